This is an optimization exercise on Yosys and OpenROAD, whose aim is small area, a short achievable clock period and few clock cycles, not a production implementation. Only simulation tests tie the RTL to the original design; equivalence was not proved. The runs stand in the order in which they began. Some may have run side by side, so a run need not build on the results above it, and the first need not be the original design. Not every run is shown, and edits may drop behaviour that the tests do not exercise. Power is estimated from default activity; no workload was simulated.

[flow/run.sh]
#!/bin/bash
# synth_recipe.tcl (not shown) runs the flow's synth.tcl, then flattens the netlist and writes it again
# the make line also repeats each setting of config.mk as NAME=value (left out here)
make -C /OpenROAD-flow-scripts/flow DESIGN_CONFIG=/design/flow/config.mk WORK_HOME=/design/flow/orfs CLKGATE_MAP_FILE= SYNTH_SCRIPT=/design/flow/synth_recipe.tcl finish
[flow/config.mk]
export PLATFORM = sky130hd
export DESIGN_NAME = RV32ICore
export DESIGN_NICKNAME = RV32ICore
export VERILOG_FILES = /design/flow/design.v
export SDC_FILE = /design/flow/constraint.sdc
export NUM_CORES = 4
export LEC_CHECK = 0
export CAP_MARGIN = 20
export CELL_PAD_IN_SITES_DETAIL_PLACEMENT = 1
export CELL_PAD_IN_SITES_GLOBAL_PLACEMENT = 2
export CORE_MARGIN = 2
export CORE_UTILIZATION = 30
export SLEW_MARGIN = 20
[flow/constraint.sdc]
create_clock -name core_clock -period 12.0 [get_ports {CPU_CLK}]
set_input_delay 2.4000 -clock core_clock [delete_from_list [all_inputs] [get_ports {CPU_CLK}]]
set_output_delay 2.4000 -clock core_clock [all_outputs]
set_load 0.01 [all_outputs]
[flow/design.v]
`timescale 1ns / 1ps
module RV32ICore(
    input         CPU_CLK,
    input         CPU_RST,
    output [31:0] imem_addr,
    input  [31:0] imem_rdata,
    output        dmem_rd,
    output [3:0]  dmem_wstrb,
    output [31:0] dmem_addr,
    output [31:0] dmem_wdata,
    input  [31:0] dmem_rdata,
    input         dmem_wait
    );
    wire clk = CPU_CLK;
    wire rst = CPU_RST;
    reg  [31:0] pc_f;
    reg  [31:0] pc_d;
    reg         v_d, pt_d, use_hold;
    reg  [31:0] ir_hold;
    reg         bp_v;
    reg  [31:0] bp_tag, bp_tgt;
    reg         e_valid, e_pt;
    reg  [31:0] e_pc, e_rs1v, e_rs2v, e_imm;
    reg  [4:0]  e_rd;
    reg         e_we, e_load, e_store, e_br, e_jal, e_jalr, e_csr;
    reg         e_f1, e_f2, e_bimm;
    reg  [2:0]  e_f3;
    reg         e_sub, e_left, e_arith;
    reg         r_add, r_slt, r_sltu, r_xor, r_or, r_and, r_sh, r_link;
    reg  [3:0]  e_csr_a;
    reg         m_we, m_rdreq, m_load;
    reg  [3:0]  m_wstrb;
    reg  [31:0] m_res, m_wdata;
    reg  [4:0]  m_rd;
    reg  [2:0]  m_f3;
    reg         w_we, w_load;
    reg  [4:0]  w_rd;
    reg  [31:0] w_res;
    reg  [2:0]  w_f3;
    reg  [31:0] rf [1:31];
    reg  [31:1] rf_v;
    reg  [31:0] csr [0:15];
    reg  [15:0] csr_v;
    wire stall_m = (m_rdreq | (|m_wstrb)) & dmem_wait;
    wire redirect;
    wire [31:0] redirect_pc;
    wire luse;
    assign imem_addr = pc_f;
    wire bp_hit = bp_v & (pc_f == bp_tag);
    always @(posedge clk) begin
        if (rst) begin
            pc_f <= 32'b0;
            v_d <= 1'b0;
            pt_d <= 1'b0;
            use_hold <= 1'b0;
        end else if (redirect & ~stall_m) begin
            pc_f <= redirect_pc;
            v_d <= 1'b0;
            use_hold <= 1'b0;
        end else if (stall_m | luse) begin
            use_hold <= 1'b1;
        end else begin
            pc_f <= bp_hit ? bp_tgt : pc_f + 32'd4;
            pc_d <= pc_f;
            pt_d <= bp_hit;
            v_d <= 1'b1;
            use_hold <= 1'b0;
        end
    end
    wire [31:0] inst = use_hold ? ir_hold : imem_rdata;
    always @(posedge clk) ir_hold <= inst;
    wire [6:0] op  = inst[6:0];
    wire [4:0] rd  = inst[11:7];
    wire [2:0] f3  = inst[14:12];
    wire [4:0] rs1 = inst[19:15];
    wire [4:0] rs2 = inst[24:20];
    wire d_lui   = op == 7'b0110111;
    wire d_auipc = op == 7'b0010111;
    wire d_jal   = op == 7'b1101111;
    wire d_jalr  = op == 7'b1100111;
    wire d_br    = op == 7'b1100011;
    wire d_load  = op == 7'b0000011;
    wire d_store = op == 7'b0100011;
    wire d_opi   = op == 7'b0010011;
    wire d_op    = op == 7'b0110011;
    wire d_csr   = (op == 7'b1110011) & (f3[1:0] != 2'b00);
    wire d_csri  = d_csr & f3[2];
    wire d_wr    = d_lui | d_auipc | d_jal | d_jalr | d_load | d_opi | d_op | d_csr;
    wire d_we    = d_wr & (rd != 5'd0);
    wire use1    = d_jalr | d_br | d_load | d_store | d_opi | d_op | (d_csr & ~f3[2]);
    wire use2    = d_br | d_store | d_op;
    wire [31:0] imm_i = {{20{inst[31]}}, inst[31:20]};
    wire [31:0] imm_s = {{20{inst[31]}}, inst[31:25], inst[11:7]};
    wire [31:0] imm_b = {{19{inst[31]}}, inst[31], inst[7], inst[30:25], inst[11:8], 1'b0};
    wire [31:0] imm_u = {inst[31:12], 12'b0};
    wire [31:0] imm_j = {{11{inst[31]}}, inst[31], inst[19:12], inst[20], inst[30:21], 1'b0};
    wire [31:0] d_imm = d_store ? imm_s :
                        d_br    ? imm_b :
                        (d_lui | d_auipc) ? imm_u :
                        d_jal   ? imm_j : imm_i;
    wire [31:0] rf1 = (rs1 != 5'd0 && rf_v[rs1]) ? rf[rs1] : 32'b0;
    wire [31:0] rf2 = (rs2 != 5'd0 && rf_v[rs2]) ? rf[rs2] : 32'b0;
    wire [31:0] w_ext;
    wire [31:0] w_data = w_load ? w_ext : w_res;
    wire m_hit1 = m_we & ~m_load & (m_rd == rs1);
    wire m_hit2 = m_we & ~m_load & (m_rd == rs2);
    wire w_hit1 = w_we & (w_rd == rs1);
    wire w_hit2 = w_we & (w_rd == rs2);
    wire [31:0] byp1 = m_hit1 ? m_res : w_hit1 ? w_data : rf1;
    wire [31:0] byp2 = m_hit2 ? m_res : w_hit2 ? w_data : rf2;
    wire e_hit1 = e_valid & e_we & (e_rd == rs1);
    wire e_hit2 = e_valid & e_we & (e_rd == rs2);
    assign luse = v_d & (
        (use1 & ((e_hit1 & e_load) | (m_we & m_load & (m_rd == rs1)))) |
        (use2 & ((e_hit2 & e_load) | (m_we & m_load & (m_rd == rs2)))));
    wire alu_r = d_op;
    wire alu_i = d_opi;
    wire is_alu = alu_r | alu_i;
    wire d_sub   = (alu_r & f3 == 3'b000 & inst[30]) | d_br | (is_alu & (f3 == 3'b010 | f3 == 3'b011));
    wire d_sh    = is_alu & (f3 == 3'b001 | f3 == 3'b101);
    always @(posedge clk) begin
        if (rst) begin
            e_valid <= 1'b0;
            e_we <= 1'b0; e_load <= 1'b0; e_store <= 1'b0; e_br <= 1'b0;
            e_jal <= 1'b0; e_jalr <= 1'b0; e_csr <= 1'b0; e_pt <= 1'b0;
        end else if (~stall_m) begin
            e_valid <= v_d & ~redirect & ~luse;
            e_pt    <= pt_d;
            e_pc    <= pc_d;
            e_rs1v  <= d_lui ? 32'b0 : d_auipc ? pc_d : d_csri ? {27'b0, rs1} : byp1;
            e_rs2v  <= byp2;
            e_imm   <= d_imm;
            e_f1    <= e_hit1 & use1;
            e_f2    <= e_hit2;
            e_rd    <= rd;
            e_we    <= d_we;
            e_load  <= d_load;
            e_store <= d_store;
            e_br    <= d_br;
            e_jal   <= d_jal;
            e_jalr  <= d_jalr;
            e_csr   <= d_csr;
            e_bimm  <= ~(d_op | d_br);
            e_f3    <= f3;
            e_sub   <= d_sub;
            e_left  <= f3 == 3'b001;
            e_arith <= inst[30];
            r_add   <= ~(is_alu & f3 != 3'b000) & ~d_jal & ~d_jalr & ~d_csr;
            r_slt   <= is_alu & f3 == 3'b010;
            r_sltu  <= is_alu & f3 == 3'b011;
            r_xor   <= is_alu & f3 == 3'b100;
            r_or    <= is_alu & f3 == 3'b110;
            r_and   <= is_alu & f3 == 3'b111;
            r_sh    <= d_sh;
            r_link  <= d_jal | d_jalr;
            e_csr_a <= inst[23:20];
        end
    end
    wire [31:0] a   = e_f1 ? m_res : e_rs1v;
    wire [31:0] r2  = e_f2 ? m_res : e_rs2v;
    wire [31:0] b   = e_bimm ? e_imm : r2;
    wire [31:0] bx  = e_sub ? ~b : b;
    wire [32:0] sum = {1'b0, a} + {1'b0, bx} + {32'b0, e_sub};
    wire ltu = ~sum[32];
    wire lt  = (a[31] == b[31]) ? sum[31] : a[31];
    wire eq  = (a == b);
    function [31:0] rev32(input [31:0] x);
        integer k;
        for (k = 0; k < 32; k = k + 1) rev32[k] = x[31-k];
    endfunction
    wire [31:0] sh_in  = e_left ? rev32(a) : a;
    wire        sh_fill = e_arith & ~e_left & sh_in[31];
    wire [31:0] sh_r   = (sh_in >> b[4:0]) | ({32{sh_fill}} & ~(32'hffffffff >> b[4:0]));
    wire [31:0] sh_out = e_left ? rev32(sh_r) : sh_r;
    wire [31:0] pc4 = e_pc + 32'd4;
    wire [31:0] tgt = e_pc + e_imm;
    wire [31:0] csr_old = csr_v[e_csr_a] ? csr[e_csr_a] : 32'b0;
    wire [31:0] csr_new = (e_f3[1:0] == 2'b01) ? a :
                          (e_f3[1:0] == 2'b10) ? (csr_old | a) : (csr_old & ~a);
    wire [31:0] result =
        ({32{r_add}}  & sum[31:0]) |
        ({32{r_slt}}  & {31'b0, lt}) |
        ({32{r_sltu}} & {31'b0, ltu}) |
        ({32{r_xor}}  & (a ^ b)) |
        ({32{r_or}}   & (a | b)) |
        ({32{r_and}}  & (a & b)) |
        ({32{r_sh}}   & sh_out) |
        ({32{r_link}} & pc4) |
        ({32{e_csr}}  & csr_old);
    reg cond;
    always @(*) begin
        case (e_f3)
            3'b000: cond = eq;
            3'b001: cond = ~eq;
            3'b100: cond = lt;
            3'b101: cond = ~lt;
            3'b110: cond = ltu;
            3'b111: cond = ~ltu;
            default: cond = 1'b0;
        endcase
    end
    wire br_taken = e_br & cond;
    assign redirect = e_valid & (e_jal | e_jalr | (e_pt ^ br_taken));
    assign redirect_pc = e_jalr ? sum[31:0] : (br_taken | e_jal) ? tgt : pc4;
    wire [3:0] strb = (e_f3[1:0] == 2'b00) ? (4'b0001 << sum[1:0]) :
                      (e_f3[1:0] == 2'b01) ? (sum[1] ? 4'b1100 : 4'b0011) : 4'b1111;
    wire [31:0] wd  = (e_f3[1:0] == 2'b00) ? {4{r2[7:0]}} :
                      (e_f3[1:0] == 2'b01) ? {2{r2[15:0]}} : r2;
    always @(posedge clk) begin
        if (rst) begin
            csr_v <= 16'b0;
        end else if (e_valid & e_csr & ~stall_m) begin
            csr_v[e_csr_a] <= 1'b1;
        end
        if (e_valid & e_csr & ~stall_m)
            csr[e_csr_a] <= csr_new;
    end
    always @(posedge clk) begin
        if (rst)
            bp_v <= 1'b0;
        else if (e_valid & br_taken & ~e_pt & e_imm[31] & ~stall_m) begin
            bp_v <= 1'b1;
            bp_tag <= e_pc;
            bp_tgt <= tgt;
        end
    end
    always @(posedge clk) begin
        if (rst) begin
            m_we <= 1'b0; m_rdreq <= 1'b0; m_wstrb <= 4'b0; m_load <= 1'b0;
        end else if (~stall_m) begin
            m_we    <= e_valid & e_we;
            m_rdreq <= e_valid & e_load;
            m_wstrb <= (e_valid & e_store) ? strb : 4'b0;
            m_load  <= e_load;
            m_res   <= result;
            m_wdata <= wd;
            m_rd    <= e_rd;
            m_f3    <= e_f3;
        end
    end
    assign dmem_rd    = m_rdreq;
    assign dmem_wstrb = m_wstrb;
    assign dmem_addr  = m_res;
    assign dmem_wdata = m_wdata;
    always @(posedge clk) begin
        if (rst) begin
            w_we <= 1'b0;
        end else begin
            w_we <= m_we & ~stall_m;
        end
        w_load <= m_load;
        w_rd   <= m_rd;
        w_res  <= m_res;
        w_f3   <= m_f3;
    end
    wire [15:0] w_half = w_res[1] ? dmem_rdata[31:16] : dmem_rdata[15:0];
    wire [7:0]  w_byte = w_res[0] ? w_half[15:8] : w_half[7:0];
    assign w_ext = (w_f3[1:0] == 2'b00) ? {{24{w_byte[7] & ~w_f3[2]}}, w_byte} :
                   (w_f3[1:0] == 2'b01) ? {{16{w_half[15] & ~w_f3[2]}}, w_half} : dmem_rdata;
    always @(posedge clk) begin
        if (w_we) rf[w_rd] <= w_data;
    end
    always @(posedge clk) begin
        if (rst) rf_v <= 31'b0;
        else if (w_we) rf_v[w_rd] <= 1'b1;
    end
endmodule
==> results.cfg, run 1 <==
[grt]
grt_pass1_vias = 79800
grt_usage_pct = 26.1
grt_pass1_wl_um = 635000
antenna_found_initial = 37
grt_start_max_net_pins = 144
grt_overflow = 0

[timing]
slew_viol_final = 0
max_slew_margin_pct = 16.7
finClkSkew_ps = 79.6
rsz0062_at_grt = false
fin_crit_ps = 7370
setup_viol = 0
hold_viol = 0
fin_setup_tns_ps = 0
finalCritPeriodShare_pct = 61.4
clock.fmax_ghz = 0.136
worst_slack_ps = 4630
worst_pin_slew_ps = 1230

[cts]
ctsRootBufferMaster = clkbuf_16
htree_levels = 4
post_cts_buffers = 0
cts_tree = done
cts_resized = 0
postCtsHoldBufs = 0
clock-sinks = 2003
clockBufferDepth = 4
clk_latency_ps = 960
numCtsBuffers = 232
clk_pin_slew_ps = 70

[run_status]
outcome = finished clean

[setup_path]
critPathKind = in2reg
cp.required_ps = 12770
cp-end-kind = flop
path_max_fanout = 62
rrSetupSlack_ps = 4870
cp-start-kind = input port
cp.arrival_ps = 8140

[synthesis]
synth_warnings = 1
yosys.area_share.simple_pct = 17.0
netlist_area_um2 = 100000
ys_dominant_reg_cell = edfxtp_1
synth-seq-cells = 2003
synth_cells = 9198
synth-seq-area-share_pct = 58.1
yosysUniqueCellTypes = 91
synth_fp_nets = 9416
ys_async_sr_fraction_pct = 0
synth-edff-count = 1826
synth-xor-area-share_pct = 2.13
synth_top_family_by_area = simple AND/OR/NAND/NOR gates
synth_compound_area_share_pct = 10.5
synth-adder-area-share_pct = 1.90
synth.mux.area_fraction_pct = 7.08
avgSynthCellArea_um2 = 10.9

[power]
powerDensity_nw_per_um2 = 156
vdd_ir_drop_max_v = 0.000137
leakage_uw = 0.0398
total_power_uw = 18000

[cells_and_area]
fin_area_um2 = 116000
area_growth_pct = 15.1
layout.cells.most_common_list = 2,250 x nand2_1, 1,826 x edfxtp_1, 919 x nand3_1
nets = 9372
final_common_cell = nand2_1
utilization_pct = 34.7
drive_gt1_share_pct = 10.9

[detailed_routing]
vias = 79500
wl_per_cell_um = 33.0
drc = 0
dr.pass1.iters = 5
via_per_inst = 5.78
wl_um = 454000
dr.first_iter.drc_count = 7819
ant_nets = 0

[die]
pin_count = 168
floorplan.initialDensity_pct = 30.1
die_h_um = 583
dieArea_um2 = 340000
rows = 212
die_w_um = 583
core_region_area_um2 = 333000

[worst_hold_path]
hold_path.class = reg2reg

[place]
io_buffers = 167
place_area_um2 = 108000
hpwl_um = 281000
preCtsSetupSlack_ps = 4200
place.gp.congestion = 0.932

[run]
maxCapViolCount = 0
## per-layer routing
| metal | GRT usage [%] | vias up | wire length (µm) |
|---|---|---|---|
| met5 | 0 | - | 68 |
| met4 | 8.88 | 10 | 17000 |
| met3 | 3.98 | 627 | 30100 |
| met2 | 40.3 | 2835 | 202000 |
| met1 | 37.0 | 41900 | 204000 |
| li1 | - | 34100 | - |
## critical path, cell delays in order
cell	delay, ps
clkdlybuf4s50_1	570
mux2i_4	200
buf_4	540
inv_8	350
xnor2_1	250
nand4_1	120
or3_1	380
o21a_1	180
o21ai_0	890
a21oi_1	210
buf_4	240
inv_1	160
a311o_2	260
clkinv_2	720
a221o_1	610
## flip-flops by register name, summed over array words and instances (netlist names), 3 cells and up, named ones only
register and cells:
w_f3 3, pc_f 32, e_rs2v 32, rf_v 31, w_rd 5, e_f3 3
pc_d 32, ir_hold 32, m_rd 5, rf 992, e_rs1v 32, csr 512
bp_tgt 32, m_f3 3, e_rd 5, m_wdata 32, w_res 32, m_wstrb 4
e_pc 32, bp_tag 32, m_res 32, csr_v 16, e_csr_a 4, e_imm 32
## Yosys cell counts, types with 13 or more instances
cell type	number	share of area, %
nand2_1	2252	8.4
edfxtp_1	1826	55
nand3_1	921	4.6
clkbuf_1	599	2.2
a21oi_1	458	2.3
a311oi_1	354	3.1
nor2_1	352	1.3
mux4_2	210	4.7
o21ai_0	207	1.0
dfxtp_1	177	3.5
inv_1	176	0.66
xnor2_1	165	1.4
and3_1	161	1.0
mux2i_1	150	1.5
ha_1	149	1.9
a31oi_1	129	0.80
xor2_1	79	0.69
nor3_1	76	0.38
mux2_2	68	0.76
o211ai_1	68	0.51
buf_1	59	0.22
o22ai_1	46	0.29
a221o_1	44	0.44
o221ai_1	43	0.37
a211oi_1	37	0.28
nand4_1	34	0.21
and2_1	28	0.17
a21o_1	27	0.20
nor2b_1	27	0.17
buf_2	19	0.095
nor4_1	19	0.12
a221oi_1	16	0.14
or3_1	16	0.10
o21a_1	13	0.097
## power by group
part           switching (µW)  total (µW)  internal, µW
combinational            1900        2690           792
sequential                171        8080          7910
clock                    3040        7230          4190
## worst paths after layout
| path | startpoint | to | depth (start not counted) |
|---|---|---|---|
| setup / recovery | imem_rdata[16] | pc_f[26] | 15 |
| hold / removal | m_f3[0] | w_f3[0] | 0 |
| setup reg to reg | e_f2 | pc_f[26] | 18 |
| hold reg to reg | m_f3[0] | w_f3[0] | 0 |
## cell families after synthesis
logic type	after synthesis
and+or+nand+nor	3947
buffers and inverters	869
DFF	2003
AOI/OAI and AO/OA	1550
adders and majority gates	151
xor gates and xnor gates	244
muxes	434
## final cells by class
type                       instances  area [µm²]
inverter                         188         767
clock inverter                   113        1210
timing repair buffer             403        3780
clock buffer                     313        6350
multi-input combinational       6326       39600
antenna                           11        27.5
tap                             4387        5490
fill                           36100      218000
sequential                      2003       58400
## through the flow
stage	std cells	hold slack, ps
global placement	13300	328
finish	13700	328
detailed placement	13300	329
floorplan	9198	323
CTS	13700	312
global route	13700	322
Testbench counts, summed over its fixed seeds: cycles 31,561.
==> run 2: changes to the inputs <==
--- a/flow/design.v
+++ b/flow/design.v
@@ -15,7 +15,7 @@
     wire rst = CPU_RST;
     reg  [31:0] pc_f;
-    reg  [31:0] pc_d;
-    reg         v_d, pt_d, use_hold;
-    reg  [31:0] ir_hold;
+    reg  [31:0] pc_r, pc_d;
+    reg         v_r, pt_r, v_d, pt_d, rhold;
+    reg  [31:0] rbuf, ir;
     reg         bp_v;
     reg  [31:0] bp_tag, bp_tgt;
@@ -25,4 +25,5 @@
     reg         e_we, e_load, e_store, e_br, e_jal, e_jalr, e_csr;
     reg         e_f1, e_f2, e_bimm;
+    reg         e_off4, e_off8, e_off12;
     reg  [2:0]  e_f3;
     reg         e_sub, e_left, e_arith;
@@ -46,28 +47,37 @@
     wire [31:0] redirect_pc;
     wire luse;
+    wire skip1, skip2;
     assign imem_addr = pc_f;
     wire bp_hit = bp_v & (pc_f == bp_tag);
+    wire [31:0] inst_r = rhold ? rbuf : imem_rdata;
     always @(posedge clk) begin
         if (rst) begin
             pc_f <= 32'b0;
+            v_r <= 1'b0;
+            pt_r <= 1'b0;
             v_d <= 1'b0;
             pt_d <= 1'b0;
-            use_hold <= 1'b0;
+            rhold <= 1'b0;
         end else if (redirect & ~stall_m) begin
             pc_f <= redirect_pc;
+            v_r <= 1'b0;
             v_d <= 1'b0;
-            use_hold <= 1'b0;
-        end else if (stall_m | luse) begin
-            use_hold <= 1'b1;
+            rhold <= 1'b0;
+        end else if (stall_m | (luse & ~skip1 & ~skip2)) begin
+            rhold <= 1'b1;
+            if (~rhold) rbuf <= imem_rdata;
         end else begin
             pc_f <= bp_hit ? bp_tgt : pc_f + 32'd4;
-            pc_d <= pc_f;
-            pt_d <= bp_hit;
-            v_d <= 1'b1;
-            use_hold <= 1'b0;
-        end
-    end
-    wire [31:0] inst = use_hold ? ir_hold : imem_rdata;
-    always @(posedge clk) ir_hold <= inst;
+            pc_r <= pc_f;
+            pt_r <= bp_hit;
+            v_r <= 1'b1;
+            ir <= inst_r;
+            pc_d <= pc_r;
+            pt_d <= pt_r;
+            v_d <= v_r & ~skip2;
+            rhold <= 1'b0;
+        end
+    end
+    wire [31:0] inst = ir;
     wire [6:0] op  = inst[6:0];
     wire [4:0] rd  = inst[11:7];
@@ -125,5 +135,5 @@
             e_jal <= 1'b0; e_jalr <= 1'b0; e_csr <= 1'b0; e_pt <= 1'b0;
         end else if (~stall_m) begin
-            e_valid <= v_d & ~redirect & ~luse;
+            e_valid <= v_d & ~redirect & ~luse & ~skip1 & ~skip2;
             e_pt    <= pt_d;
             e_pc    <= pc_d;
@@ -131,4 +141,7 @@
             e_rs2v  <= byp2;
             e_imm   <= d_imm;
+            e_off4  <= (d_br | d_jal) & (d_imm == 32'd4);
+            e_off8  <= (d_br | d_jal) & (d_imm == 32'd8);
+            e_off12 <= (d_br | d_jal) & (d_imm == 32'd12);
             e_f1    <= e_hit1 & use1;
             e_f2    <= e_hit2;
@@ -201,5 +214,10 @@
     end
     wire br_taken = e_br & cond;
-    assign redirect = e_valid & (e_jal | e_jalr | (e_pt ^ br_taken));
+    wire jump    = e_jal | br_taken;
+    wire sk1     = jump & ~e_pt & e_off8 & ~pt_d;
+    wire sk2     = jump & ~e_pt & e_off12 & ~pt_d & ~pt_r;
+    assign skip1 = e_valid & sk1;
+    assign skip2 = e_valid & sk2;
+    assign redirect = e_valid & (e_jalr | (jump & ~e_pt & ~e_off4 & ~sk1 & ~sk2) | (e_pt & ~br_taken));
     assign redirect_pc = e_jalr ? sum[31:0] : (br_taken | e_jal) ? tgt : pc4;
     wire [3:0] strb = (e_f3[1:0] == 2'b00) ? (4'b0001 << sum[1:0]) :
==> results.cfg, run 2 <==
[run_status]
outcome = finished clean

[timing]
max_slew_margin_pct = 21.7
finClkSkew_ps = 88.0
clock.fmax_ghz = 0.110
finalCritPeriodShare_pct = 75.7
slew_viol_final = 0
fin_setup_tns_ps = 0
worst_pin_slew_ps = 1140
holdWs_ps = 347
fin_crit_ps = 9080
hold_viol = 0
rsz0062_at_grt = false
setup_viol = 0

[die]
die_h_um = 583
core_region_area_um2 = 334000
die_w_um = 583
dieArea_um2 = 340000
rows = 212
pin_count = 168
floorplan.initialDensity_pct = 30.2

[place]
dp_cells = 10700
place.gp.congestion = 0.924
hpwl_um = 265000
place_area_um2 = 108000
io_buffers = 167

[power]
total_power_uw = 18300
vdd_ir_drop_max_v = 0.000126
leakage_uw = 0.0379
powerDensity_nw_per_um2 = 157

[cells_and_area]
layout.cells.most_common_list = 1,925 x edfxtp_1, 787 x mux4_2, 415 x nand2_1
num-fill-cells = 33900
top_register = rf
final_cells = 11200
final_common_cell = edfxtp_1
multiInputGateArea_um2 = 37900
drive_gt1_share_pct = 23.0
area_growth_pct = 15.4
fin_area_um2 = 116000
seq_area_um2 = 61000
nets = 6774
largest_reg_flops = 992
reg_top3 = rf (992), csr (512)

[synthesis]
avgSynthCellArea_um2 = 15.7
synth-edff-count = 1925
synth-seq-cells = 2082
netlist_area_um2 = 101000
ys_dominant_reg_cell = edfxtp_1
synth_largest_area_cell = edfxtp_1
ys_async_sr_fraction_pct = 0
yosysUniqueCellTypes = 92
synth_cells = 6394
synth_fp_nets = 6610
synth_warnings = 1
synth_common_cells = 1,925 x edfxtp_1, 787 x mux4_2, 418 x nand2_1, 312 x clkbuf_1, 304 x nor2_1
synth_area_leaders = edfxtp_1 57%, mux4_2 18%, dfxtp_1 3.1%
synth_most_common_cell = edfxtp_1
synth_top_area_share_pct = 57.4
synth-seq-area-share_pct = 60.6

[setup_path]
reg2reg_depth = 23
cp.arrival_ps = 9850
cp.required_ps = 12770
cp-start-kind = flop
cp-end-kind = flop
path_max_fanout = 33
critPathKind = reg2reg

[detailed_routing]
wl_um = 402000
via_per_inst = 5.65
dr.first_iter.drc_count = 6759
vias = 63100
ant_nets = 0
dr.pass1.iters = 6
drc = 0
wl_per_cell_um = 36.0

[worst_hold_path]
holdPathStages = 0
hold_path.class = reg2reg

[cts]
post_cts_buffers = 0
clockBufferDepth = 4
htree_levels = 4
ctsRootBufferMaster = clkbuf_16
clock-sinks = 2082
clk_pin_slew_ps = 60
cts_tree = done
numCtsBuffers = 235
postCtsHoldBufs = 0
cts_resized = 0
clk_latency_ps = 940

[grt]
grt_start_max_net_pins = 145
antenna_found_initial = 27
grt_usage_pct = 23.2
grt_pass1_wl_um = 552000
grt_pass1_vias = 65200
grt_overflow = 0

[run]
maxCapViolCount = 0
==> run 2: cell types whose count changed after synthesis, sizes merged, moves of 124 or more <==
cell / delta
nand2: -1834
nand3: -817
mux4: +575
a311oi: -352
clkbuf: -287
a21oi: -167
and3: -125
mux2i: +124
==> run 2: power by group <==
group          switching (µW)  total [µW]  leakage, µW  internal, µW
sequential                199        8380       0.0188          8180
clock                    3110        7450      0.00378          4350
combinational            1570        2450       0.0152           878
total                    4870       18300       0.0379         13400
==> run 2: area by class of cell <==
cell class              instances  area share (%)
clock inverters               159            1.53
repair buffers                368            2.81
diodes                         12          0.0259
well taps                    4387            4.73
inverters                     154           0.502
flip-flops and latches       2082            52.5
multi-input cells            3717            32.7
clock buffers                 275            5.20
==> run 2: through the flow <==
stage                     utilization, %  worst slack, ps
final                               34.8             2920
after global routing                34.8             2640
after CTS                           34.8             2920
after detailed placement            32.4             2920
after global placement              32.4             2950
after floorplan                        -             1850
==> run 2: final timing paths <==
kind / slack, ps / from / end
worst max-delay path: 2920 / e_f2 / flop
worst min-delay path: 350 / m_f3[1] / w_f3[1]
worst max register to register: 2920 / e_f2 / flop
worst min register to register: 350 / m_f3[1] / w_f3[1]
==> run 2: worst max-delay path, stage by stage (launching register included) <==
cell,delay (ps)
edfxtp_1,320
buf_4,410
mux2_4,310
o21ai_2,60
buf_4,280
inv_2,600
o21ai_0,300
fa_1,530
nor2b_1,130
o21a_1,140
o21ai_0,130
a21oi_1,310
a31oi_1,190
buf_4,200
o31ai_1,920
nand3b_1,210
nand4_1,200
or3_4,470
o31a_1,350
o31ai_2,310
nand3_2,820
inv_6,770
buf_4,470
mux2_2,380
==> run 2: per-layer routing <==
layer  GRT usage (%)  up-vias  wire length, µm
li1                -    26100                -
met1            30.7    34400           167000
met2            38.3     2093           193000
met3            3.18      522            22300
met4            9.73        6            19200
met5               0        -               36
==> run 2: logic make-up after synthesis <==
group,synth area share [%]
xor gates and xnor gates,2.20
and+or+nand+nor,5.01
buffers and inverters,2.24
AOI/OAI and AO/OA,6.58
adders and majority gates,1.87
muxes,21.5
DFF,60.6
Testbench counts for the RTL of run 2, summed over its fixed seeds: cycles 31,203.
==> run 3: changes to the inputs <==
--- a/flow/config.mk
+++ b/flow/config.mk
@@ -6,4 +6,5 @@
 export NUM_CORES = 4
 export LEC_CHECK = 0
+export ABC_CLOCK_PERIOD_IN_PS = 4000
 export CAP_MARGIN = 20
 export CELL_PAD_IN_SITES_DETAIL_PLACEMENT = 1
@@ -11,3 +12,4 @@
 export CORE_MARGIN = 2
 export CORE_UTILIZATION = 30
+export SETUP_SLACK_MARGIN = 5
 export SLEW_MARGIN = 20
==> results.cfg, run 3 <==
[run_status]
outcome = finished clean

[grt]
grt_overflow = 0
antenna_found_initial = 41
grt_pass1_vias = 64200
grt_usage_pct = 23.1
grt_start_max_net_pins = 99
grt_pass1_wl_um = 547000

[synthesis]
synth-seq-area-share_pct = 60.6
synth_largest_area_cell = edfxtp_1
synth_fp_nets = 6610
ys_async_sr_fraction_pct = 0
synth-edff-count = 1925
synth_common_cells = 1,925 x edfxtp_1, 787 x mux4_2, 418 x nand2_1, 312 x clkbuf_1, 304 x nor2_1
synth_warnings = 1
synth_most_common_cell = edfxtp_1
ys_dominant_reg_cell = edfxtp_1
synth-seq-cells = 2082
synth_top_area_share_pct = 57.4
netlist_area_um2 = 101000
synth_area_leaders = edfxtp_1 57%, mux4_2 18%, dfxtp_1 3.1%
synth_cells = 6394
yosysUniqueCellTypes = 92
avgSynthCellArea_um2 = 15.7

[die]
rows = 212
floorplan.initialDensity_pct = 30.2
die_h_um = 583
core_region_area_um2 = 334000
pin_count = 168
die_w_um = 583
dieArea_um2 = 340000

[setup_path]
cp.arrival_ps = 7170
critPathMaxStageDelay_ps = 640
cp_cell_sequence = buf_4, mux2i_1, inv_1, ha_1, and3_1, nand4_1, o311ai_4, o221ai_2, o21ai_2, a31oi_4, o211a_1, o31a_1, buf_4, o31a_1, o31ai_4, nand3_4, inv_12, buf_12
crit_buf_inv = 5
crit_family = compound AO/OA/AOI/OAI gates
cp-end-kind = flop
cp-start-kind = flop
path_max_fanout = 56
cp_slowest_cell = mux2i_1
cp.required_ps = 12550
critPathKind = reg2reg

[place]
place_area_um2 = 108000
dp_cells = 10700
io_buffers = 167
place.gp.congestion = 0.930
hpwl_um = 263000

[power]
p_seq_share_pct = 45.7
swShare_pct = 26.7
combPwrFrac_pct = 13.4
total_power_uw = 18400
powerDensity_nw_per_um2 = 158
power.share.clock_pct = 40.9
intPower_uw = 13500
leakage_uw = 0.0380
switchingPower_uw = 4900
vdd_ir_drop_max_v = 0.000134

[cts]
htree_levels = 4
postCtsHoldBufs = 0
clockBufferDepth = 4
ctsRootBufferMaster = clkbuf_16
clk_pin_slew_ps = 60
cts_tree = done
numCtsBuffers = 232
clock-sinks = 2082
clk_latency_ps = 930

[timing]
rsz0062_at_grt = false
hold_viol = 0
slew_viol_final = 0
worst_pin_slew_ps = 1180
finClkSkew_ps = 61.4
fin_setup_tns_ps = 0
clock.fmax_ghz = 0.151
holdWs_ps = 360
max_slew_margin_pct = 18.8
finalCritPeriodShare_pct = 55.2
fin_crit_ps = 6620
setup_viol = 0

[cells_and_area]
area_growth_pct = 15.6
drive_gt1_share_pct = 23.2
layout.cells.most_common_list = 1,925 x edfxtp_1, 787 x mux4_2, 415 x nand2_1
final_cells = 11200
final_common_cell = edfxtp_1
num-fill-cells = 33900
nets = 6772
largest_reg_flops = 992
fin_area_um2 = 116000
top_register = rf
reg_top3 = rf (992), csr (512)

[detailed_routing]
wl_um = 399000
drc = 0
ant_nets = 0
dr.first_iter.drc_count = 6780
wl_per_cell_um = 35.8
vias = 62700
dr.pass1.iters = 6
via_per_inst = 5.62

[run]
maxCapViolCount = 0

[worst_hold_path]
hold_path.class = reg2reg
## run 3: cell counts after synthesis
No cell type changed its count.
## run 3: per-stage QoR
stage | util [%] | setup WS, ps
5_1_grt | 34.8 | 5030
2_1_floorplan | - | 5230
3_5_place_dp | 32.4 | 3640
3_3_place_gp | 32.4 | 3730
4_1_cts | 34.8 | 5000
6_report | 34.9 | 5380
## run 3: repair_timing
| action | CTS | global route |
|---|---|---|
| resized for setup | 12 | 10 |
| setup buffers | 2 | 2 |
| setup endpoints to repair | 167 | 130 |
| hold endpoints to repair | 0 | 0 |
| cloned | 1 | 0 |
| pin swaps | 2 | 1 |
## run 3: power by group through the flow
stage          Clock (µW)  Sequential [µW]  Combinational [µW]
6_report             7510             8400                2470
5_1_grt              7920             8400                2580
4_1_cts              7680             8390                2440
3_5_place_dp            0             8540                2430
3_3_place_gp            0             8540                2420
2_1_floorplan           0             8390                1450
## run 3: path summary, 6_finish.rpt
kind / to / slack, ps / cells past startpoint / from
worst max-delay path: pc_r[14] / 5380 / 18 / e_f1
worst min-delay path: w_f3[0] / 360 / 0 / m_f3[0]
worst max register to register: pc_r[14] / 5380 / 18 / e_f1
worst min register to register: w_f3[0] / 360 / 0 / m_f3[0]
## run 3: logic make-up after synthesis
| kind of cell | share of synthesized area (%) |
|---|---|
| mux | 21.5 |
| xor+xnor | 2.20 |
| simple gates | 5.01 |
| buf+inv | 2.24 |
| fa+ha+maj | 1.87 |
| flops | 60.6 |
| compound gates | 6.58 |
## run 3: worst register-to-register path: stages, from the launching register on
cell and delay (ps):
edfxtp_1 330, buf_4 570, mux2i_1 720, inv_1 250, ha_1 440, and3_1 290
nand4_1 180, o311ai_4 460, o221ai_2 220, o21ai_2 280, a31oi_4 180, o211a_1 320
o31a_1 330, buf_4 230, o31a_1 360, o31ai_4 260, nand3_4 170, inv_12 240
buf_12 300
## run 3: per-layer routing
| layer | vias up | wire (µm) | global-route usage, % |
|---|---|---|---|
| li1 | 26100 | - | - |
| met1 | 34000 | 166000 | 30.5 |
| met2 | 2092 | 194000 | 38.6 |
| met3 | 507 | 22500 | 3.13 |
| met4 | 14 | 17100 | 8.49 |
| met5 | - | 99 | 0 |
## run 3: final cells by class
type | instances | area [µm²] | area share [%]
flip-flops and latches | 2082 | 61000 | 52.4
multi-input cells | 3718 | 38000 | 32.7
clock buffers | 284 | 6100 | 5.25
well taps | 4387 | 5490 | 4.72
repair buffers | 368 | 3300 | 2.84
clock inverters | 148 | 1760 | 1.52
inverters | 154 | 593 | 0.510
diodes | 18 | 45.0 | 0.0387
==> run 4: changes to the inputs <==
--- a/flow/design.v
+++ b/flow/design.v
@@ -109,6 +109,14 @@
                         (d_lui | d_auipc) ? imm_u :
                         d_jal   ? imm_j : imm_i;
-    wire [31:0] rf1 = (rs1 != 5'd0 && rf_v[rs1]) ? rf[rs1] : 32'b0;
-    wire [31:0] rf2 = (rs2 != 5'd0 && rf_v[rs2]) ? rf[rs2] : 32'b0;
+    reg  [31:0] rf1, rf2;
+    integer ri;
+    always @(*) begin
+        rf1 = 32'b0;
+        rf2 = 32'b0;
+        for (ri = 1; ri < 32; ri = ri + 1) begin
+            rf1 = rf1 | ({32{rs1 == ri && rf_v[ri]}} & rf[ri]);
+            rf2 = rf2 | ({32{rs2 == ri && rf_v[ri]}} & rf[ri]);
+        end
+    end
     wire [31:0] w_ext;
     wire [31:0] w_data = w_load ? w_ext : w_res;
@@ -188,5 +196,11 @@
     wire [31:0] pc4 = e_pc + 32'd4;
     wire [31:0] tgt = e_pc + e_imm;
-    wire [31:0] csr_old = csr_v[e_csr_a] ? csr[e_csr_a] : 32'b0;
+    reg  [31:0] csr_old;
+    integer ci;
+    always @(*) begin
+        csr_old = 32'b0;
+        for (ci = 0; ci < 16; ci = ci + 1)
+            csr_old = csr_old | ({32{e_csr_a == ci && csr_v[ci]}} & csr[ci]);
+    end
     wire [31:0] csr_new = (e_f3[1:0] == 2'b01) ? a :
                           (e_f3[1:0] == 2'b10) ? (csr_old | a) : (csr_old & ~a);
==> results.cfg, run 4 <==
[place]
hpwl_um = 319000
io_buffers = 167
place.gp.congestion = 0.993
place_area_um2 = 102000

[synthesis]
synth_top_area_share_pct = 61.3
synth_largest_area_cell = edfxtp_1
synth_warnings = 1
synth_fp_nets = 7392
ys_async_sr_fraction_pct = 0
synth-seq-cells = 2068
yosysUniqueCellTypes = 84
netlist_area_um2 = 94300
synth_cells = 7178
avgSynthCellArea_um2 = 13.1
synth_common_cells = 1,925 x edfxtp_1, 675 x a22oi_1, 487 x clkbuf_1, 427 x nor2_1, 342 x nand2_1
ys_dominant_reg_cell = edfxtp_1
synth_area_leaders = edfxtp_1 61%, a22oi_1 5.4%, dfxtp_1 3.0%
synth_most_common_cell = edfxtp_1
synth-seq-area-share_pct = 64.4
synth-edff-count = 1925

[grt]
grt_usage_pct = 31.0
grt_pass1_vias = 73200
grt_overflow = 0
grt_pass1_wl_um = 674000
antenna_found_initial = 42
grt_start_max_net_pins = 138

[setup_path]
cp-end-kind = flop
rrSetupSlack_ps = 5370
cp-start-kind = flop
path_max_fanout = 68
reg2reg_depth = 16
timing.rr.end = ir[6]
cp.required_ps = 12500
worstReg2RegStart = e_f1
crit_start = e_f1
endpoint = ir[6]
cp.arrival_ps = 7130
critPathKind = reg2reg

[detailed_routing]
dr.pass1.iters = 10
wl_per_cell_um = 43.7
ant_nets = 0
wl_um = 509000
drc = 0
vias = 76400
via_per_inst = 6.56
dr.first_iter.drc_count = 13600

[cells_and_area]
multiInputGateArea_um2 = 31800
fin_area_um2 = 109000
layout.cells.most_common_list = 1,925 x edfxtp_1, 675 x a22oi_1, 376 x nor2_1
drive_gt1_share_pct = 13.1
final_common_cell = edfxtp_1
reg_top3 = rf (992), csr (512)
largest_reg_flops = 992
top_register = rf
num-fill-cells = 32500
nets = 7503
area_growth_pct = 16.0
seq_area_um2 = 60700

[timing]
finalCritPeriodShare_pct = 55.2
rsz0062_at_grt = false
holdWs_ps = 288
max_slew_margin_pct = 17.8
hold_viol = 0
finClkSkew_ps = 89.7
fin_crit_ps = 6630
clock.fmax_ghz = 0.151
worst_pin_slew_ps = 1230
fin_setup_tns_ps = 0
setup_viol = 0
slew_viol_final = 0

[die]
core_region_area_um2 = 312000
die_w_um = 565
pin_count = 168
rows = 205
floorplan.initialDensity_pct = 30.2
dieArea_um2 = 319000
die_h_um = 565

[power]
powerDensity_nw_per_um2 = 156
vdd_ir_drop_max_v = 0.000123
leakage_uw = 0.0363

[cts]
ctsRootBufferMaster = clkbuf_16
clk_latency_ps = 960
numCtsBuffers = 230
clockBufferDepth = 4
clock-sinks = 2068
htree_levels = 4
cts_tree = done
clk_pin_slew_ps = 60

[worst_hold_path]
hold_path.class = reg2reg

[run_status]
outcome = finished clean

[run]
maxCapViolCount = 0
-- run 4: cell types whose count changed in the layout (fill, tap and decap cells not counted), sizes merged, moves of 95 or more --
cell,previous run,this run
a221oi,18,247
a222oi,1,96
a22o,4,218
a22oi,17,675
mux2i,277,92
mux4,787,39
nand3,107,286
nand4,34,173
nor2,305,428
-- run 4: metrics by stage --
| step | setup slack (ps) | total power (µW) | cells | util [%] |
|---|---|---|---|---|
| 2_1_floorplan | 3920 | 9130 | 7178 | - |
| 6_report | 5370 | 17000 | 11600 | 35.0 |
| 4_1_cts | 5230 | 17000 | 11600 | 35.0 |
| 3_5_place_dp | 4960 | 9970 | 11200 | 32.6 |
| 5_1_grt | 5100 | 17400 | 11600 | 35.0 |
| 3_3_place_gp | 5200 | 9950 | 11200 | 32.6 |
-- run 4: how the worst min path moves through the flow --
| stage | slack (ps) | start | endpoint | cells after the start |
|---|---|---|---|---|
| after floorplan | 320 | m_f3[0] | w_f3[0] | 0 |
| after detailed placement | 330 | m_f3[2] | w_f3[2] | 0 |
| final | 290 | m_f3[1] | w_f3[1] | 0 |
| after global placement | 330 | m_f3[0] | w_f3[0] | 0 |
| after CTS | 290 | m_f3[1] | w_f3[1] | 0 |
| after global routing | 300 | m_f3[1] | w_f3[1] | 0 |
-- run 4: final cells by class --
| cell class | instances | area share, % |
|---|---|---|
| clock buffers | 290 | 5.56 |
| flip-flops and latches | 2068 | 55.5 |
| repair buffers | 435 | 3.38 |
| inverters | 130 | 0.448 |
| diodes | 25 | 0.0572 |
| clock inverters | 137 | 1.23 |
| well taps | 4140 | 4.74 |
| multi-input cells | 4424 | 29.1 |
-- run 4: power by group --
group | internal (µW) | switching, µW | leakage, µW
clock | 4010 | 3140 | 0.00359
combinational | 447 | 1150 | 0.0139
sequential | 8120 | 167 | 0.0187
total | 12600 | 4460 | 0.0363
-- run 4: cell families (layout without fill, tap and decap cells) --
family	Yosys count	after routing	share of synthesized area (%)
AO/OA/AOI/OAI	2156	2156	17.0
flip-flops	2068	2068	64.4
AND/OR/NAND/NOR	1641	1641	8.49
buffers and inverters	686	992	2.76
XOR/XNOR	247	247	2.29
multiplexers	233	233	3.15
adder cells (fa/ha/maj)	147	147	1.97
other	0	25	0
-- run 4: timing repair --
| action | 4_1_cts | 5_1_grt |
|---|---|---|
| endpoints found under the setup margin | 32 | 99 |
| gates cloned | 0 | 0 |
| setup buffers | 0 | 0 |
| gates resized for setup | 1 | 3 |
| hold buffers | 0 | 0 |
| pin swaps | 0 | 0 |
-- run 4: worst max-delay path: stages (launching register included) --
cell and delay, ps:
edfxtp_1 330, buf_4 490, mux2i_1 860, inv_1 510, ha_1 560, a21oi_1 190, o21bai_1 130, a311oi_1 380
xor2_1 180, o21ai_0 110, mux2_4 360, mux2_4 400, a21oi_1 270, nor2_2 70, buf_4 290, nor3_4 230
buf_4 730
-- run 4: metal layers --
layer  vias up  global-route usage [%]  share of wire [%]
li1      29200                       -                  -
met2      5896                    44.0                 41
met3      1343                    7.57                 11
met4        16                    18.2                6.8
met5         -                  0.0149              0.020
met1     39900                    42.8                 41
Testbench counts for the RTL of run 4, summed over its fixed seeds: cycles 31,203.
==> run 5: changes to the inputs <==
==> flow/flow/run.sh (new file) <==
#!/bin/bash
# The standard layout (standard.sh: standard synthesis, floorplan,
# place, CTS, route, finish) with a larger setup margin for ORFS's
# repair_timing, so that timing repair keeps working below the period.
# Clock, constraints and every other setting are the standard flow's.
set -euo pipefail
bash standard.sh SETUP_SLACK_MARGIN=8 finish > standard_flow.log 2>&1
==> flow/standard.sh (new file) <==
#!/bin/bash
# synth_recipe.tcl (not shown) runs the flow's synth.tcl, then flattens the netlist and writes it again
# the make line also repeats each setting of config.mk as NAME=value (left out here)
make -C /OpenROAD-flow-scripts/flow DESIGN_CONFIG=/design/flow/config.mk WORK_HOME=/design/flow/orfs CLKGATE_MAP_FILE= SYNTH_SCRIPT=/design/flow/synth_recipe.tcl "${@:-finish}"
--- a/flow/config.mk
+++ b/flow/config.mk
@@ -6,5 +6,4 @@
 export NUM_CORES = 4
 export LEC_CHECK = 0
-export ABC_CLOCK_PERIOD_IN_PS = 4000
 export CAP_MARGIN = 20
 export CELL_PAD_IN_SITES_DETAIL_PLACEMENT = 1
@@ -12,4 +11,3 @@
 export CORE_MARGIN = 2
 export CORE_UTILIZATION = 30
-export SETUP_SLACK_MARGIN = 5
 export SLEW_MARGIN = 20
removed: flow/run.sh
==> results.cfg, run 5 <==
[run]
maxCapViolCount = 0

[synthesis]
synth_fp_nets = 7392
synth_area_leaders = edfxtp_1 61%, a22oi_1 5.4%, dfxtp_1 3.0%
synth_cells = 7178
avgSynthCellArea_um2 = 13.1
synth_warnings = 1
synth-seq-cells = 2068
synth_top_area_share_pct = 61.3
yosysUniqueCellTypes = 84
ys_dominant_reg_cell = edfxtp_1
synth_largest_area_cell = edfxtp_1
synth-seq-area-share_pct = 64.4
synth_most_common_cell = edfxtp_1
ys_async_sr_fraction_pct = 0
synth_common_cells = 1,925 x edfxtp_1, 675 x a22oi_1, 487 x clkbuf_1, 427 x nor2_1, 342 x nand2_1
synth-edff-count = 1925
netlist_area_um2 = 94300

[cells_and_area]
layout.cells.most_common_list = 1,925 x edfxtp_1, 674 x a22oi_1, 510 x buf_4
top_register = rf
nets = 8015
area_growth_pct = 27.0
reg_top3 = rf (992), csr (512)
multiInputGateArea_um2 = 35600
largest_reg_flops = 992
num-fill-cells = 32000
seq_area_um2 = 60800
drive_gt1_share_pct = 25.8
final_common_cell = edfxtp_1

[power]
total_power_uw = 17600
leakage_uw = 0.0404
powerDensity_nw_per_um2 = 147
vdd_ir_drop_max_v = 0.000132

[worst_hold_path]
hold_path.class = reg2reg

[detailed_routing]
wl_um = 536000
dr.first_iter.drc_count = 14300
via_per_inst = 6.56
dr.pass1.iters = 9
wl_per_cell_um = 44.1
drc = 0
ant_nets = 0
vias = 79700

[grt]
grt_pass1_vias = 76200
grt_pass1_wl_um = 700000
grt_overflow = 0
grt_usage_pct = 32.3
grt_start_max_net_pins = 66
antenna_found_initial = 41

[cts]
clockBufferDepth = 4
clk_pin_slew_ps = 70
htree_levels = 4
ctsRootBufferMaster = clkbuf_16
cts_tree = done
postCtsHoldBufs = 0
clk_latency_ps = 960
numCtsBuffers = 231
clock-sinks = 2068

[timing]
slew_viol_final = 0
rsz0062_at_grt = true
max_slew_margin_pct = 16.7
finClkSkew_ps = 115
worst_pin_slew_ps = 1250
setup_viol = 0
hold_viol = 0
finalCritPeriodShare_pct = 41.9
fin_crit_ps = 5030
clock.fmax_ghz = 0.199
fin_setup_tns_ps = 0

[die]
rows = 205
pin_count = 168
dieArea_um2 = 319000
floorplan.initialDensity_pct = 30.2
die_h_um = 565
die_w_um = 565
core_region_area_um2 = 312000

[place]
io_buffers = 167
place.gp.congestion = 0.963
hpwl_um = 313000

[setup_path]
path_max_fanout = 9
critPathKind = reg2reg
critPathMaxStageDelay_ps = 680
cp-start-kind = flop
cp.arrival_ps = 5930
cp.required_ps = 12890
cp_cell_sequence = buf_6, buf_16, mux2_4, mux2i_4, xnor2_2, ha_1, nand4_1, buf_6, nor4_4, o2111ai_2, nand3_4, o21ai_4, mux2_4, mux2_4, buf_4, buf_12, nand2_8, o211ai_1, a211oi_1, a221o_1
cp_common_cell = mux2_4
cp_slowest_cell = a211oi_1
cp-end-kind = flop

[run_status]
outcome = finished clean
-- run 5: changes by cell type in the layout (fill, tap and decap cells not counted), moves of 32 or more --
cell | before | now
mux2i_1 | 87 | 34
buf_12 | 1 | 84
clkdlybuf4s50_1 | 166 | 39
a21oi_1 | 282 | 205
buf_4 | 267 | 510
dfxtp_1 | 139 | 106
buf_16 | 0 | 34
o21ai_0 | 170 | 124
mux2i_4 | 4 | 41
buf_6 | 0 | 116
a21oi_4 | 8 | 40
a21oi_2 | 12 | 69
-- run 5: repair_timing --
item	CTS	global route
pin swaps	144	169
resized for setup	1197	321
setup endpoints to repair	1895	611
gates cloned	68	15
buffers inserted	328	118
-- run 5: cell families (layout without fill, tap and decap cells) --
logic type	Yosys count	count (layout)	synth area share [%]
compound gates	2156	2170	17.0
flops	2068	2068	64.4
simple gates	1641	1647	8.49
buf+inv	686	1476	2.76
xor+xnor	247	247	2.29
mux	233	234	3.15
fa+ha+maj	147	147	1.97
other cells	0	24	0
-- run 5: critical path, delay by kind of cell, from the launching register on --
kind | cells | cell delay [ps]
buf+inv | 5 | 790
compound gates | 5 | 1290
simple gates | 4 | 750
flops | 1 | 410
mux | 4 | 1290
xor+xnor | 1 | 120
fa+ha+maj | 1 | 360
-- run 5: power breakdown --
| part | switching [µW] | internal (µW) | total (µW) |
|---|---|---|---|
| registers | 127 | 8110 | 8240 |
| logic | 1400 | 789 | 2190 |
| clock network | 3160 | 4020 | 7180 |
-- run 5: metrics by stage --
step | instance area, µm² | hold slack, ps | utilization, % | setup WS (ps) | std cells
final | 120000 | 342 | 38.4 | 6970 | 12200
after global routing | 120000 | 351 | 38.3 | 6940 | 12100
after CTS | 117000 | 345 | 37.5 | 7160 | 12000
after detailed placement | 102000 | 330 | 32.7 | 5270 | 11200
after global placement | 102000 | 331 | 32.7 | 5290 | 11200
after floorplan | 95300 | 323 | - | 3920 | 7178
-- run 5: cell type report --
class	instances	share of cell area, %
sequential	2068	50.8
multi-input combinational	4445	29.7
timing repair buffer	919	8.38
clock buffer	277	5.08
tap	4140	4.33
clock inverter	144	1.18
inverter	130	0.440
antenna	24	0.0502
timing repair inverter	6	0.0251
-- run 5: path summary, 6_finish.rpt --
| kind | from | end | slack [ps] | cells after the start |
|---|---|---|---|---|
| setup reg to reg | e_f2 | pc_f[4] | 6970 | 20 |
| setup / recovery | e_f2 | pc_f[4] | 6970 | 20 |
| hold / removal | m_f3[1] | w_f3[1] | 340 | 0 |
| hold reg to reg | m_f3[1] | w_f3[1] | 340 | 0 |
-- run 5: routing by layer --
metal	GRT usage, %	vias to the layer above	wire length [µm]
met3	8.79	1529	67600
li1	-	30300	-
met1	43.8	41400	209000
met5	0	-	100
met2	45.6	6417	218000
met4	20.0	14	40900
==> run 6: changes to the inputs <==
--- a/flow/design.v
+++ b/flow/design.v
@@ -20,17 +20,17 @@
     reg         bp_v;
     reg  [31:0] bp_tag, bp_tgt;
-    reg         e_valid, e_pt;
-    reg  [31:0] e_pc, e_rs1v, e_rs2v, e_imm;
+    reg         e_valid, e_pt, e_ptf;
+    reg  [31:0] e_pc, e_a, e_b, e_x;
     reg  [4:0]  e_rd;
     reg         e_we, e_load, e_store, e_br, e_jal, e_jalr, e_csr;
-    reg         e_f1, e_f2, e_bimm;
-    reg         e_off4, e_off8, e_off12;
+    reg         e_off4, e_off8, e_off12, e_bwd;
     reg  [2:0]  e_f3;
     reg         e_sub, e_left, e_arith;
     reg         r_add, r_slt, r_sltu, r_xor, r_or, r_and, r_sh, r_link;
     reg  [3:0]  e_csr_a;
+    reg         c_eq, c_ne, c_lt, c_ge, c_ltu, c_geu;
     reg         m_we, m_rdreq, m_load;
     reg  [3:0]  m_wstrb;
-    reg  [31:0] m_res, m_wdata;
+    reg  [31:0] m_res, m_wdata, m_pc4;
     reg  [4:0]  m_rd;
     reg  [2:0]  m_f3;
@@ -48,31 +48,47 @@
     wire luse;
     wire skip1, skip2;
+    wire id_redir;
+    wire [31:0] d_tgt;
     assign imem_addr = pc_f;
     wire bp_hit = bp_v & (pc_f == bp_tag);
     wire [31:0] inst_r = rhold ? rbuf : imem_rdata;
     always @(posedge clk) begin
+        if (~rhold) rbuf <= imem_rdata;
+        if (~luse) begin
+            pc_r <= pc_f;
+            pt_r <= bp_hit;
+            ir <= inst_r;
+            pc_d <= pc_r;
+            pt_d <= pt_r;
+        end
+    end
+    always @(posedge clk) begin
         if (rst) begin
             pc_f <= 32'b0;
             v_r <= 1'b0;
-            pt_r <= 1'b0;
             v_d <= 1'b0;
-            pt_d <= 1'b0;
             rhold <= 1'b0;
-        end else if (redirect & ~stall_m) begin
+        end else if (stall_m) begin
+            pc_f <= m_pc4;
+            v_r <= 1'b0;
+            v_d <= 1'b0;
+            rhold <= 1'b0;
+        end else if (redirect) begin
             pc_f <= redirect_pc;
             v_r <= 1'b0;
             v_d <= 1'b0;
             rhold <= 1'b0;
-        end else if (stall_m | (luse & ~skip1 & ~skip2)) begin
+        end else if (id_redir) begin
+            pc_f <= d_tgt;
+            v_r <= 1'b0;
+            v_d <= 1'b0;
+            rhold <= 1'b0;
+        end else if (luse) begin
             rhold <= 1'b1;
-            if (~rhold) rbuf <= imem_rdata;
+            if (skip1 | skip2) v_d <= 1'b0;
+            if (skip2) v_r <= 1'b0;
         end else begin
             pc_f <= bp_hit ? bp_tgt : pc_f + 32'd4;
-            pc_r <= pc_f;
-            pt_r <= bp_hit;
             v_r <= 1'b1;
-            ir <= inst_r;
-            pc_d <= pc_r;
-            pt_d <= pt_r;
             v_d <= v_r & ~skip2;
             rhold <= 1'b0;
@@ -129,4 +145,11 @@
     wire e_hit1 = e_valid & e_we & (e_rd == rs1);
     wire e_hit2 = e_valid & e_we & (e_rd == rs2);
+    wire [31:0] result;
+    wire [31:0] fwd1 = e_hit1 ? result : byp1;
+    wire [31:0] fwd2 = e_hit2 ? result : byp2;
+    assign d_tgt = pc_d + d_imm;
+    wire d_short = (d_imm == 32'd4) | (d_imm == 32'd8) | (d_imm == 32'd12);
+    wire d_pred  = (d_br & d_imm[31]) | (d_jal & ~d_short);
+    assign id_redir = v_d & ~pt_d & d_pred & ~luse & ~stall_m & ~redirect & ~skip1 & ~skip2;
     assign luse = v_d & (
         (use1 & ((e_hit1 & e_load) | (m_we & m_load & (m_rd == rs1)))) |
@@ -138,20 +161,16 @@
     wire d_sh    = is_alu & (f3 == 3'b001 | f3 == 3'b101);
     always @(posedge clk) begin
-        if (rst) begin
-            e_valid <= 1'b0;
-            e_we <= 1'b0; e_load <= 1'b0; e_store <= 1'b0; e_br <= 1'b0;
-            e_jal <= 1'b0; e_jalr <= 1'b0; e_csr <= 1'b0; e_pt <= 1'b0;
-        end else if (~stall_m) begin
-            e_valid <= v_d & ~redirect & ~luse & ~skip1 & ~skip2;
-            e_pt    <= pt_d;
+        e_valid <= ~rst & v_d & ~stall_m & ~redirect & ~luse & ~skip1 & ~skip2;
+        begin
+            e_pt    <= pt_d | (~pt_d & d_pred);
+            e_ptf   <= pt_d;
             e_pc    <= pc_d;
-            e_rs1v  <= d_lui ? 32'b0 : d_auipc ? pc_d : d_csri ? {27'b0, rs1} : byp1;
-            e_rs2v  <= byp2;
-            e_imm   <= d_imm;
+            e_a     <= d_lui ? 32'b0 : d_auipc ? pc_d : d_csri ? {27'b0, rs1} : fwd1;
+            e_b     <= (d_op | d_br) ? fwd2 : d_imm;
+            e_x     <= d_store ? fwd2 : d_tgt;
+            e_bwd   <= d_imm[31];
             e_off4  <= (d_br | d_jal) & (d_imm == 32'd4);
             e_off8  <= (d_br | d_jal) & (d_imm == 32'd8);
             e_off12 <= (d_br | d_jal) & (d_imm == 32'd12);
-            e_f1    <= e_hit1 & use1;
-            e_f2    <= e_hit2;
             e_rd    <= rd;
             e_we    <= d_we;
@@ -162,6 +181,11 @@
             e_jalr  <= d_jalr;
             e_csr   <= d_csr;
-            e_bimm  <= ~(d_op | d_br);
             e_f3    <= f3;
+            c_eq    <= d_br & (f3 == 3'b000);
+            c_ne    <= d_br & (f3 == 3'b001);
+            c_lt    <= d_br & (f3 == 3'b100);
+            c_ge    <= d_br & (f3 == 3'b101);
+            c_ltu   <= d_br & (f3 == 3'b110);
+            c_geu   <= d_br & (f3 == 3'b111);
             e_sub   <= d_sub;
             e_left  <= f3 == 3'b001;
@@ -178,7 +202,6 @@
         end
     end
-    wire [31:0] a   = e_f1 ? m_res : e_rs1v;
-    wire [31:0] r2  = e_f2 ? m_res : e_rs2v;
-    wire [31:0] b   = e_bimm ? e_imm : r2;
+    wire [31:0] a   = e_a;
+    wire [31:0] b   = e_b;
     wire [31:0] bx  = e_sub ? ~b : b;
     wire [32:0] sum = {1'b0, a} + {1'b0, bx} + {32'b0, e_sub};
@@ -195,5 +218,5 @@
     wire [31:0] sh_out = e_left ? rev32(sh_r) : sh_r;
     wire [31:0] pc4 = e_pc + 32'd4;
-    wire [31:0] tgt = e_pc + e_imm;
+    wire [31:0] tgt = e_x;
     reg  [31:0] csr_old;
     integer ci;
@@ -205,5 +228,5 @@
     wire [31:0] csr_new = (e_f3[1:0] == 2'b01) ? a :
                           (e_f3[1:0] == 2'b10) ? (csr_old | a) : (csr_old & ~a);
-    wire [31:0] result =
+    assign result =
         ({32{r_add}}  & sum[31:0]) |
         ({32{r_slt}}  & {31'b0, lt}) |
@@ -215,17 +238,6 @@
         ({32{r_link}} & pc4) |
         ({32{e_csr}}  & csr_old);
-    reg cond;
-    always @(*) begin
-        case (e_f3)
-            3'b000: cond = eq;
-            3'b001: cond = ~eq;
-            3'b100: cond = lt;
-            3'b101: cond = ~lt;
-            3'b110: cond = ltu;
-            3'b111: cond = ~ltu;
-            default: cond = 1'b0;
-        endcase
-    end
-    wire br_taken = e_br & cond;
+    wire br_taken = (c_eq & eq) | (c_ne & ~eq) | (c_lt & lt) | (c_ge & ~lt) |
+                    (c_ltu & ltu) | (c_geu & ~ltu);
     wire jump    = e_jal | br_taken;
     wire sk1     = jump & ~e_pt & e_off8 & ~pt_d;
@@ -233,10 +245,10 @@
     assign skip1 = e_valid & sk1;
     assign skip2 = e_valid & sk2;
-    assign redirect = e_valid & (e_jalr | (jump & ~e_pt & ~e_off4 & ~sk1 & ~sk2) | (e_pt & ~br_taken));
+    assign redirect = e_valid & (e_jalr | (jump & ~e_pt & ~e_off4 & ~sk1 & ~sk2) | (e_pt & ~jump));
     assign redirect_pc = e_jalr ? sum[31:0] : (br_taken | e_jal) ? tgt : pc4;
     wire [3:0] strb = (e_f3[1:0] == 2'b00) ? (4'b0001 << sum[1:0]) :
                       (e_f3[1:0] == 2'b01) ? (sum[1] ? 4'b1100 : 4'b0011) : 4'b1111;
-    wire [31:0] wd  = (e_f3[1:0] == 2'b00) ? {4{r2[7:0]}} :
-                      (e_f3[1:0] == 2'b01) ? {2{r2[15:0]}} : r2;
+    wire [31:0] wd  = (e_f3[1:0] == 2'b00) ? {4{e_x[7:0]}} :
+                      (e_f3[1:0] == 2'b01) ? {2{e_x[15:0]}} : e_x;
     always @(posedge clk) begin
         if (rst) begin
@@ -251,6 +263,6 @@
         if (rst)
             bp_v <= 1'b0;
-        else if (e_valid & br_taken & ~e_pt & e_imm[31] & ~stall_m) begin
-            bp_v <= 1'b1;
+        else if (e_valid & e_br & e_bwd & ~e_ptf) begin
+            bp_v <= br_taken;
             bp_tag <= e_pc;
             bp_tgt <= tgt;
@@ -267,4 +279,5 @@
             m_res   <= result;
             m_wdata <= wd;
+            m_pc4   <= pc4;
             m_rd    <= e_rd;
             m_f3    <= e_f3;
--- a/flow/config.mk
+++ b/flow/config.mk
@@ -7,7 +7,8 @@
 export LEC_CHECK = 0
 export CAP_MARGIN = 20
-export CELL_PAD_IN_SITES_DETAIL_PLACEMENT = 1
-export CELL_PAD_IN_SITES_GLOBAL_PLACEMENT = 2
+export CELL_PAD_IN_SITES_DETAIL_PLACEMENT = 0
+export CELL_PAD_IN_SITES_GLOBAL_PLACEMENT = 1
 export CORE_MARGIN = 2
-export CORE_UTILIZATION = 30
+export CORE_UTILIZATION = 50
+export CTS_BUF_LIST = sky130_fd_sc_hd__clkbuf_4 sky130_fd_sc_hd__clkbuf_8
 export SLEW_MARGIN = 20
==> results.cfg, run 6 <==
[worst_hold_path]
hold_path.class = reg2reg
min_from = m_f3[2]
holdPathStages = 0
hold_end = w_f3[2]

[setup_path]
cp-start-kind = flop
rrSetupSlack_ps = 7330
reg2reg_depth = 16
cp.required_ps = 13010
critPathKind = reg2reg
crit_start = e_a[7]
worstReg2RegStart = e_a[7]
path_max_fanout = 9
cp-end-kind = flop
cp.arrival_ps = 5680
timing.rr.end = pc_f[17]

[place]
io_buffers = 167
dp_cells = 9423
place.gp.congestion = 1.04
hpwl_um = 267000

[synthesis]
synth-seq-cells = 2105
ys_dominant_reg_cell = edfxtp_1
netlist_area_um2 = 93300
synth_fp_nets = 7340
synth_most_common_cell = edfxtp_1
synth-seq-area-share_pct = 64.2
synth_area_leaders = edfxtp_1 57%, dfxtp_1 7.2%, a221oi_1 4.5%
yosysUniqueCellTypes = 93
ys_async_sr_fraction_pct = 0
synth_cells = 7126
synth_warnings = 1
synth_largest_area_cell = edfxtp_1
synth_common_cells = 1,770 x edfxtp_1, 484 x clkbuf_1, 478 x a221oi_1, 459 x a22o_1, 401 x nand2_1
synth_top_area_share_pct = 57.0
synth-edff-count = 1770
avgSynthCellArea_um2 = 13.1

[power]
leakage_uw = 0.0390
vdd_ir_drop_max_v = 0.000123
total_power_uw = 15500
powerDensity_nw_per_um2 = 139

[timing]
hold_viol = 0
fin_setup_tns_ps = 0
fin_crit_ps = 4670
worst_pin_slew_ps = 1290
setup_viol = 0
clock.fmax_ghz = 0.214
finalCritPeriodShare_pct = 38.9
max_slew_margin_pct = 14.1
rsz0062_at_grt = true
finClkSkew_ps = 110
slew_viol_final = 0

[cells_and_area]
final_cells = 10400
num-fill-cells = 14800
top_register = rf
largest_reg_flops = 992
drive_gt1_share_pct = 25.0
reg_top3 = rf (992), csr (512)
layout.cells.most_common_list = 1,770 x edfxtp_1, 458 x a22o_1, 453 x a221oi_1
utilization_pct = 60.5
nets = 7897
area_growth_pct = 20.3
final_common_cell = edfxtp_1

[die]
floorplan.initialDensity_pct = 50.3
die_h_um = 436
core_region_area_um2 = 185000
rows = 158
dieArea_um2 = 190000
pin_count = 168
die_w_um = 436

[detailed_routing]
dr.pass1.iters = 10
via_per_inst = 7.51
vias = 78500
drc = 0
wl_um = 462000
ant_nets = 0
wl_per_cell_um = 44.3
dr.first_iter.drc_count = 14900

[grt]
grt_usage_pct = 46.8
grt_start_max_net_pins = 66
antenna_found_initial = 34
grt_pass1_vias = 72500
grt_overflow = 0
grt_pass1_wl_um = 611000

[cts]
numCtsBuffers = 361
clock-sinks = 2105
ctsRootBufferMaster = clkbuf_8
cts_tree = done
htree_levels = 5
postCtsHoldBufs = 0
clockBufferDepth = 4
clk_latency_ps = 1150
clk_pin_slew_ps = 70

[run_status]
outcome = finished clean

[run]
maxCapViolCount = 0
-- run 6: how the worst max path moves through the flow --
stage | endpoint | cells after the start
after floorplan | pc_f[27] | 5
after global placement | e_a[19] | 12
after detailed placement | e_a[21] | 11
after CTS | pc_f[27] | 18
after global routing | pc_f[29] | 20
final | pc_f[17] | 16
-- run 6: cell families (layout without fill, tap and decap cells) --
group                      Yosys count  in the layout  synth area share, %
AOI/OAI and AO/OA                 2203           2221                 18.0
DFF                               2105           2105                 64.2
and+or+nand+nor                   1522           1529                 7.89
buffers and inverters              704           1502                 2.89
muxes                              234            236                 3.08
xor gates and xnor gates           211            211                 1.98
adders and majority gates          147            147                 1.99
other                                0             12                    0
-- run 6: through the flow --
| step | hold WS [ps] | instance area [µm²] | setup slack, ps |
|---|---|---|---|
| 2_1_floorplan | 323 | 94000 | 7090 |
| 3_3_place_gp | 333 | 98500 | 6060 |
| 3_5_place_dp | 336 | 98500 | 5990 |
| 4_1_cts | 356 | 109000 | 7450 |
| 5_1_grt | 361 | 112000 | 7200 |
| 6_report | 354 | 112000 | 7330 |
-- run 6: report_power, final --
group	leakage (µW)	switching (µW)	total, µW	internal (µW)
clock	0.00376	3010	6570	3560
sequential	0.0187	125	8110	7980
combinational	0.0166	568	867	299
total	0.0390	3710	15500	11800
-- run 6: final cells by class --
class | count | area [µm²] | share of cell area (%)
timing repair inverter | 3 | 22.5 | 0.0201
inverter | 150 | 584 | 0.521
antenna | 12 | 30.0 | 0.0268
clock buffer | 506 | 6290 | 5.60
multi-input combinational | 4344 | 34500 | 30.8
clock inverter | 125 | 787 | 0.701
timing repair buffer | 718 | 6840 | 6.09
sequential | 2105 | 60000 | 53.5
tap | 2480 | 3100 | 2.77
-- run 6: critical path: stages (launching register included) --
cell and delay [ps]:
dfxtp_1 790, inv_1 100, ha_1 390, nor4_1 360
nand4_1 190, nor2_2 230, mux2i_2 310, or4b_4 530
buf_6 140, a21o_4 210, o21ai_4 170, nand4_1 250
buf_6 230, clkbuf_16 180, mux2i_1 130, o21ai_1 270
o22ai_1 140
-- run 6: layer usage --
metal,routed length [µm],global-route usage [%]
met5,644,0.655
met1,155000,56.4
met3,66900,17.4
met4,45300,35.6
met2,194000,68.1
-- run 6: repair_timing --
item                                    4_1_cts  5_1_grt
cloned                                       36       14
endpoints found under the setup margin     1141      466
pin swaps                                   110      151
setup buffers                               213      112
resized for setup                           889      337
Testbench counts for the RTL of run 6, summed over its fixed seeds: cycles 30,817.
==> run 7: changes to the inputs <==
==> flow/config.mk (replaced) <==
export PLATFORM = sky130hd
export DESIGN_NAME = RV32ICore
export DESIGN_NICKNAME = RV32ICore
export VERILOG_FILES = /design/flow/design.v
export SDC_FILE = /design/flow/constraint.sdc
export NUM_CORES = 4
export LEC_CHECK = 0
export CAP_MARGIN = 20
export CELL_PAD_IN_SITES_DETAIL_PLACEMENT = 1
export CELL_PAD_IN_SITES_GLOBAL_PLACEMENT = 2
export CORE_MARGIN = 2
export CORE_UTILIZATION = 30
export SLEW_MARGIN = 20
==> results.cfg, run 7 <==
[worst_hold_path]
hold_path.class = reg2reg

[cells_and_area]
layout.cells.most_common_list = 1,770 x edfxtp_1, 480 x buf_4, 457 x a22o_1
reg_top3 = rf (992), csr (512)
drive_gt1_share_pct = 24.5
final_cells = 12000
top_register = rf
final_common_cell = edfxtp_1
largest_reg_flops = 992
nets = 7879
area_growth_pct = 25.5

[cts]
ctsRootBufferMaster = clkbuf_16
clock-sinks = 2105
clk_pin_slew_ps = 70
clk_latency_ps = 970
clockBufferDepth = 4
numCtsBuffers = 235
cts_tree = done
htree_levels = 4

[setup_path]
cp.arrival_ps = 5460
path_max_fanout = 3
cp.required_ps = 12810
critPathKind = reg2reg
cp-start-kind = flop
cp-end-kind = flop

[synthesis]
ys_async_sr_fraction_pct = 0
synth_top_area_share_pct = 57.0
yosysUniqueCellTypes = 93
ys_dominant_reg_cell = edfxtp_1
synth_most_common_cell = edfxtp_1
synth-edff-count = 1770
synth_area_leaders = edfxtp_1 57%, dfxtp_1 7.2%, a221oi_1 4.5%
synth-seq-area-share_pct = 64.2
synth-seq-cells = 2105
synth_largest_area_cell = edfxtp_1
synth_common_cells = 1,770 x edfxtp_1, 484 x clkbuf_1, 478 x a221oi_1, 459 x a22o_1, 401 x nand2_1
synth_warnings = 1
avgSynthCellArea_um2 = 13.1
synth_fp_nets = 7340
netlist_area_um2 = 93300
synth_cells = 7126

[grt]
grt_overflow = 0
grt_start_max_net_pins = 66
grt_pass1_wl_um = 682000
grt_pass1_vias = 75100
antenna_found_initial = 33
grt_usage_pct = 31.4

[power]
swShare_pct = 23.4
vdd_ir_drop_max_v = 0.000116
leakage_uw = 0.0399
intPower_uw = 12800
p_seq_share_pct = 48.4
combPwrFrac_pct = 5.5
power.share.clock_pct = 46.1
powerDensity_nw_per_um2 = 143
switchingPower_uw = 3930

[timing]
rsz0062_at_grt = true
max_slew_margin_pct = 17.0
slew_viol_final = 0
fin_setup_tns_ps = 0
setup_viol = 0
clock.fmax_ghz = 0.215
fin_crit_ps = 4660
worst_slack_ps = 7340
finClkSkew_ps = 71.5
finalCritPeriodShare_pct = 38.8
worst_pin_slew_ps = 1250
hold_viol = 0

[detailed_routing]
wl_um = 516000
vias = 77500
drc = 0
ant_nets = 0
via_per_inst = 6.45
dr.pass1.iters = 7
dr.first_iter.drc_count = 11800
wl_per_cell_um = 43.0

[run_status]
outcome = finished clean

[place]
preCtsSetupSlack_ps = 5820
place.gp.congestion = 0.964
hpwl_um = 304000
io_buffers = 167
dp_cells = 11100

[die]
core_region_area_um2 = 309000
rows = 204
die_w_um = 562
floorplan.initialDensity_pct = 30.2
pin_count = 168
die_h_um = 562
dieArea_um2 = 315000

[run]
maxCapViolCount = 0
## run 7: cell counts after synthesis
No cell type changed its count.
## run 7: power groups by stage
| stage | combinational [µW] | clock, µW | sequential [µW] |
|---|---|---|---|
| 6_report | 923 | 7730 | 8110 |
| 5_1_grt | 947 | 8040 | 8100 |
| 4_1_cts | 842 | 7790 | 8100 |
| 3_5_place_dp | 651 | 0 | 8280 |
| 3_3_place_gp | 641 | 0 | 8280 |
| 2_1_floorplan | 340 | 0 | 8190 |
## run 7: worst paths after layout
| path | slack [ps] | to | cells past startpoint | start |
|---|---|---|---|---|
| min | 360 | w_f3[1] | 0 | m_f3[1] |
| max | 7340 | pc_f[30] | 24 | ir[4] |
| max reg2reg | 7340 | pc_f[30] | 24 | ir[4] |
| min reg2reg | 360 | w_f3[1] | 0 | m_f3[1] |
## run 7: per-stage QoR
stage | hold slack, ps | util, % | instance area (µm²) | total power, µW
6_report | 362 | 37.9 | 117000 | 16800
5_1_grt | 381 | 37.9 | 117000 | 17100
4_1_cts | 364 | 37.2 | 115000 | 16700
3_5_place_dp | 334 | 32.6 | 101000 | 8930
3_3_place_gp | 346 | 32.6 | 101000 | 8920
2_1_floorplan | 323 | - | 94000 | 8530
## run 7: cell families after synthesis
| logic type | after synthesis | synth area share (%) |
|---|---|---|
| xor gates and xnor gates | 211 | 1.98 |
| AOI/OAI and AO/OA | 2203 | 18.0 |
| adders and majority gates | 147 | 1.99 |
| DFF | 2105 | 64.2 |
| and+or+nand+nor | 1522 | 7.89 |
| buffers and inverters | 704 | 2.89 |
| muxes | 234 | 3.08 |
## run 7: metal layers
metal | part of all wire [%] | GRT usage, %
met3 | 11 | 9.17
met1 | 37 | 38.3
met2 | 45 | 49.6
met4 | 7.1 | 17.9
met5 | 0.082 | 0.331
## run 7: final cells by class
cell class                 count  area [µm²]
timing repair inverter         8        57.6
inverter                     150         604
clock buffer                 281        6230
clock inverter               159        1870
tap                         4120        5150
multi-input combinational   4353       35200
fill                       31800      192000
sequential                  2105       60000
timing repair buffer         812        7900
antenna                       16        40.0
## run 7: critical path, cell delays in order, from the launching register on
cell	delay (ps)
edfxtp_1	450
buf_6	160
nor2b_4	120
nand4_1	200
inv_2	140
nor2_4	50
a32oi_4	280
inv_2	80
ha_4	170
inv_2	50
fa_2	200
nor2b_2	50
o31a_1	280
o211ai_1	190
buf_4	170
a21oi_4	60
o22ai_4	200
o31ai_4	100
a221oi_4	330
a41oi_2	180
a21o_1	210
a21oi_2	170
xor2_2	140
o2111a_1	260
a311oi_1	250
## run 7: what timing repair did
item	4_1_cts	5_1_grt
setup buffers	291	82
gates cloned	57	6
gates resized for setup	962	305
endpoints found under the setup margin	1745	953
hold buffers	0	0
pin swaps	155	143
==> run 8: changes to the inputs <==
--- a/flow/design.v
+++ b/flow/design.v
@@ -33,4 +33,6 @@
     reg  [3:0]  m_wstrb;
     reg  [31:0] m_res, m_wdata, m_pc4;
+    reg         m_csr_we;
+    reg  [3:0]  m_csr_a;
     reg  [4:0]  m_rd;
     reg  [2:0]  m_f3;
@@ -80,5 +82,5 @@
             rhold <= 1'b0;
         end else if (id_redir) begin
-            pc_f <= d_tgt;
+            pc_f <= d_btgt;
             v_r <= 1'b0;
             v_d <= 1'b0;
@@ -149,6 +151,6 @@
     wire [31:0] fwd2 = e_hit2 ? result : byp2;
     assign d_tgt = pc_d + d_imm;
-    wire d_short = (d_imm == 32'd4) | (d_imm == 32'd8) | (d_imm == 32'd12);
-    wire d_pred  = (d_br & d_imm[31]) | (d_jal & ~d_short);
+    wire [31:0] d_btgt = pc_d + imm_b;
+    wire d_pred  = d_br & inst[31];
     assign id_redir = v_d & ~pt_d & d_pred & ~luse & ~stall_m & ~redirect & ~skip1 & ~skip2;
     assign luse = v_d & (
@@ -219,11 +221,12 @@
     wire [31:0] pc4 = e_pc + 32'd4;
     wire [31:0] tgt = e_x;
-    reg  [31:0] csr_old;
+    reg  [31:0] csr_rd;
     integer ci;
     always @(*) begin
-        csr_old = 32'b0;
+        csr_rd = 32'b0;
         for (ci = 0; ci < 16; ci = ci + 1)
-            csr_old = csr_old | ({32{e_csr_a == ci && csr_v[ci]}} & csr[ci]);
+            csr_rd = csr_rd | ({32{e_csr_a == ci && csr_v[ci]}} & csr[ci]);
     end
+    wire [31:0] csr_old = (m_csr_we && m_csr_a == e_csr_a) ? m_wdata : csr_rd;
     wire [31:0] csr_new = (e_f3[1:0] == 2'b01) ? a :
                           (e_f3[1:0] == 2'b10) ? (csr_old | a) : (csr_old & ~a);
@@ -254,9 +257,9 @@
         if (rst) begin
             csr_v <= 16'b0;
-        end else if (e_valid & e_csr & ~stall_m) begin
-            csr_v[e_csr_a] <= 1'b1;
+        end else if (m_csr_we) begin
+            csr_v[m_csr_a] <= 1'b1;
         end
-        if (e_valid & e_csr & ~stall_m)
-            csr[e_csr_a] <= csr_new;
+        if (m_csr_we)
+            csr[m_csr_a] <= m_wdata;
     end
     always @(posedge clk) begin
@@ -272,11 +275,14 @@
         if (rst) begin
             m_we <= 1'b0; m_rdreq <= 1'b0; m_wstrb <= 4'b0; m_load <= 1'b0;
+            m_csr_we <= 1'b0;
         end else if (~stall_m) begin
             m_we    <= e_valid & e_we;
+            m_csr_we <= e_valid & e_csr;
             m_rdreq <= e_valid & e_load;
             m_wstrb <= (e_valid & e_store) ? strb : 4'b0;
             m_load  <= e_load;
             m_res   <= result;
-            m_wdata <= wd;
+            m_wdata <= e_csr ? csr_new : wd;
+            m_csr_a <= e_csr_a;
             m_pc4   <= pc4;
             m_rd    <= e_rd;
==> results.cfg, run 8 <==
[setup_path]
worstReg2RegStart = ir[3]
endpoint = e_x[31]
crit_start = ir[3]
crit_family = compound AO/OA/AOI/OAI gates
path_max_fanout = 5
critPathMaxStageDelay_ps = 390
cp-start-kind = flop
critPathKind = reg2reg
reg2reg_depth = 20
cp.arrival_ps = 5130
cp.required_ps = 12800
cp_slowest_cell = edfxtp_1
cp_common_cell = a21oi_2
cp_cell_sequence = buf_4, or3_4, buf_6, nor2_4, nor2_2, a22oi_2, inv_2, ha_4, a211oi_4, o21ai_2, nand4_1, a31oi_4, a221o_1, o21a_1, a21oi_2, a21oi_2, a41oi_2, a21oi_2, xnor2_1, mux2_4
crit_buf_inv = 3
cp-end-kind = flop
path_depth = 20
timing.rr.end = e_x[31]
rrSetupSlack_ps = 7670

[timing]
max_slew_margin_pct = 18.2
clock.fmax_ghz = 0.231
finClkSkew_ps = 85.4
slew_viol_final = 0
worst_pin_slew_ps = 1230
fin_crit_ps = 4330
rsz0062_at_grt = true
fin_setup_tns_ps = 0
setup_viol = 0
holdWs_ps = 349
finalCritPeriodShare_pct = 36.1
hold_viol = 0

[die]
dieArea_um2 = 324000
die_w_um = 569
core_region_area_um2 = 318000
die_h_um = 569
pin_count = 168
floorplan.initialDensity_pct = 30.1
rows = 207

[synthesis]
synth_cells = 7577
synth-seq-area-share_pct = 62.6
ys_async_sr_fraction_pct = 0
avgSynthCellArea_um2 = 12.6
synth_common_cells = 1,774 x edfxtp_1, 525 x a22oi_1, 474 x clkbuf_1, 472 x nor2_1, 400 x nand2_1
synth_fp_nets = 7822
synth_top_area_share_pct = 55.6
synth_area_leaders = edfxtp_1 56%, dfxtp_1 7.0%, a22oi_1 4.1%
synth_largest_area_cell = edfxtp_1
synth-edff-count = 1774
synth_warnings = 1
yosysUniqueCellTypes = 89
synth_most_common_cell = edfxtp_1
ys_dominant_reg_cell = edfxtp_1
synth-seq-cells = 2110
netlist_area_um2 = 95800

[place]
io_buffers = 167
place.gp.congestion = 0.965
hpwl_um = 323000

[grt]
grt_usage_pct = 32.0
grt_pass1_vias = 78600
grt_pass1_wl_um = 711000
antenna_found_initial = 50
grt_overflow = 0
grt_start_max_net_pins = 71

[detailed_routing]
vias = 80800
wl_per_cell_um = 42.9
wl_um = 537000
drc = 0
dr.pass1.iters = 10
via_per_inst = 6.44
dr.first_iter.drc_count = 13100
ant_nets = 0

[cells_and_area]
utilization_pct = 37.4
reg_top3 = rf (992), csr (512)
nets = 8384
drive_gt1_share_pct = 23.3
layout.cells.most_common_list = 1,774 x edfxtp_1, 542 x buf_4, 511 x a22oi_1
num-fill-cells = 33100
top_register = rf
area_growth_pct = 24.1
final_common_cell = edfxtp_1
largest_reg_flops = 992

[power]
p_seq_share_pct = 48.9
leakage_uw = 0.0419
vdd_ir_drop_max_v = 0.000144
combPwrFrac_pct = 6.1
powerDensity_nw_per_um2 = 141
swShare_pct = 24.2
power.share.clock_pct = 44.9
intPower_uw = 12700
switchingPower_uw = 4040
total_power_uw = 16700

[worst_hold_path]
hold_path.class = reg2reg

[run_status]
outcome = finished clean

[cts]
clockBufferDepth = 4
clk_pin_slew_ps = 70
numCtsBuffers = 239
ctsRootBufferMaster = clkbuf_16
postCtsHoldBufs = 0
cts_tree = done
clock-sinks = 2110
htree_levels = 4
clk_latency_ps = 950

[run]
maxCapViolCount = 0
==> run 8: cell types whose count changed after synthesis, sizes merged, moves of 29 or more <==
cell	previous run	this run
a22oi	244	525
a21oi	279	393
a22o	459	346
a221oi	478	370
nor2	366	474
mux2i	100	172
nand3	155	225
a222oi	100	65
ha	145	175
a211oi	75	46
==> run 8: cell type report <==
type	instances	area (µm²)	share of cell area, %
tap	4180	5230	4.40
inverter	150	599	0.504
sequential	2110	60200	50.6
timing repair buffer	862	8020	6.74
antenna	16	40.0	0.0337
multi-input combinational	4775	36900	31.1
clock inverter	129	1260	1.06
clock buffer	315	6650	5.59
timing repair inverter	1	5.00	0.00421
==> run 8: kinds of logic after synthesis <==
logic type / after synthesis / share of synthesized area [%]
xor gates and xnor gates: 240 / 2.19
DFF: 2110 / 62.6
and+or+nand+nor: 1712 / 8.52
adders and majority gates: 178 / 2.35
AOI/OAI and AO/OA: 2333 / 17.9
muxes: 289 / 3.59
buffers and inverters: 715 / 2.85
==> run 8: power groups by stage <==
stage / registers [µW] / clock network, µW / logic (µW)
after floorplan: 8280 / 0 / 372
after global placement: 8400 / 0 / 708
after detailed placement: 8400 / 0 / 717
after CTS: 8180 / 7570 / 953
after global routing: 8180 / 7820 / 1060
final: 8190 / 7520 / 1020
==> run 8: how the worst min path moves through the flow <==
stage / from / end / slack (ps) / depth (start not counted)
global route: m_f3[0] / w_f3[0] / 360 / 0
detailed placement: m_f3[2] / w_f3[2] / 330 / 0
floorplan: m_f3[0] / w_f3[0] / 320 / 0
finish: m_f3[2] / w_f3[2] / 350 / 0
global placement: m_f3[1] / w_f3[1] / 330 / 0
CTS: m_f3[0] / w_f3[0] / 340 / 0
==> run 8: routing by layer <==
layer | part of all wire [%] | global-route usage (%) | up-vias
met3 | 11 | 8.06 | 1308
li1 | - | - | 31400
met2 | 41 | 45.6 | 5874
met5 | 0.025 | 0 | -
met4 | 7.4 | 19.4 | 20
met1 | 40 | 43.6 | 42200
==> run 8: per-stage QoR <==
stage / cells / area, µm² / setup slack, ps
floorplan: 7577 / 96400 / 7220
global placement: 11700 / 104000 / 5640
detailed placement: 11700 / 104000 / 5630
CTS: 12400 / 117000 / 7730
global route: 12500 / 119000 / 7560
finish: 12500 / 119000 / 7670
==> run 8: what timing repair did <==
item,CTS,global route
resized for setup,1047,264
endpoints found under the setup margin,950,460
cloned,38,2
pin swaps,157,134
setup buffers,297,76
Testbench counts for the RTL of run 8, summed over its fixed seeds: cycles 30,850.
==> run 9: changes to the inputs <==
--- a/flow/config.mk
+++ b/flow/config.mk
@@ -7,7 +7,9 @@
 export LEC_CHECK = 0
 export CAP_MARGIN = 20
-export CELL_PAD_IN_SITES_DETAIL_PLACEMENT = 1
-export CELL_PAD_IN_SITES_GLOBAL_PLACEMENT = 2
+export CELL_PAD_IN_SITES_DETAIL_PLACEMENT = 0
+export CELL_PAD_IN_SITES_GLOBAL_PLACEMENT = 1
 export CORE_MARGIN = 2
-export CORE_UTILIZATION = 30
+export CORE_UTILIZATION = 50
+export CTS_BUF_LIST = sky130_fd_sc_hd__clkbuf_4 sky130_fd_sc_hd__clkbuf_8
 export SLEW_MARGIN = 20
+export TNS_END_PERCENT = 10
==> results.cfg, run 9 <==
[grt]
grt_pass1_wl_um = 627000
antenna_found_initial = 38
grt_start_max_net_pins = 86
grt_overflow = 0
grt_pass1_vias = 75300
grt_usage_pct = 46.6

[synthesis]
synth_fp_nets = 7822
synth-seq-area-share_pct = 62.6
synth_largest_area_cell = edfxtp_1
netlist_area_um2 = 95800
synth-edff-count = 1774
yosysUniqueCellTypes = 89
synth_most_common_cell = edfxtp_1
synth_area_leaders = edfxtp_1 56%, dfxtp_1 7.0%, a22oi_1 4.1%
synth_top_area_share_pct = 55.6
avgSynthCellArea_um2 = 12.6
synth_cells = 7577
synth_warnings = 1
synth-seq-cells = 2110
ys_async_sr_fraction_pct = 0
ys_dominant_reg_cell = edfxtp_1
synth_common_cells = 1,774 x edfxtp_1, 525 x a22oi_1, 474 x clkbuf_1, 472 x nor2_1, 400 x nand2_1

[run]
maxCapViolCount = 0

[setup_path]
timing.rr.end = e_b[14]
cp.required_ps = 12910
rrSetupSlack_ps = 7540
path_max_fanout = 26
critPathKind = reg2reg
cp.arrival_ps = 5370
cp-start-kind = flop
reg2reg_depth = 13
worstReg2RegStart = ir[22]
cp-end-kind = flop

[run_status]
outcome = finished clean

[timing]
finalCritPeriodShare_pct = 37.2
finClkSkew_ps = 96.2
hold_viol = 0
slew_viol_final = 0
max_slew_margin_pct = 8.20
rsz0062_at_grt = true
setup_viol = 0
clock.fmax_ghz = 0.224
fin_crit_ps = 4460
fin_setup_tns_ps = 0
worst_pin_slew_ps = 1370

[power]
total_power_uw = 15700
vdd_ir_drop_max_v = 0.000114
leakage_uw = 0.0412
powerDensity_nw_per_um2 = 137

[cells_and_area]
top_register = rf
largest_reg_flops = 992
utilization_pct = 60.1
area_growth_pct = 19.4
nets = 8441
layout.cells.most_common_list = 1,774 x edfxtp_1, 519 x buf_4, 512 x a22oi_1
reg_top3 = rf (992), csr (512)
drive_gt1_share_pct = 22.9
final_common_cell = edfxtp_1

[die]
die_h_um = 442
rows = 160
die_w_um = 442
pin_count = 168
dieArea_um2 = 195000
core_region_area_um2 = 190000
floorplan.initialDensity_pct = 50.4

[place]
hpwl_um = 283000
place.gp.congestion = 1.04
io_buffers = 167

[worst_hold_path]
hold_path.class = reg2reg
holdPathStages = 0
hold_end = w_f3[1]
min_from = m_f3[1]

[cts]
clk_latency_ps = 1130
ctsRootBufferMaster = clkbuf_8
clk_pin_slew_ps = 60
postCtsHoldBufs = 0
clockBufferDepth = 4
numCtsBuffers = 363
htree_levels = 5
clock-sinks = 2110
cts_tree = done

[detailed_routing]
dr.first_iter.drc_count = 18000
via_per_inst = 7.51
vias = 82600
dr.pass1.iters = 14
ant_nets = 0
drc = 0
wl_um = 473000
wl_per_cell_um = 43.0
## run 9: layout make-up
class                      count  area (µm²)
inverter                     150         593
multi-input combinational   4765       36000
clock inverter               114         732
timing repair inverter         3        15.0
tap                         2511        3140
antenna                       17        42.5
fill                       15300       75800
sequential                  2110       60200
clock buffer                 521        6380
timing repair buffer         803        7270
## run 9: logic make-up after synthesis
| logic type | synth area share (%) |
|---|---|
| buffers and inverters | 2.85 |
| muxes | 3.59 |
| xor gates and xnor gates | 2.19 |
| AOI/OAI and AO/OA | 17.9 |
| and+or+nand+nor | 8.52 |
| adders and majority gates | 2.35 |
| DFF | 62.6 |
## run 9: routing by layer
layer	part of all wire, %	up-vias	track usage (%)	wire (µm)
met5	0.092	-	0.611	433
met4	8.0	38	27.8	37700
met3	17	2076	19.0	80800
met2	39	8444	62.5	184000
met1	36	40500	62.7	170000
li1	-	31500	-	-
## run 9: worst max path at each step
| stage | startpoint | end | slack (ps) | depth (start not counted) |
|---|---|---|---|---|
| after global routing | ir[3] | e_x[22] | 7620 | 22 |
| after detailed placement | dmem_rdata[31] | e_b[29] | 6040 | 14 |
| after CTS | m_wdata[28] | dmem_wdata[28] | 7720 | 1 |
| final | ir[22] | e_b[14] | 7540 | 13 |
| after global placement | dmem_rdata[15] | e_b[29] | 6010 | 14 |
| after floorplan | dmem_rdata[31] | e_b[25] | 7200 | 13 |
## run 9: through the flow
stage / std cells / cell area [µm²] / setup WS, ps / hold WS [ps]
after floorplan: 7577 / 96000 / 7200 / 323
after global placement: 9992 / 101000 / 6010 / 340
after detailed placement: 9992 / 101000 / 6040 / 328
after CTS: 10900 / 112000 / 7720 / 340
after global routing: 11000 / 114000 / 7620 / 365
final: 11000 / 114000 / 7540 / 339
## run 9: worst max-delay path, stage by stage (launching register included)
cell      delay (ps)
edfxtp_1         360
buf_4            260
and3_1           280
and3_2           370
buf_4            440
a22o_1           360
a221oi_1         270
nand4_1          190
nor3_2           470
mux2i_1          300
mux2i_1          310
nor2_1           140
a21oi_1          330
o21ai_0          130
## run 9: what timing repair did
action,CTS,global route
pin swaps,73,99
gates cloned,24,13
endpoints found under the setup margin,571,467
resized for setup,588,313
buffers inserted,201,110
## run 9: where the power goes
part	switching, µW	total [µW]	internal (µW)
Sequential	144	8190	8050
Combinational	596	903	307
Clock	3020	6600	3580
==> run 10: changes to the inputs <==
--- a/flow/design.v
+++ b/flow/design.v
@@ -51,5 +51,5 @@
     wire skip1, skip2;
     wire id_redir;
-    wire [31:0] d_tgt;
+    wire [31:0] d_tgt, d_btgt;
     assign imem_addr = pc_f;
     wire bp_hit = bp_v & (pc_f == bp_tag);
@@ -150,6 +150,6 @@
     wire [31:0] fwd1 = e_hit1 ? result : byp1;
     wire [31:0] fwd2 = e_hit2 ? result : byp2;
-    assign d_tgt = pc_d + d_imm;
-    wire [31:0] d_btgt = pc_d + imm_b;
+    assign d_tgt = d_jal ? pc_d + imm_j : d_btgt;
+    assign d_btgt = pc_d + imm_b;
     wire d_pred  = d_br & inst[31];
     assign id_redir = v_d & ~pt_d & d_pred & ~luse & ~stall_m & ~redirect & ~skip1 & ~skip2;
--- a/flow/config.mk
+++ b/flow/config.mk
@@ -13,3 +13,2 @@
 export CTS_BUF_LIST = sky130_fd_sc_hd__clkbuf_4 sky130_fd_sc_hd__clkbuf_8
 export SLEW_MARGIN = 20
-export TNS_END_PERCENT = 10
==> results.cfg, run 10 <==
[run_status]
outcome = finished clean

[setup_path]
rrSetupSlack_ps = 7730
cp.arrival_ps = 5250
path_max_fanout = 6
critPathKind = reg2reg
worstReg2RegStart = e_sub
cp.required_ps = 12980
endpoint = pc_f[5]
cp-end-kind = flop
cp-start-kind = flop
reg2reg_depth = 19
crit_start = e_sub
timing.rr.end = pc_f[5]

[die]
core_region_area_um2 = 190000
die_h_um = 441
pin_count = 168
dieArea_um2 = 194000
die_w_um = 441
floorplan.initialDensity_pct = 50.2
rows = 160

[timing]
slew_viol_final = 0
finClkSkew_ps = 114
rsz0062_at_grt = true
fin_crit_ps = 4270
setup_viol = 0
max_slew_margin_pct = 8.42
clock.fmax_ghz = 0.234
fin_setup_tns_ps = 0
hold_viol = 0
worst_pin_slew_ps = 1360
finalCritPeriodShare_pct = 35.6

[cells_and_area]
top_register = rf
final_common_cell = edfxtp_1
multiInputGateArea_um2 = 34800
layout.cells.most_common_list = 1,774 x edfxtp_1, 448 x a22o_1, 448 x a221oi_1
num-fill-cells = 15400
drive_gt1_share_pct = 22.2
reg_top3 = rf (992), csr (512)
fin_area_um2 = 113000
nets = 8246
area_growth_pct = 18.2
seq_area_um2 = 60200
final_cells = 10800
largest_reg_flops = 992

[place]
hpwl_um = 281000
io_buffers = 167
dp_cells = 9848
place_area_um2 = 101000
place.gp.congestion = 1.07

[grt]
grt_pass1_vias = 74400
grt_pass1_wl_um = 623000
antenna_found_initial = 41
grt_use_met2_pct = 67.5
grt-busiest-layer = met2
grtUsageMet1_pct = 57.9
grt_usage_pct = 47.0
grtUsageMet3_pct = 16.2
grt_start_max_net_pins = 64
grt_overflow = 0

[detailed_routing]
wl_per_cell_um = 43.3
vias = 80300
via_per_inst = 7.42
dr.pass1.iters = 10
wl_um = 469000
ant_nets = 0
dr.first_iter.drc_count = 14900
drc = 0

[run]
maxCapViolCount = 0

[synthesis]
synth_area_leaders = edfxtp_1 56%, dfxtp_1 7.1%, a221oi_1 4.3%
synth_cells = 7498
synth_common_cells = 1,774 x edfxtp_1, 491 x clkbuf_1, 463 x a221oi_1, 448 x a22o_1, 443 x nor2_1
synth_warnings = 1
ys_async_sr_fraction_pct = 0
synth-edff-count = 1774
synth_fp_nets = 7725
synth_largest_area_cell = edfxtp_1
ys_dominant_reg_cell = edfxtp_1
yosysUniqueCellTypes = 92
avgSynthCellArea_um2 = 12.7
synth_top_area_share_pct = 55.9
netlist_area_um2 = 95300
synth-seq-area-share_pct = 63.0
synth-seq-cells = 2110
synth_most_common_cell = edfxtp_1

[cts]
clk_pin_slew_ps = 60
htree_levels = 5
clock-sinks = 2110
clockBufferDepth = 4
clk_latency_ps = 1150
numCtsBuffers = 361
postCtsHoldBufs = 0
ctsRootBufferMaster = clkbuf_8
cts_tree = done

[worst_hold_path]
hold_path.class = reg2reg

[power]
vdd_ir_drop_max_v = 0.000104
powerDensity_nw_per_um2 = 140
leakage_uw = 0.0393
run 10: cell count changes in the layout (fill, tap and decap cells not counted), sizes merged, moves of 40 or more:
cell	previous run	this run
o21ai	237	300
mux2i	172	106
a21oi	393	353
a211oi	46	95
clkbuf	531	489
nand3	225	147
a221oi	370	463
a22oi	525	360
a22o	346	448
run 10: worst min-delay path by stage:
stage / start / endpoint / slack (ps) / cells after the start
finish: m_f3[1] / w_f3[1] / 340 / 0
detailed placement: m_f3[1] / w_f3[1] / 330 / 0
global placement: m_f3[2] / w_f3[2] / 330 / 0
CTS: m_f3[1] / w_f3[1] / 340 / 0
global route: m_f3[1] / w_f3[1] / 350 / 0
floorplan: m_f3[0] / w_f3[0] / 320 / 0
run 10: per-stage QoR:
stage | total power [µW] | hold slack [ps] | worst slack (ps) | utilization, %
finish | 15700 | 342 | 7730 | 59.3
global route | 16000 | 350 | 7670 | 59.3
CTS | 15600 | 344 | 7680 | 58.4
detailed placement | 9040 | 335 | 5830 | 53.0
global placement | 9030 | 329 | 5920 | 53.0
floorplan | 8640 | 323 | 6810 | -
run 10: logic make-up after synthesis:
family	share of synthesized area (%)
adders and majority gates	2.12
AOI/OAI and AO/OA	18.7
and+or+nand+nor	8.28
muxes	2.71
xor gates and xnor gates	2.21
DFF	63.0
buffers and inverters	3.01
run 10: power by group:
part           internal, µW  switching [µW]
clock network          3600            3050
registers              8050             131
logic                   299             612
run 10: worst max-delay path: stages, from the launching register on:
cell	delay, ps
dfxtp_4	410
buf_6	140
buf_6	130
xor2_4	160
inv_2	60
fa_2	390
nor2b_2	150
o31a_1	190
o21ai_2	110
o31a_1	260
buf_6	140
o21a_1	200
o211ai_1	220
and4_4	290
a2111oi_4	80
buf_4	180
or3_4	430
o211ai_1	180
o31ai_4	160
a221o_1	300
run 10: routing by layer:
| metal | vias to the layer above | routed length [µm] |
|---|---|---|
| met5 | - | 141 |
| met2 | 7645 | 195000 |
| met4 | 24 | 47000 |
| met3 | 2233 | 66700 |
| li1 | 31100 | - |
| met1 | 39300 | 160000 |
run 10: cell type report:
class / instances / area share [%]
Antenna cell: 24 / 0.0533
Inverter: 171 / 0.615
Timing Repair inverter: 3 / 0.0133
Timing Repair Buffer: 722 / 5.85
Clock inverter: 155 / 0.980
Clock buffer: 485 / 5.36
Sequential cell: 2110 / 53.5
Tap cell: 2511 / 2.79
Multi-Input combinational cell: 4650 / 30.9
run 10: timing repair:
action,CTS,global route
buffers inserted,208,83
gates cloned,16,12
resized for setup,857,215
endpoints found under the hold margin,0,0
setup endpoints to repair,1195,297
pin swaps,53,59
Testbench counts for the RTL of run 10, summed over its fixed seeds: cycles 30,850.
==> run 11: changes to the inputs <==
--- a/flow/design.v
+++ b/flow/design.v
@@ -243,10 +243,13 @@
     wire br_taken = (c_eq & eq) | (c_ne & ~eq) | (c_lt & lt) | (c_ge & ~lt) |
                     (c_ltu & ltu) | (c_geu & ~ltu);
-    wire jump    = e_jal | br_taken;
-    wire sk1     = jump & ~e_pt & e_off8 & ~pt_d;
-    wire sk2     = jump & ~e_pt & e_off12 & ~pt_d & ~pt_r;
-    assign skip1 = e_valid & sk1;
-    assign skip2 = e_valid & sk2;
-    assign redirect = e_valid & (e_jalr | (jump & ~e_pt & ~e_off4 & ~sk1 & ~sk2) | (e_pt & ~jump));
+    wire s1      = e_off8 & ~pt_d;
+    wire s2      = e_off12 & ~pt_d & ~pt_r;
+    wire far     = ~e_off4 & ~s1 & ~s2;
+    wire r_fix   = e_valid & (e_jalr | (e_jal & ~e_pt & far) | (e_pt & ~e_br & ~e_jal));
+    wire r_tk    = e_valid & e_br & ~e_pt & far;
+    wire r_nt    = e_valid & e_br & e_pt;
+    assign skip1 = e_valid & ~e_pt & s1 & (e_jal | br_taken);
+    assign skip2 = e_valid & ~e_pt & s2 & (e_jal | br_taken);
+    assign redirect = r_fix | (r_tk & br_taken) | (r_nt & ~br_taken);
     assign redirect_pc = e_jalr ? sum[31:0] : (br_taken | e_jal) ? tgt : pc4;
     wire [3:0] strb = (e_f3[1:0] == 2'b00) ? (4'b0001 << sum[1:0]) :
==> results.cfg, run 11 <==
[cts]
clockBufferDepth = 4
cts_tree = done
clock-sinks = 2110
ctsRootBufferMaster = clkbuf_8
numCtsBuffers = 363
clk_latency_ps = 1150
htree_levels = 5
clk_pin_slew_ps = 60

[setup_path]
cp.arrival_ps = 1940
crit_family = flip-flops
cp-end-kind = primary output
critPathKind = reg2out
critPathMaxStageDelay_ps = 610
cp-start-kind = flop
cp_cell_sequence = buf_2
cp_slowest_cell = edfxtp_1
crit_buf_inv = 1
cp.required_ps = 9600
path_max_fanout = 2

[cells_and_area]
largest_reg_flops = 992
reg_top3 = rf (992), csr (512)
final_common_cell = edfxtp_1
nets = 8291
utilization_pct = 59.4
area_growth_pct = 18.2
drive_gt1_share_pct = 22.6
top_register = rf
layout.cells.most_common_list = 1,774 x edfxtp_1, 483 x buf_4, 428 x a22oi_1

[die]
floorplan.initialDensity_pct = 50.2
die_w_um = 441
rows = 160
die_h_um = 441
pin_count = 168
dieArea_um2 = 194000
core_region_area_um2 = 190000

[grt]
grt_pass1_vias = 75200
grt_pass1_wl_um = 623000
grt_usage_pct = 46.8
grt_start_max_net_pins = 73
antenna_found_initial = 26
grt_overflow = 0

[detailed_routing]
dr.pass1.iters = 10
drc = 0
wl_per_cell_um = 43.1
wl_um = 467000
ant_nets = 0
via_per_inst = 7.42
vias = 80600
dr.first_iter.drc_count = 15300

[synthesis]
synth_top_area_share_pct = 55.8
synth-edff-count = 1774
synth-seq-area-share_pct = 62.8
avgSynthCellArea_um2 = 12.6
synth_warnings = 1
synth_fp_nets = 7774
yosysUniqueCellTypes = 92
ys_dominant_reg_cell = edfxtp_1
synth_largest_area_cell = edfxtp_1
synth_area_leaders = edfxtp_1 56%, dfxtp_1 7.0%, a221oi_1 3.9%
netlist_area_um2 = 95500
synth_common_cells = 1,774 x edfxtp_1, 499 x clkbuf_1, 442 x nor2_1, 431 x a22oi_1, 421 x a221oi_1
synth_cells = 7547
synth_most_common_cell = edfxtp_1
ys_async_sr_fraction_pct = 0
synth-seq-cells = 2110

[timing]
worst_pin_slew_ps = 1210
fin_setup_tns_ps = 0
rsz0062_at_grt = true
slew_viol_final = 0
fin_crit_ps = 4340
finalCritPeriodShare_pct = 36.1
hold_viol = 0
max_slew_margin_pct = 19.5
finClkSkew_ps = 118
clock.fmax_ghz = 0.231
setup_viol = 0

[power]
vdd_ir_drop_max_v = 0.000112
powerDensity_nw_per_um2 = 140
leakage_uw = 0.0397

[worst_hold_path]
hold_path.class = reg2reg

[place]
place.gp.congestion = 1.04
hpwl_um = 284000
io_buffers = 167

[run_status]
outcome = finished clean

[run]
maxCapViolCount = 0
-- run 11: cell count changes after synthesis, moves of 12 or more --
cell,change
o21ai_0,-53
a22o_1,-49
a221oi_1,-42
nor2b_1,-16
nand2b_1,-12
a21oi_1,+29
nand3_1,+38
a22oi_1,+71
nor3_1,+19
-- run 11: where the power goes --
group          total, µW  internal [µW]  leakage, µW  switching [µW]
Sequential          8190           8040       0.0191             152
Combinational        888            291       0.0167             596
Clock               6730           3690      0.00381            3040
Total              15800          12000       0.0397            3780
-- run 11: worst paths after layout --
check / start / to / slack, ps / cells past startpoint
setup / recovery: m_res[9] / dmem_addr[9] / 7660 / 1
hold / removal: m_f3[1] / w_f3[1] / 350 / 0
setup reg to reg: e_a[28] / pc_f[20] / 7670 / 13
hold reg to reg: m_f3[1] / w_f3[1] / 350 / 0
-- run 11: area by class of cell --
type	count	area, µm²
Fill cell	15400	77100
Sequential cell	2110	60200
Multi-Input combinational cell	4689	35100
Timing Repair Buffer	732	6460
Clock buffer	492	6150
Tap cell	2511	3140
Clock inverter	132	1060
Inverter	164	687
Antenna cell	19	47.5
Timing Repair inverter	4	23.8
-- run 11: what timing repair did --
| action | CTS | global route |
|---|---|---|
| setup buffers | 227 | 58 |
| pin swaps | 49 | 45 |
| gates cloned | 24 | 6 |
| hold buffers | 0 | 0 |
| endpoints found under the setup margin | 438 | 226 |
| gates resized for setup | 828 | 200 |
-- run 11: logic make-up (layout without fill, tap and decap cells) --
logic type      after synthesis  in the layout  share of synthesized area (%)
compound gates             2375           2377                           18.5
flops                      2110           2110                           62.8
simple gates               1695           1701                           8.56
buf+inv                     766           1524                           3.07
xor+xnor                    233            233                           2.14
mux                         208            218                           2.76
fa+ha+maj                   160            160                           2.12
other cells                   0             19                              0
-- run 11: per-stage QoR --
stage               instance area [µm²]  worst slack (ps)  hold slack (ps)  cells  total power [µW]
floorplan                         95900              6700              323   7547              8620
global placement                 101000              5850              333   9895              9020
finish                           113000              7660              353  10900             15800
global route                     113000              7640              364  10800             16100
CTS                              111000              7690              351  10800             15700
detailed placement               101000              5850              328   9895              9030
-- run 11: per-layer routing --
metal / vias up / global-route usage [%] / routed length (µm)
met5: - / 0 / 355
met2: 7525 / 67.8 / 196000
met1: 39500 / 57.5 / 159000
met3: 2250 / 15.4 / 65400
li1: 31300 / - / -
met4: 16 / 37.0 / 47200
Testbench counts for the RTL of run 11, summed over its fixed seeds: cycles 30,850.
==> run 12: changes to the inputs <==
--- a/flow/design.v
+++ b/flow/design.v
@@ -243,13 +243,10 @@
     wire br_taken = (c_eq & eq) | (c_ne & ~eq) | (c_lt & lt) | (c_ge & ~lt) |
                     (c_ltu & ltu) | (c_geu & ~ltu);
-    wire s1      = e_off8 & ~pt_d;
-    wire s2      = e_off12 & ~pt_d & ~pt_r;
-    wire far     = ~e_off4 & ~s1 & ~s2;
-    wire r_fix   = e_valid & (e_jalr | (e_jal & ~e_pt & far) | (e_pt & ~e_br & ~e_jal));
-    wire r_tk    = e_valid & e_br & ~e_pt & far;
-    wire r_nt    = e_valid & e_br & e_pt;
-    assign skip1 = e_valid & ~e_pt & s1 & (e_jal | br_taken);
-    assign skip2 = e_valid & ~e_pt & s2 & (e_jal | br_taken);
-    assign redirect = r_fix | (r_tk & br_taken) | (r_nt & ~br_taken);
+    wire jump    = e_jal | br_taken;
+    wire sk1     = jump & ~e_pt & e_off8 & ~pt_d;
+    wire sk2     = jump & ~e_pt & e_off12 & ~pt_d & ~pt_r;
+    assign skip1 = e_valid & sk1;
+    assign skip2 = e_valid & sk2;
+    assign redirect = e_valid & (e_jalr | (jump & ~e_pt & ~e_off4 & ~sk1 & ~sk2) | (e_pt & ~jump));
     assign redirect_pc = e_jalr ? sum[31:0] : (br_taken | e_jal) ? tgt : pc4;
     wire [3:0] strb = (e_f3[1:0] == 2'b00) ? (4'b0001 << sum[1:0]) :
--- a/flow/config.mk
+++ b/flow/config.mk
@@ -11,4 +11,4 @@
 export CORE_MARGIN = 2
 export CORE_UTILIZATION = 50
-export CTS_BUF_LIST = sky130_fd_sc_hd__clkbuf_4 sky130_fd_sc_hd__clkbuf_8
+export CTS_BUF_LIST = sky130_fd_sc_hd__clkbuf_8 sky130_fd_sc_hd__clkbuf_16
 export SLEW_MARGIN = 20
==> results.cfg, run 12 <==
[run_status]
outcome = finished clean

[cts]
numCtsBuffers = 213
ctsRootBufferMaster = clkbuf_16
postCtsHoldBufs = 0
clock-sinks = 2110
clockBufferDepth = 3
clk_pin_slew_ps = 70
clk_latency_ps = 900
cts_tree = done
htree_levels = 4

[synthesis]
synth_cells = 7498
synth_common_cells = 1,774 x edfxtp_1, 491 x clkbuf_1, 463 x a221oi_1, 448 x a22o_1, 443 x nor2_1
synth_most_common_cell = edfxtp_1
netlist_area_um2 = 95300
synth_area_leaders = edfxtp_1 56%, dfxtp_1 7.1%, a221oi_1 4.3%
synth_top_area_share_pct = 55.9
yosysUniqueCellTypes = 92
synth_top_family_by_area = compound AO/OA/AOI/OAI gates
ys_async_sr_fraction_pct = 0
ys_dominant_reg_cell = edfxtp_1
synth-edff-count = 1774
synth-xor-area-share_pct = 2.21
synth-adder-area-share_pct = 2.12
yosys.area_share.simple_pct = 8.28
synth_warnings = 1
synth_largest_area_cell = edfxtp_1
synth.mux.area_fraction_pct = 2.71
avgSynthCellArea_um2 = 12.7
synth-seq-area-share_pct = 63.0
synth_fp_nets = 7725
synth_compound_area_share_pct = 18.7
synth-seq-cells = 2110

[grt]
grt_start_max_net_pins = 64
grt_overflow = 0
grt_use_met2_pct = 67.1
grtUsageMet3_pct = 14.3
grt-busiest-layer = met2
grtUsageMet1_pct = 58.5
grt_pass1_wl_um = 617000
grt_usage_pct = 46.6
antenna_found_initial = 37
grt_pass1_vias = 72700

[place]
io_buffers = 167
hpwl_um = 281000
place.gp.congestion = 1.07
place_area_um2 = 101000

[setup_path]
critPathKind = reg2reg
crit_family = simple AND/OR/NAND/NOR gates
rrSetupSlack_ps = 7660
cp.arrival_ps = 5070
reg2reg_depth = 11
cp_cell_sequence = nor2b_1, and3_2, buf_4, a22oi_1, nand4_1, nor3_4, nand2_1, o21ai_2, o2111ai_2, o211ai_1, a21oi_1
worstReg2RegStart = ir[19]
cp_slowest_cell = and3_2
path_max_fanout = 17
timing.rr.end = e_a[2]
crit_buf_inv = 1
cp.required_ps = 12740
cp-start-kind = flop
critPathMaxStageDelay_ps = 1030
cp-end-kind = flop

[worst_hold_path]
hold_end = w_f3[2]
min_from = m_f3[2]
hold_path.class = reg2reg
holdPathStages = 0

[detailed_routing]
vias = 79500
wl_um = 468000
wl_per_cell_um = 44.2
via_per_inst = 7.51
dr.first_iter.drc_count = 14800
drc = 0
ant_nets = 0
dr.pass1.iters = 10

[timing]
hold_viol = 0
slew_viol_final = 0
rsz0062_at_grt = true
fin_setup_tns_ps = 0
max_slew_margin_pct = 9.07
setup_viol = 0
clock.fmax_ghz = 0.231
fin_crit_ps = 4340
worst_pin_slew_ps = 1360
finClkSkew_ps = 91.9
finalCritPeriodShare_pct = 36.1

[power]
leakage_uw = 0.0393
vdd_ir_drop_max_v = 0.000148
total_power_uw = 16100
powerDensity_nw_per_um2 = 143

[cells_and_area]
area_growth_pct = 18.5
fin_area_um2 = 113000
num-fill-cells = 15200
utilization_pct = 59.5
largest_reg_flops = 992
nets = 8091
layout.cells.most_common_list = 1,774 x edfxtp_1, 449 x a221oi_1, 448 x a22o_1
top_register = rf
drive_gt1_share_pct = 19.9
reg_top3 = rf (992), csr (512)
final_common_cell = edfxtp_1

[die]
dieArea_um2 = 194000
floorplan.initialDensity_pct = 50.2
pin_count = 168
die_w_um = 441
rows = 160
core_region_area_um2 = 190000
die_h_um = 441

[run]
maxCapViolCount = 0
## run 12: changes by cell type after synthesis, moves of 11 or more
cell,before,now
nand3_1,185,147
a22oi_1,431,360
a221oi_1,421,463
o21ai_0,239,292
a21oi_1,381,352
nor2b_1,37,53
nand2b_1,26,38
a211oi_1,106,95
nor3_1,157,138
a22o_1,399,448
## run 12: area by class of cell
cell class | count | area (µm²) | area share, %
Timing Repair inverter | 5 | 25.0 | 0.0222
Clock buffer | 236 | 5740 | 5.08
Inverter | 171 | 724 | 0.642
Antenna cell | 21 | 52.6 | 0.0466
Timing Repair Buffer | 710 | 6470 | 5.73
Clock inverter | 164 | 1610 | 1.43
Sequential cell | 2110 | 60200 | 53.3
Multi-Input combinational cell | 4653 | 34900 | 31.0
Tap cell | 2511 | 3140 | 2.78
## run 12: metal layers
layer | routed length [µm] | share of wire, %
met1 | 161000 | 34
met2 | 195000 | 42
met3 | 64800 | 14
met4 | 46800 | 10
met5 | 272 | 0.058
## run 12: worst max-delay path by stage
stage	startpoint	to	slack, ps	cells after the start
floorplan	dmem_wait	pc_f[15]	6810	7
global placement	dmem_rdata[31]	e_b[18]	5920	13
detailed placement	e_sub	pc_f[15]	5830	14
CTS	e_csr_a[0]	e_b[20]	7920	12
global route	e_sub	pc_f[15]	7730	20
finish	ir[19]	e_a[2]	7660	11
## run 12: metrics by stage
stage | hold WS (ps) | cells | setup slack (ps)
global route | 354 | 10600 | 7730
floorplan | 323 | 7498 | 6810
global placement | 329 | 9847 | 5920
CTS | 341 | 10400 | 7920
finish | 351 | 10600 | 7660
detailed placement | 335 | 9848 | 5830
## run 12: kinds of logic (layout without fill, tap and decap cells)
family,after synthesis,after routing
AO/OA/AOI/OAI,2385,2385
XOR/XNOR,240,240
adder cells (fa/ha/maj),160,160
buffers and inverters,754,1286
flip-flops,2110,2110
multiplexers,208,218
other,0,21
AND/OR/NAND/NOR,1641,1650
## run 12: what timing repair did
action / 4_1_cts / 5_1_grt
resized for setup: 682 / 282
setup endpoints to repair: 1179 / 201
setup buffers: 176 / 92
cloned: 19 / 23
pin swaps: 46 / 88
## run 12: worst register-to-register path, stage by stage (launching register included)
cell and delay, ps:
edfxtp_1 550, nor2b_1 370, and3_2 1030, buf_4 610, a22oi_1 180, nand4_1 220, nor3_4 100, nand2_1 90
o21ai_2 230, o2111ai_2 320, o211ai_1 200, a21oi_1 310
## run 12: where the power goes
part	total, µW	internal (µW)	switching, µW
Sequential	8180	8040	139
Clock	7010	4010	3000
Combinational	914	302	612
Testbench counts for the RTL of run 12, summed over its fixed seeds: cycles 30,850.
==> run 13: changes to the inputs <==
--- a/flow/config.mk
+++ b/flow/config.mk
@@ -7,8 +7,8 @@
 export LEC_CHECK = 0
 export CAP_MARGIN = 20
-export CELL_PAD_IN_SITES_DETAIL_PLACEMENT = 0
-export CELL_PAD_IN_SITES_GLOBAL_PLACEMENT = 1
+export CELL_PAD_IN_SITES_DETAIL_PLACEMENT = 1
+export CELL_PAD_IN_SITES_GLOBAL_PLACEMENT = 2
 export CORE_MARGIN = 2
-export CORE_UTILIZATION = 50
+export CORE_UTILIZATION = 30
 export CTS_BUF_LIST = sky130_fd_sc_hd__clkbuf_8 sky130_fd_sc_hd__clkbuf_16
 export SLEW_MARGIN = 20
==> results.cfg, run 13 <==
[detailed_routing]
dr.first_iter.drc_count = 12500
dr.pass1.iters = 8
wl_um = 531000
drt-met1-wl_um = 199000
wl_met2_um = 238000
dr_wl_met3_um = 49900
ant_nets = 0
routed.top_layer = met5
drc = 0
vias = 79500
wl_per_cell_um = 43.2
via_per_inst = 6.46

[cells_and_area]
final_cells = 12300
reg_top3 = rf (992), csr (512)
nets = 8152
largest_reg_flops = 992
drive_gt1_share_pct = 20.9
layout.cells.most_common_list = 1,774 x edfxtp_1, 464 x buf_4, 449 x a221oi_1
multiInputGateArea_um2 = 35200
seq_area_um2 = 60200
final_common_cell = edfxtp_1
top_register = rf
area_growth_pct = 22.1
num-fill-cells = 33000

[synthesis]
synth_most_common_cell = edfxtp_1
synth_area_leaders = edfxtp_1 56%, dfxtp_1 7.1%, a221oi_1 4.3%
synth_top_area_share_pct = 55.9
ys_dominant_reg_cell = edfxtp_1
synth_common_cells = 1,774 x edfxtp_1, 491 x clkbuf_1, 463 x a221oi_1, 448 x a22o_1, 443 x nor2_1
synth_largest_area_cell = edfxtp_1
netlist_area_um2 = 95300
avgSynthCellArea_um2 = 12.7
synth-seq-cells = 2110
ys_async_sr_fraction_pct = 0
synth-seq-area-share_pct = 63.0
synth_fp_nets = 7725
synth_warnings = 1
synth_cells = 7498
synth-edff-count = 1774
yosysUniqueCellTypes = 92

[timing]
max_slew_margin_pct = 15.5
fin_setup_tns_ps = 0
finClkSkew_ps = 81.4
rsz0062_at_grt = true
worst_pin_slew_ps = 1260
slew_viol_final = 0
hold_viol = 0
setup_viol = 0
finalCritPeriodShare_pct = 36.1
clock.fmax_ghz = 0.231
fin_crit_ps = 4330

[setup_path]
critPathKind = reg2reg
cp-start-kind = flop
cp-end-kind = flop
path_max_fanout = 16
cp.required_ps = 12760
cp.arrival_ps = 5090

[power]
powerDensity_nw_per_um2 = 142
vdd_ir_drop_max_v = 0.000122
leakage_uw = 0.0398

[cts]
clk_pin_slew_ps = 60
clock-sinks = 2110
htree_levels = 4
numCtsBuffers = 229
clockBufferDepth = 4
postCtsHoldBufs = 0
clk_latency_ps = 980
cts_tree = done
ctsRootBufferMaster = clkbuf_16

[place]
dp_cells = 11500
io_buffers = 167
hpwl_um = 324000
place.gp.congestion = 0.978

[die]
core_region_area_um2 = 315000
die_w_um = 568
die_h_um = 568
dieArea_um2 = 322000
floorplan.initialDensity_pct = 30.2
rows = 206
pin_count = 168

[grt]
grt_overflow = 0
grt_pass1_vias = 77000
antenna_found_initial = 28
grt_pass1_wl_um = 703000
grt_start_max_net_pins = 84
grt_usage_pct = 31.7

[worst_hold_path]
hold_path.class = reg2reg

[run_status]
outcome = finished clean

[run]
maxCapViolCount = 0
## run 13: power breakdown
part | switching, µW | internal (µW)
combinational | 669 | 323
clock | 3180 | 4170
sequential | 133 | 8040
total | 3980 | 12500
## run 13: cell type report
cell class              count  area share, %
inverters                 171          0.611
clock inverters           188           1.52
well taps                4160           4.47
flip-flops and latches   2110           51.7
repair inverters            4         0.0204
multi-input cells        4651           30.2
clock buffers             238           5.05
diodes                     25         0.0538
repair buffers            758           6.28
## run 13: path summary, 6_finish.rpt
path,startpoint,end,slack (ps),cells past startpoint
setup / recovery,e_sub,pc_f[23],7670,18
hold / removal,m_f3[1],w_f3[1],350,0
setup reg to reg,e_sub,pc_f[23],7670,18
hold reg to reg,m_f3[1],w_f3[1],350,0
## run 13: timing repair
item,CTS,global route
pin swaps,63,54
gates cloned,34,6
gates resized for setup,910,194
setup endpoints to repair,972,258
setup buffers,242,39
## run 13: cell families (layout without fill, tap and decap cells)
kind of cell | count (synthesis) | after routing | synth area share (%)
buffers and inverters | 754 | 1359 | 3.01
DFF | 2110 | 2110 | 63.0
adders and majority gates | 160 | 160 | 2.12
other | 0 | 25 | 0
xor gates and xnor gates | 240 | 240 | 2.21
and+or+nand+nor | 1641 | 1648 | 8.28
AOI/OAI and AO/OA | 2385 | 2385 | 18.7
muxes | 208 | 218 | 2.71
## run 13: routing by layer
| metal | vias to the layer above | global-route usage (%) |
|---|---|---|
| met1 | 41500 | 39.1 |
| met3 | 1617 | 6.78 |
| met5 | - | 0.0297 |
| li1 | 30900 | - |
| met2 | 5466 | 49.7 |
| met4 | 14 | 22.1 |
## run 13: worst max-delay path, stage by stage, from the launching register on
cell	delay, ps
dfxtp_4	360
buf_12	140
buf_16	170
xor2_1	160
ha_1	400
and3_1	260
nand3_1	140
o31a_1	410
o21a_1	220
o211ai_1	260
nand4_1	200
buf_4	200
nor2_4	190
buf_12	150
clkbuf_16	180
mux2i_1	190
mux2i_1	100
a22oi_1	260
o221ai_2	150
## run 13: through the flow
stage	hold slack [ps]	utilization [%]	total power, µW	worst slack [ps]	instance area (µm²)
2_1_floorplan	323	-	8640	6810	95700
3_3_place_gp	335	32.7	9100	5780	103000
3_5_place_dp	334	32.7	9110	5730	103000
4_1_cts	348	36.5	16500	7730	115000
5_1_grt	361	36.9	16900	7530	116000
6_report	349	36.9	16500	7670	116000
==> run 14: changes to the inputs <==
--- a/flow/flow/run.sh
+++ b/flow/flow/run.sh
@@ -5,3 +5,3 @@
 # Clock, constraints and every other setting are the standard flow's.
 set -euo pipefail
-bash standard.sh SETUP_SLACK_MARGIN=8 finish > standard_flow.log 2>&1
+bash standard.sh SETUP_SLACK_MARGIN=9 finish > standard_flow.log 2>&1
==> flow/config.mk (replaced) <==
export PLATFORM = sky130hd
export DESIGN_NAME = RV32ICore
export DESIGN_NICKNAME = RV32ICore
export VERILOG_FILES = /design/flow/design.v
export SDC_FILE = /design/flow/constraint.sdc
export NUM_CORES = 4
export LEC_CHECK = 0
export CAP_MARGIN = 20
export CELL_PAD_IN_SITES_DETAIL_PLACEMENT = 0
export CELL_PAD_IN_SITES_GLOBAL_PLACEMENT = 1
export CORE_MARGIN = 2
export CORE_UTILIZATION = 50
export CTS_BUF_LIST = sky130_fd_sc_hd__clkbuf_4 sky130_fd_sc_hd__clkbuf_8
export SLEW_MARGIN = 20
==> results.cfg, run 14 <==
[cts]
htree_levels = 5
ctsRootBufferMaster = clkbuf_8
clock-sinks = 2110
postCtsHoldBufs = 0
numCtsBuffers = 362
clk_pin_slew_ps = 60
clk_latency_ps = 1130
clockBufferDepth = 4
cts_tree = done

[cells_and_area]
largest_reg_flops = 992
layout.cells.most_common_list = 1,774 x edfxtp_1, 595 x buf_4, 447 x a22o_1
reg_top3 = rf (992), csr (512)
final_common_cell = edfxtp_1
num-fill-cells = 14100
top_register = rf
drive_gt1_share_pct = 32.9
nets = 8812
fin_area_um2 = 125000
area_growth_pct = 30.9

[timing]
setup_viol = 0
finalCritPeriodShare_pct = 35.6
finClkSkew_ps = 96.3
rsz0062_at_grt = true
slew_viol_final = 0
fin_crit_ps = 4280
fin_setup_tns_ps = 0
clock.fmax_ghz = 0.234
worst_pin_slew_ps = 1330
max_slew_margin_pct = 10.5
hold_viol = 0

[grt]
grt_usage_pct = 50.5
antenna_found_initial = 32
grt_pass1_wl_um = 666000
grt_pass1_vias = 78800
grt_overflow = 0
grt_start_max_net_pins = 77

[synthesis]
synth.mux.area_fraction_pct = 2.71
synth-xor-area-share_pct = 2.21
ys_async_sr_fraction_pct = 0
synth-adder-area-share_pct = 2.12
synth_area_leaders = edfxtp_1 56%, dfxtp_1 7.1%, a221oi_1 4.3%
synth-edff-count = 1774
synth-seq-cells = 2110
synth_most_common_cell = edfxtp_1
avgSynthCellArea_um2 = 12.7
synth_largest_area_cell = edfxtp_1
synth_top_area_share_pct = 55.9
synth-seq-area-share_pct = 63.0
synth_fp_nets = 7725
synth_warnings = 1
synth_cells = 7498
synth_common_cells = 1,774 x edfxtp_1, 491 x clkbuf_1, 463 x a221oi_1, 448 x a22o_1, 443 x nor2_1
ys_dominant_reg_cell = edfxtp_1
yosys.area_share.simple_pct = 8.28
yosysUniqueCellTypes = 92
synth_top_family_by_area = compound AO/OA/AOI/OAI gates
netlist_area_um2 = 95300
synth_compound_area_share_pct = 18.7

[setup_path]
critPathKind = reg2reg
timing.rr.end = pc_f[25]
cp.required_ps = 12950
worstReg2RegStart = e_sub
reg2reg_depth = 21
path_max_fanout = 8
cp.arrival_ps = 5220
cp-end-kind = flop
rrSetupSlack_ps = 7720
cp-start-kind = flop

[detailed_routing]
drc = 0
wl_per_cell_um = 44.3
wl_um = 506000
dr.pass1.iters = 10
ant_nets = 0
vias = 85400
via_per_inst = 7.49
dr.first_iter.drc_count = 16200

[worst_hold_path]
hold_end = w_f3[1]
min_from = m_f3[1]
hold_path.class = reg2reg
holdPathStages = 0

[die]
rows = 160
die_h_um = 441
floorplan.initialDensity_pct = 50.2
pin_count = 168
core_region_area_um2 = 190000
die_w_um = 441
dieArea_um2 = 194000

[place]
place.gp.congestion = 1.06
hpwl_um = 283000
place_area_um2 = 101000
io_buffers = 167

[power]
vdd_ir_drop_max_v = 0.000132
leakage_uw = 0.0442
powerDensity_nw_per_um2 = 130

[run_status]
outcome = finished clean

[run]
maxCapViolCount = 0
-- run 14: cell families (layout without fill, tap and decap cells) --
| kind of cell | after synthesis | after routing |
|---|---|---|
| AOI/OAI and AO/OA | 2385 | 2392 |
| DFF | 2110 | 2110 |
| and+or+nand+nor | 1641 | 1649 |
| buffers and inverters | 754 | 2084 |
| xor gates and xnor gates | 240 | 240 |
| muxes | 208 | 230 |
| adders and majority gates | 160 | 160 |
| other | 0 | 30 |
-- run 14: per-layer routing --
metal	vias up	wire length, µm	GRT usage (%)
met5	-	276	0.844
met4	18	57100	44.1
met3	2792	77000	19.1
met2	8634	206000	71.2
met1	41600	165000	60.3
li1	32400	-	-
-- run 14: metrics by stage --
step / hold slack, ps / util, % / worst slack [ps] / std cells / power (µW)
final: 299 / 65.7 / 7720 / 11400 / 16200
after global routing: 311 / 65.7 / 7630 / 11400 / 16500
after CTS: 282 / 63.8 / 7680 / 11200 / 15900
after detailed placement: 328 / 53.1 / 6110 / 9840 / 9050
after global placement: 325 / 53.1 / 6070 / 9839 / 9040
after floorplan: 323 / - / 6810 / 7498 / 8650
-- run 14: critical path, stage by stage (launching register included) --
cell       delay [ps]
dfxtp_4           430
buf_12            200
buf_6             120
xor2_1            150
ha_1              270
o21a_1            180
o31a_1            100
buf_6             140
o21ai_4           170
o31a_1            310
o21a_1            200
o211ai_1          140
and4_4            250
a2111oi_4         430
buf_4             200
nor4_4             30
buf_4             180
buf_12            150
buf_6             120
nand2_4            40
o21ai_2            50
a221o_1           290
-- run 14: cell type report --
type / count / area [µm²] / share of cell area [%]
Antenna cell: 30 / 75.1 / 0.0602
Clock buffer: 490 / 6120 / 4.91
Clock inverter: 154 / 1120 / 0.901
Inverter: 171 / 792 / 0.635
Multi-Input combinational cell: 4671 / 39000 / 31.3
Sequential cell: 2110 / 60200 / 48.3
Tap cell: 2511 / 3140 / 2.52
Timing Repair Buffer: 1251 / 14000 / 11.2
Timing Repair inverter: 18 / 240 / 0.193
-- run 14: repair_timing --
| item | CTS | global route |
|---|---|---|
| cloned | 80 | 23 |
| gates resized for setup | 2037 | 415 |
| endpoints found under the setup margin | 1622 | 1396 |
| pin swaps | 338 | 227 |
| buffers inserted | 628 | 160 |
-- run 14: power breakdown --
group | total, µW | internal (µW) | switching (µW)
logic | 1250 | 502 | 743
registers | 8180 | 8040 | 138
clock network | 6740 | 3650 | 3090
total | 16200 | 12200 | 3970
-- run 14: how the worst max path moves through the flow --
stage / from / to / slack, ps / cells after the start
finish: e_sub / pc_f[25] / 7720 / 21
global route: e_sub / pc_f[20] / 7630 / 22
CTS: m_res[8] / dmem_addr[8] / 7680 / 1
detailed placement: dmem_rdata[31] / e_x[18] / 6110 / 13
global placement: dmem_rdata[31] / e_b[20] / 6070 / 13
floorplan: dmem_wait / pc_f[15] / 6810 / 7

what the ideal ports hide:
In the flow no input, the clock included, has a driving cell. The finished layouts below were timed again as built, in two steps. Step 1 assumes that a clkbuf_16 drives the clock port and a buf_2 every other input. Step 2 moves the port delays by t, midway between the first and last clock arrival at a register: inputs arrive t later, outputs are due t later. That takes back most of the time a late clock gives input paths. Slacks: ideal ports / drivers / drivers and shift; pairs: ideal ports / drivers.
run | t (ns) | setup WS [ns] | worst slew at a driven data input, ns
run 1 | 1.018 | 4.628 / 4.706 / 3.688 | 0.15
run 2 | 0.992 | 2.918 / 2.918 / 2.918 | 0.15
run 3 | 1.002 | 5.376 / 5.376 / 5.376 | 0.21
run 4 | 1.016 | 5.371 / 5.371 / 5.371 | 0.11
run 5 | 1.003 | 6.966 / 6.966 / 6.675 | 0.13
run 6 | 1.191 | 7.334 / 7.334 / 6.659 | 0.16
run 7 | 1.027 | 7.345 / 7.345 / 6.958 | 0.11
run 8 | 1.019 | 7.674 / 7.674 / 6.941 | 0.13
run 9 | 1.175 | 7.541 / 7.541 / 6.623 | 0.05
run 10 | 1.198 | 7.731 / 7.638 / 6.850 | 0.09
run 11 | 1.184 | 7.662 / 7.571 / 6.889 | 0.08
run 12 | 0.962 | 7.665 / 7.665 / 6.955 | 0.09
run 13 | 1.036 | 7.671 / 7.671 / 7.054 | 0.09
run 14 | 1.174 | 7.722 / 7.626 / 6.999 | 0.08
After both steps setup and hold are still met in every run listed. For run 1, which loses most, drivers alone change the setup slack by +0.078 ns; drivers and shift together by -0.940 ns.
